Background: an optimization exercise with open tools, aiming at small area, a short achievable clock period and few clock cycles. Do not read the settings as production practice. At most, simulation tests tie the RTL to the original design; equivalence was not proved. Order is by start time. A run may have started before the one above it ended, and the first run may already hold edits. The series may have gaps, and a smaller design here may also do less where the tests do not look. For runs 4 and 5, only the layout was checked, not whether the RTL still works.

### run.sh
#!/bin/bash
# synth_recipe.tcl (not shown) runs the flow's synth.tcl, then flattens the netlist and writes it again
# the make line also repeats each setting of config.mk as NAME=value (left out here)
make -C /OpenROAD-flow-scripts/flow DESIGN_CONFIG=/design/flow/config.mk WORK_HOME=/design/flow/orfs CLKGATE_MAP_FILE= SYNTH_SCRIPT=/design/flow/synth_recipe.tcl finish
### config.mk
export PLATFORM = sky130hd
export DESIGN_NAME = alu_unit
export DESIGN_NICKNAME = alu_unit
export VERILOG_FILES = /design/flow/design.v
export SDC_FILE = /design/flow/constraint.sdc
export NUM_CORES = 4
export LEC_CHECK = 0
export CAP_MARGIN = 20
export CORE_MARGIN = 2
export CORE_UTILIZATION = 40
export SLEW_MARGIN = 20
### constraint.sdc
create_clock -name core_clock -period 85.0 [get_ports {clk}]
set_input_delay 17.0000 -clock core_clock [delete_from_list [all_inputs] [get_ports {clk}]]
set_output_delay 17.0000 -clock core_clock [all_outputs]
set_load 0.01 [all_outputs]
### design.v
module rca #(parameter N = 32) (
	input  [N-1:0] a,
	input  [N-1:0] b,
	input          ci,
	output [N-1:0] s,
	output         co
);
wire [N:0] c;
assign c[0] = ci;
genvar i;
generate for (i = 0; i < N; i = i + 1) begin : g
	assign s[i]   = a[i] ^ b[i] ^ c[i];
	assign c[i+1] = (a[i] & b[i]) | (a[i] & c[i]) | (b[i] & c[i]);
end endgenerate
assign co = c[N];
endmodule
module csa #(parameter N = 32) (
	input  [N-1:0] x,
	input  [N-1:0] y,
	input  [N-1:0] z,
	output [N-1:0] s,
	output [N-1:0] c
);
assign s = x ^ y ^ z;
wire [N-1:0] m = (x & y) | (x & z) | (y & z);
assign c = {m[N-2:0], 1'b0};
endmodule
module clz32 (
	input  [31:0] x,
	output reg [4:0] n
);
integer i;
always @(*) begin
	n = 5'd0;
	for (i = 0; i < 32; i = i + 1)
		if (x[i]) n = 5'd31 - i[4:0];
end
endmodule
module alu_unit (
	input  wire        clk,
	input  wire        rst,
	input  wire        start,
	input  wire [31:0] op1,
	input  wire [31:0] op2,
	input  wire [3:0]  selALU,
	output wire        done,
	output wire [31:0] result
);
reg [31:0] res;    
reg [31:0] ra;     
reg [31:0] rb;     
reg        rdone;
reg        busy;
reg        mdiv;   
reg        norm;   
reg [4:0]  cnt;    
assign result = res;
assign done   = rdone;
wire        inv = |selALU;
wire [32:0] s   = {1'b0, op1} + {1'b0, op2 ^ {32{inv}}} + {32'b0, inv};
wire        lt  = ~s[32];
wire        eq  = (op1 == op2);
wire        gt  = ~lt & ~eq;
wire        z1  = ~|op1;
wire        z2  = ~|op2;
reg [31:0] r0;
always @(*) begin
	case (selALU)
		4'd0, 4'd1: r0 = s[31:0];
		4'd3:       r0 = {32{z2}};
		4'd6:       r0 = ~op1;
		4'd10:      r0 = {32{eq}};
		4'd11:      r0 = {32{~eq}};
		4'd12:      r0 = {32{gt}};
		4'd13:      r0 = {32{lt}};
		default:    r0 = 32'd0;
	endcase
end
wire is_mul   = (selALU == 4'd2);
wire is_div   = (selALU == 4'd3);
wire mul_long = is_mul & ~z1 & ~z2;
wire div_long = is_div & ~z2 & ~lt;
wire swap     = lt & ~selALU[0];
wire [31:0] pp0 = rb[0] ? ra        : 32'd0;
wire [31:0] pp1 = rb[1] ? (ra << 1) : 32'd0;
wire [31:0] pp2 = rb[2] ? (ra << 2) : 32'd0;
wire [31:0] pp3 = rb[3] ? (ra << 3) : 32'd0;
wire [31:0] s1, c1, s2, c2, s3, c3, mp;
wire        mco;
csa #(32) u_c1 (.x(res), .y(pp0), .z(pp1), .s(s1), .c(c1));
csa #(32) u_c2 (.x(s1),  .y(c1),  .z(pp2), .s(s2), .c(c2));
csa #(32) u_c3 (.x(s2),  .y(c2),  .z(pp3), .s(s3), .c(c3));
rca #(32) u_ma (.a(s3), .b(c3), .ci(1'b0), .s(mp), .co(mco));
wire mul_last = ~|rb[31:4];
wire [4:0] lza, lzb;
clz32 u_lza (.x(ra), .n(lza));
clz32 u_lzb (.x(rb), .n(lzb));
wire [4:0] sh = lzb - lza;
wire [31:0] dt;
wire        dge;
rca #(32) u_ds (.a(ra), .b(~rb), .ci(1'b1), .s(dt), .co(dge));
wire div_last = (cnt == 5'd0);
always @(posedge clk) begin
	if (start) begin
		res  <= r0;
		ra   <= swap ? op2 : op1;
		rb   <= swap ? op1 : op2;
		mdiv <= is_div;
		norm <= 1'b1;
	end else if (mdiv) begin
		if (norm) begin
			rb   <= rb << sh;
			cnt  <= sh;
			norm <= 1'b0;
		end else begin
			res <= {res[30:0], dge};
			if (dge) ra <= dt;
			rb  <= rb >> 1;
			cnt <= cnt - 5'd1;
		end
	end else begin
		res <= mp;
		ra  <= ra << 4;
		rb  <= rb >> 4;
	end
	if (rst) begin
		rdone <= 1'b0;
		busy  <= 1'b0;
	end else if (start) begin
		rdone <= ~(mul_long | div_long);
		busy  <= mul_long | div_long;
	end else if (busy) begin
		if (mdiv ? (~norm & div_last) : mul_last) begin
			rdone <= 1'b1;
			busy  <= 1'b0;
		end else begin
			rdone <= 1'b0;
		end
	end else begin
		rdone <= 1'b0;
	end
end
endmodule
==> metrics.md, run 1 <==
| Metric | Value |
|---|---|
| Critical Path End Type | flop |
| Grt ovf | 0 |
| H-Tree Depth | 3 |
| Synth Flop Type | edfxtp_1 |
| Post-synthesis cell type count | 76 |
| Layout cell share with drive strength beyond 1 | 0.0581 |
| R2r setup slk | 67,690 ps |
| Global routing usage on met1 | 0.434 |
| Top cell type by total area after synthesis | fa_1 |
| Fmax achieved | 45.3 MHz |
| Most frequent cell after synthesis | nor2_1 |
| Post-synthesis net count | 1,997 |
| Number of vias in the routed layout | 13,900 |
| Total wire length | 56,800 um |
| Clk sinks | 105 |
| Ports | 104 |
| IO buf count | 103 |
| Final Skew | 17.9 ps |
| Root buf cell | clkbuf_16 |
| CTS tree | built |
| Final setup vio count | 0 |
| RR Endpoint | res[31] |
| Tightest Pin Transition | ~1100 ps |
| Setup crit start kind | primary input |
| Cell Area, Synth | between 15,000 and 20,000 um2 |
| Post-synth EDFFs | 72 |
| Post-synthesis sequential area ratio | 0.185 |
| RD Place Congestion | 0.955 |
| DR WL/cell | about 25 um |
| Post-CTS Resized | 0 |
| Setup TNS | 0 ps |
| Slew HR | 0.278 |
| RSZ-0062 raised after global routing | no |
| GRT met2 Usage | 0.431 |
| Synth warn | 2 |
| Vias per cell | 6.07 |
| Post-CTS Setup Inserts | 0 |
| Number of buffers created by CTS | 9 |
| Hold Crit Start | busy |
| Worst path required time | 85,100 ps |
| Final nets | 2,032 |
| Number of synthesized register bits | 105 |
| CTS max path bufs | 2 |
| CTS clk-pin slew, worst paths | around 90 ps |
| Period utilization | 0.260 |
| Synth top area share | 0.193 |
| Global Route Usage Sum | 0.292 |
| Diodes inserted | 0 |
| Worst hold path class | flop to flop |
| Die Width | approximately 200 um |
| Mean Syn Cell Area | 8.80 um2 |
| WHS Endpoint | busy |
| GRT met3 Usage | 0.0417 |
| Area of the die | ~40,000 um2 |
| Max cap viols | 0 |
| Worst skew pair latency | 380 ps |
| FILL cells | about 3,700 |
| Critical path arrival | 22,160 ps |
| Max Slew Vio Count | 0 |
| Minimum clock period | 22,060 ps |
| Initial core utilization | 0.406 |
| Ys async rst share | 0 |
| Residual DRC | 0 |
| Commonest cells in the netlist | nor2_1 (182), inv_1 (167), mux2i_1 (153) |
| R2r worst-path depth | 42 |
| Gate Count Post-Synth | 1,733 |
| Crit path kind | primary input to flop |
| Crit path max fanout | 65 |
| Iter 0 DRT Violations | between 1,500 and 2,000 |
| Post-detail-place hpwl | about 43,000 um |
| Grt peak-use layer | met1 |
| Vias in the first global route | ~14,000 |
| Placeable Area | 37,600 um2 |
| Die Y-Extent | 199 um |
| DRT Pass-1 Iters | 6 |
| Crit path launch | selALU[3] |
| Largest net degree at the start of global routing | 85 |
| Worst R2R Start | rb[1] |
| Status | no timing/DRC/antenna violations |
| # hold bufs at CTS | 0 |
| Rows | ~70 |
| Final hold viol count | 0 |
| Synth area leaders | fa_1 (19%), edfxtp_1 (14%), mux2i_1 (10%) |
| P&R area growth vs syn | 11.6% |
| Hold Crit Depth | 2 |
| Initial antenna violation count | 1 |
| Final ANT Viol Nets | 0 |
| First-pass GRT wire length | 85,900 um |
worst max path at each step:
stage                     cells past startpoint  slack [ps]  endpoint
after global routing                         17       62720     ra[2]
after floorplan                              16       64090     ra[1]
after detailed placement                     16       62210   res[12]
after global placement                       17       62340     ra[3]
final                                        16       62940    ra[18]
after CTS                                    17       62610     ra[2]
worst max-delay path: stages:
cell and delay (ps):
clkdlybuf4s50_1 520, or3_1 400, buf_4 220, nor2_4 370
buf_12 250, xnor2_1 90, ha_1 400, a21oi_1 100
o21ai_0 340, o21ai_1 220, a2111oi_4 510, o311ai_4 140
nand3b_1 130, buf_4 780, mux2i_1 500, a21oi_1 120
stage by stage:
stage               utilization  area [um2]  hold WS (ps)  setup slack, ps  instances
floorplan                     -       15200           471            64090       1733
global placement          0.444       16700           489            62340       2267
detailed placement        0.444       16700           497            62210       2267
CTS                       0.452       17000           516            62610       2283
global route              0.453       17000           538            62720       2284
finish                    0.453       17000           506            62940       2284
layout by cell type (no fill, tap or decap), drive strengths merged, types with 6 or more instances in the layout:
cell type        n
a222oi          12
xor2            17
xnor2           85
a21o            17
and3             6
nor4            32
nand4           19
edfxtp          72
nor2           182
o221ai          17
ha              46
clkdlybuf4s50  102
clkbuf           9
a31oi           12
o31ai            9
nand2          118
mux2            15
and2            38
fa             147
o311ai           7
nand3           18
clkinv           7
o211ai          10
inv            171
buf             30
dfxtp           33
nand2b           6
o21ai           75
o22ai           14
nor3            18
nor2b            8
mux4            17
a21oi          151
a211oi          27
o21a             6
mux2i          153
flip-flops by register name, summed over array words and instances (netlist names):
register	cells
busy	1
cnt	5
mdiv	1
norm	1
ra	32
rb	32
rdone	1
res	32
routing by layer:
metal | wire, um | part of all wire
met2 | 24000 | 0.42
met1 | 24900 | 0.44
met3 | 5730 | 0.10
met4 | 2180 | 0.038
met5 | 0 | 0
logic make-up (layout without fill, tap and decap cells):
family	after synthesis	after routing	share of synthesized area
compound gates	400	400	0.169
xor+xnor	103	103	0.0601
simple gates	468	468	0.144
buf+inv	279	319	0.0736
flops	105	105	0.185
fa+ha+maj	193	193	0.231
mux	185	185	0.137
final cells by class:
type / count / area [um2] / area share
clock buffer: 9 / 225 / 0.0132
tap: 511 / 639 / 0.0376
clock inverter: 7 / 81.3 / 0.00478
inverter: 171 / 642 / 0.0377
timing repair buffer: 132 / 1260 / 0.0740
multi-input combinational: 1349 / 11300 / 0.667
sequential: 105 / 2820 / 0.166
Testbench counts, summed over its fixed seeds: cycles 70,885.
Power of run 1 is not shown: the default activity estimate is doubtful for this run.
==> run 2, diff against run 1 <==
--- a/design.v
+++ b/design.v
@@ -54,3 +54,3 @@
 reg        mdiv;   
-reg        norm;   
+reg        first;  
 reg [4:0]  cnt;    
@@ -58,3 +58,3 @@
 assign done   = rdone;
-wire        inv = |selALU;
+wire        inv = selALU[0] | selALU[3];
 wire [32:0] s   = {1'b0, op1} + {1'b0, op2 ^ {32{inv}}} + {32'b0, inv};
@@ -82,7 +82,12 @@
 wire div_long = is_div & ~z2 & ~lt;
-wire swap     = lt & ~selALU[0];
-wire [31:0] pp0 = rb[0] ? ra        : 32'd0;
-wire [31:0] pp1 = rb[1] ? (ra << 1) : 32'd0;
-wire [31:0] pp2 = rb[2] ? (ra << 2) : 32'd0;
-wire [31:0] pp3 = rb[3] ? (ra << 3) : 32'd0;
+wire [4:0] lza, lzb;
+clz32 u_lza (.x(ra), .n(lza));
+clz32 u_lzb (.x(rb), .n(lzb));
+wire        swap = first & (lza > lzb);
+wire [31:0] mx   = swap ? rb : ra;
+wire [31:0] my   = swap ? ra : rb;
+wire [31:0] pp0 = my[0] ? mx        : 32'd0;
+wire [31:0] pp1 = my[1] ? (mx << 1) : 32'd0;
+wire [31:0] pp2 = my[2] ? (mx << 2) : 32'd0;
+wire [31:0] pp3 = my[3] ? (mx << 3) : 32'd0;
 wire [31:0] s1, c1, s2, c2, s3, c3, mp;
@@ -93,33 +98,29 @@
 rca #(32) u_ma (.a(s3), .b(c3), .ci(1'b0), .s(mp), .co(mco));
-wire mul_last = ~|rb[31:4];
-wire [4:0] lza, lzb;
-clz32 u_lza (.x(ra), .n(lza));
-clz32 u_lzb (.x(rb), .n(lzb));
-wire [4:0] sh = lzb - lza;
+wire mul_last = ~|my[31:4];
+wire [4:0]  sh  = first ? (lzb - lza) : 5'd0;
+wire [31:0] dv  = rb << sh;
+wire [4:0]  ce  = first ? sh : cnt;
 wire [31:0] dt;
 wire        dge;
-rca #(32) u_ds (.a(ra), .b(~rb), .ci(1'b1), .s(dt), .co(dge));
-wire div_last = (cnt == 5'd0);
+rca #(32) u_ds (.a(ra), .b(~dv), .ci(1'b1), .s(dt), .co(dge));
+wire div_last = (ce == 5'd0);
 always @(posedge clk) begin
 	if (start) begin
-		res  <= r0;
-		ra   <= swap ? op2 : op1;
-		rb   <= swap ? op1 : op2;
-		mdiv <= is_div;
-		norm <= 1'b1;
-	end else if (mdiv) begin
-		if (norm) begin
-			rb   <= rb << sh;
-			cnt  <= sh;
-			norm <= 1'b0;
+		res   <= r0;
+		ra    <= op1;
+		rb    <= op2;
+		mdiv  <= is_div;
+		first <= 1'b1;
+	end else begin
+		first <= 1'b0;
+		if (mdiv) begin
+			res <= {res[30:0], dge};
+			ra  <= dge ? dt : ra;
+			rb  <= dv >> 1;
+			cnt <= ce - 5'd1;
 		end else begin
-			res <= {res[30:0], dge};
-			if (dge) ra <= dt;
-			rb  <= rb >> 1;
-			cnt <= cnt - 5'd1;
+			res <= mp;
+			ra  <= mx << 4;
+			rb  <= my >> 4;
 		end
-	end else begin
-		res <= mp;
-		ra  <= ra << 4;
-		rb  <= rb >> 4;
 	end
@@ -131,9 +132,5 @@
 		busy  <= mul_long | div_long;
-	end else if (busy) begin
-		if (mdiv ? (~norm & div_last) : mul_last) begin
-			rdone <= 1'b1;
-			busy  <= 1'b0;
-		end else begin
-			rdone <= 1'b0;
-		end
+	end else if (busy & (mdiv ? div_last : mul_last)) begin
+		rdone <= 1'b1;
+		busy  <= 1'b0;
 	end else begin
==> run 2 against run 1 <==
Routed wire length decreased by 2.9%. Largest cell class unchanged. Flip-flop and latch count stayed put. Global-route usage down 0.49 points. Register-to-register slack got worse by 3300 ps. Critical endpoint is now res[20]. Clock-buffer cell count grew 2. Die area fell by 2.8%.
==> metrics.md, run 2 <==
| Metric | Value |
|---|---|
| Status | no timing/DRC/antenna violations |
| Top cell type by total area after synthesis | fa_1 |
| Post-Synth Adder-Cell Area | 0.234 |
| Number of vias in the routed layout | 13,900 |
| Post-synth EDFFs | 38 |
| Post-detail-place hpwl | 43,400 um |
| Synth Area in XOR/XNOR | 0.0615 |
| Global routing usage on met1 | 0.398 |
| Total wire length | between 50,000 and 60,000 um |
| Cells along the critical path | clkdlybuf4s50_1 > nor2_4 > buf_4 > xnor2_1 > inv_1 > fa_1 > and2b_1 > o311a_1 > o21ai_0 > a211oi_1 > o211ai_2 > a31o_2 > a221oi_4 > nand2b_1 > o221ai_1 |
| RR Endpoint | res[31] |
| Number of buffers created by CTS | 9 |
| # hold bufs at CTS | 0 |
| Ys async rst share | 0 |
| Worst hold path class | flop to flop |
| Worst skew pair latency | approximately 370 ps |
| RSZ-0062 raised after global routing | no |
| Synth top area share | 0.199 |
| Final hold viol count | 0 |
| Vias in the first global route | ~13,000 |
| R2r setup slk | 64,370 ps |
| Most common cell after layout, fill and taps aside | nor2_1 |
| CTS tree | built |
| Period utilization | 0.258 |
| Max incr delay on CP | 830 ps |
| Kind of cell adding the most delay to the critical path | compound AO/OA/AOI/OAI gates |
| Die Y-Extent | 196 um |
| FF/Latch Area | 2480 um2 |
| Setup crit start kind | primary input |
| Post-synthesis net count | 2,057 |
| Max cap viols | 0 |
| Root buf cell | clkbuf_16 |
| Final Skew | roughly 12 ps |
| Die Width | 196 um |
| Area of the die | 38,600 um2 |
| Grt ovf | 0 |
| CTS clk-pin slew, worst paths | 80 ps |
| Setup TNS | 0 ps |
| RD Place Congestion | 0.978 |
| R2r worst-path depth | 57 |
| WHS Endpoint | busy |
| Critical path arrival | 22,130 ps |
| GRT met3 Usage | 0.0536 |
| Tightest Pin Transition | 1020 ps |
| P&R area growth vs syn | 11.7% |
| Placeable Area | 36,500 um2 |
| Largest registers | ra x32, rb x32, res x32 |
| Fmax achieved | 45.6 MHz |
| Vias per cell | between 6 and 7 |
| Residual DRC | 0 |
| First-pass GRT wire length | 83,200 um |
| Final nets | 2,091 |
| Rows | 70 |
| Synth warn | 2 |
| FILL cells | ~3,700 |
| Global Route Usage Sum | 0.287 |
| Most frequent cell after synthesis | nor2_1 |
| DRT Pass-1 Iters | 6 |
| Worst R2R Start | ra[5] |
| Hold Crit Start | busy |
| DR WL/cell | 23.9 um |
| Final ANT Viol Nets | 0 |
| Post-CTS Resized | 0 |
| Slew HR | 0.319 |
| Iter 0 DRT Violations | 1,352 |
| CTS max path bufs | 2 |
| Post-CTS Setup Inserts | 0 |
| H-Tree Depth | 3 |
| Critical Path End Type | flop |
| IO buf count | 103 |
| Number of synthesized register bits | 105 |
| Bufs and invs on worst path | 3 |
| Grt peak-use layer | met2 |
| Largest family of logic cells by synthesized area | adder cells |
| Ports | between 100 and 150 |
| Worst path required time | about 85,000 ps |
| Crit path kind | primary input to flop |
| Clk sinks | 105 |
| Gate Count Post-Synth | 1,797 |
| Final setup vio count | 0 |
| Hold Crit Depth | 2 |
| Commonest cells in the netlist | nor2_1 (194), nand2_1 (180), mux2i_1 (158) |
| Crit path max fanout | 33 |
| Minimum clock period | around 22,000 ps |
| Cell Area, Synth | approximately 15,000 um2 |
| Initial core utilization | 0.406 |
| Mean Syn Cell Area | 8.24 um2 |
| Synth area leaders | fa_1 (20%), mux2i_1 (11%), dfxtp_1 (9.1%) |
| Post-synthesis simple-gate area fraction | 0.170 |
| Mux share of post-synthesis cell area | 0.133 |
| GRT met2 Usage | 0.451 |
| Initial antenna violation count | 2 |
| Most frequent cells in the layout | nor2_1 (193), nand2_1 (178), mux2i_1 (156) |
| Area taken by multi-input logic gates | 11,300 um2 |
| Largest net degree at the start of global routing | 97 |
| Max Slew Vio Count | 0 |
| Crit path max-delay cell type | nand2b_1 |
| Layout cell share with drive strength beyond 1 | 0.0648 |
| Synth Flop Type | dfxtp_1 |
| Post-synthesis sequential area ratio | 0.168 |
| Synth Area in Compound Gates | 0.165 |
| Post-synthesis cell type count | 68 |
-- run 2: cells by family (layout without fill, tap and decap cells) --
group / after synthesis / after routing
simple gates: 560 / 560
xor+xnor: 104 / 104
buf+inv: 263 / 302
flops: 105 / 105
mux: 190 / 190
fa+ha+maj: 189 / 189
compound gates: 386 / 386
other cells: 0 / 1
-- run 2: how the worst max path moves through the flow --
| stage | from | to | slack, ps | cells past startpoint |
|---|---|---|---|---|
| finish | selALU[3] | res[20] | 63060 | 15 |
| global route | selALU[3] | res[12] | 62680 | 15 |
| CTS | selALU[3] | res[9] | 63110 | 15 |
| detailed placement | selALU[3] | res[9] | 62720 | 15 |
| global placement | selALU[3] | res[2] | 62850 | 15 |
| floorplan | selALU[0] | res[19] | 64530 | 17 |
-- run 2: worst register-to-register path, delay by kind of cell (launching register included) --
| family | cells | cell delay [ps] |
|---|---|---|
| flip-flops | 1 | 520 |
| AND/OR/NAND/NOR | 5 | 1110 |
| adder cells (fa/ha/maj) | 32 | 14410 |
| buffers and inverters | 3 | 500 |
| XOR/XNOR | 5 | 880 |
| AO/OA/AOI/OAI | 11 | 2890 |
| multiplexers | 1 | 300 |
-- run 2: stage by stage --
stage               hold WS [ps]  instance area [um2]  worst slack [ps]  utilization  cells
detailed placement           468                16200             62720        0.445   2288
floorplan                    442                14800             64530            -   1797
finish                       486                16500             63060        0.453   2305
global route                 517                16500             62680        0.453   2304
global placement             457                16200             62850        0.445   2288
CTS                          481                16500             63110        0.453   2304
-- run 2: routing by layer --
layer | share of wire | up-vias
li1 | - | 6288
met1 | 0.43 | 6851
met2 | 0.45 | 659
met3 | 0.089 | 105
met4 | 0.037 | 0
met5 | 0 | -
-- run 2: layout make-up --
cell class,instances,area share
Tap cell,468,0.0354
Inverter,152,0.0345
Timing Repair Buffer,134,0.0762
Clock inverter,5,0.00295
Antenna cell,1,0.000151
Multi-Input combinational cell,1429,0.686
Clock buffer,11,0.0147
Sequential cell,105,0.150
Testbench counts for the RTL of run 2, summed over its fixed seeds: cycles 69,196.
Power of run 2 is left out: the tool's default activity adds up to more than one toggle a clock period on the data nets, which glitch-free logic cannot reach.
==> run 3, diff against run 2 <==
==> flow/run.sh (new file) <==
#!/bin/bash
# Standard ORFS layout, with the timing repair steps asked to leave
# SETUP_SLACK_MARGIN ns of setup slack so that they work on the paths
# that set the achieved period. Constraints and clock are the standard flow's own.
set -euo pipefail
export SETUP_SLACK_MARGIN=$(cat flow/margin.txt)
bash standard.sh > standard.log 2>&1
==> flow/margin.txt (new file) <==
66.5
==> standard.sh (new file) <==
#!/bin/bash
# synth_recipe.tcl (not shown) runs the flow's synth.tcl, then flattens the netlist and writes it again
# the make line also repeats each setting of config.mk as NAME=value (left out here)
make -C /OpenROAD-flow-scripts/flow DESIGN_CONFIG=/design/flow/config.mk WORK_HOME=/design/flow/orfs CLKGATE_MAP_FILE= SYNTH_SCRIPT=/design/flow/synth_recipe.tcl "${@:-finish}"
removed: run.sh
==> run 3 against run 2 <==
Synthesized cell count unchanged. Clock-buffer cell count decreased by 2. Clock skew decreased by 2.5 ps. Flip-flop and latch count unchanged. Non-clock buffer count increased by 60. Largest cell class unchanged.
==> metrics.md, run 3 <==
| Metric | Value |
|---|---|
| DRT Pass-1 Iters | 6 |
| Most frequent cells in the layout | nor2_1 (188), nand2_1 (175), mux2i_1 (155) |
| First-pass GRT wire length | around 88,000 um |
| Most frequent cell after synthesis | nor2_1 |
| Fmax achieved | ~50 MHz |
| Critical Path End Type | flop |
| Mean Syn Cell Area | 8.24 um2 |
| RSZ-0062 raised after global routing | yes |
| Tightest Pin Transition | 1210 ps |
| Number of vias in the routed layout | 14,400 |
| Vias in the first global route | ~14,000 |
| Synth area leaders | fa_1 (20%), mux2i_1 (11%), dfxtp_1 (9.1%) |
| Largest net degree at the start of global routing | 82 |
| H-Tree Depth | 3 |
| Post-synthesis net count | slightly above 2,000 |
| Worst path required time | 85,230 ps |
| Area taken by multi-input logic gates | approximately 12,000 um2 |
| Number of buffers created by CTS | 9 |
| Residual DRC | 0 |
| Gate Count Post-Synth | between 1,500 and 2,000 |
| Hold Crit Depth | 2 |
| Synth warn | 2 |
| Global Route Usage Sum | 0.301 |
| Setup crit start kind | primary input |
| Critical path arrival | 20,120 ps |
| FILL cells | between 3,000 and 4,000 |
| Setup TNS | 0 ps |
| Diodes inserted | 0 |
| R2r setup slk | 65,800 ps |
| Cell Area, Synth | about 15,000 um2 |
| Crit path launch | selALU[0] |
| Final setup vio count | 0 |
| Die Width | 196 um |
| Area of the die | 38,600 um2 |
| Initial core utilization | 0.406 |
| Layout cell share with drive strength beyond 1 | 0.151 |
| R2r worst-path depth | 58 |
| Root buf cell | clkbuf_16 |
| Worst hold path class | flop to flop |
| Clk sinks | 105 |
| CP endpoint | res[4] |
| Crit path kind | primary input to flop |
| Grt ovf | 0 |
| IO buf count | 103 |
| Max Slew Vio Count | 0 |
| Final Skew | between 9 and 10 ps |
| Most common cell after layout, fill and taps aside | nor2_1 |
| Largest registers | ra x32, rb x32, res x32 |
| Die Y-Extent | 196 um |
| Vias per cell | 6.07 |
| Period utilization | 0.234 |
| Final ANT Viol Nets | 0 |
| Top cell type by total area after synthesis | fa_1 |
| RR Endpoint | res[31] |
| FF/Latch Area | 2490 um2 |
| Ports | 104 |
| Placeable Area | 36,500 um2 |
| Minimum clock period | 19,890 ps |
| Ys async rst share | 0 |
| Synth top area share | 0.199 |
| Post-detail-place hpwl | 43,000 um |
| Worst R2R Start | ra[0] |
| Initial antenna violation count | 0 |
| Post-synth EDFFs | 38 |
| DR WL/cell | between 20 and 25 um |
| Max cap viols | 0 |
| Commonest cells in the netlist | nor2_1 (194), nand2_1 (180), mux2i_1 (158) |
| Final nets | 2,157 |
| Iter 0 DRT Violations | around 1,400 |
| Rows | 70 |
| RD Place Congestion | 0.983 |
| Number of synthesized register bits | ~110 |
| CTS max path bufs | 2 |
| Post-synthesis cell type count | 68 |
| P&R area growth vs syn | 20.7% |
| CTS tree | built |
| Synth Flop Type | dfxtp_1 |
| Worst skew pair latency | 380 ps |
| Total wire length | approximately 58,000 um |
| Status | no timing/DRC/antenna violations |
| Post-synthesis sequential area ratio | 0.168 |
| CTS clk-pin slew, worst paths | roughly 80 ps |
| Final hold viol count | 0 |
| Slew HR | 0.187 |
| Crit path max fanout | 7 |
==> run 3: changes by cell type in the layout (fill, tap and decap cells not counted), moves of 10 or more <==
cell,previous run,this run
buf_4,32,78
clkdlybuf4s50_1,102,58
dlygate4sd2_1,0,28
dlymetal6s2s_1,0,10
ha_1,42,30
o221ai_1,25,4
o221ai_2,0,21
==> run 3: layout make-up <==
cell class              count  share of cell area
repair buffers            194               0.105
inverters                 152              0.0323
clock buffers               9              0.0126
flip-flops and latches    105               0.139
multi-input cells        1435               0.671
well taps                 468              0.0327
clock inverters             7             0.00658
==> run 3: cell families (layout without fill, tap and decap cells) <==
group,count (synthesis),after routing,share of synthesized area
simple gates,560,566,0.170
compound gates,386,386,0.165
buf+inv,263,362,0.0691
mux,190,190,0.133
fa+ha+maj,189,189,0.234
flops,105,105,0.168
xor+xnor,104,104,0.0615
==> run 3: metrics by stage <==
| step | std cells | util | worst slack [ps] | instance area, um2 | hold slack (ps) |
|---|---|---|---|---|---|
| floorplan | 1797 | - | 65040 | 14900 | 442 |
| global placement | 2286 | 0.446 | 63570 | 16300 | 457 |
| detailed placement | 2286 | 0.446 | 63450 | 16300 | 458 |
| CTS | 2340 | 0.472 | 65140 | 17200 | 470 |
| global route | 2370 | 0.490 | 65060 | 17900 | 489 |
| finish | 2370 | 0.490 | 65110 | 17900 | 473 |
==> run 3: worst min path at each step <==
stage          from   end  slack [ps]
3_3_place_gp   busy  busy         460
5_1_grt        busy  busy         490
3_5_place_dp   busy  busy         460
4_1_cts        busy  busy         470
6_report       busy  busy         470
2_1_floorplan  busy  busy         440
==> run 3: what timing repair did <==
action / CTS / global route
hold endpoints to repair: 0 / 0
setup endpoints to repair: 77 / 72
buffers inserted: 33 / 25
gates resized for setup: 122 / 79
gates cloned: 5 / 4
hold buffers: 0 / 0
pin swaps: 16 / 27
==> run 3: layer usage <==
| metal | track usage | share of wire |
|---|---|---|
| met1 | 0.419 | 0.43 |
| met2 | 0.483 | 0.46 |
| met3 | 0.0500 | 0.082 |
| met4 | 0.0822 | 0.031 |
| met5 | 0 | 0 |
==> run 3: critical path: stages <==
cell and delay [ps]:
buf_12 110, nor2_4 130, buf_12 170, buf_6 150, xnor2_1 70, ha_1 350, a21oi_2 170, a21boi_4 220
o22ai_2 120, or3_4 360, o211ai_4 260, a311oi_2 160, a221oi_4 260, buf_6 190, nand2b_4 240, o221ai_1 130
Power of run 3 is left out for the same reason.
==> run 4, diff against run 3 <==
--- a/design.v
+++ b/design.v
@@ -15,2 +15,17 @@
 assign co = c[N];
+endmodule
+module csel32 (
+	input  [31:0] a,
+	input  [31:0] b,
+	input         ci,
+	output [31:0] s,
+	output        co
+);
+wire        cm, c0, c1;
+wire [15:0] h0, h1;
+rca #(16) u_lo (.a(a[15:0]),  .b(b[15:0]),  .ci(ci),   .s(s[15:0]), .co(cm));
+rca #(16) u_h0 (.a(a[31:16]), .b(b[31:16]), .ci(1'b0), .s(h0),      .co(c0));
+rca #(16) u_h1 (.a(a[31:16]), .b(b[31:16]), .ci(1'b1), .s(h1),      .co(c1));
+assign s[31:16] = cm ? h1 : h0;
+assign co       = cm ? c1 : c0;
 endmodule
@@ -55,2 +70,3 @@
 reg        first;  
+reg        swp;    
 reg [4:0]  cnt;    
@@ -58,5 +74,5 @@
 assign done   = rdone;
-wire        inv = selALU[0] | selALU[3];
+wire        inv = selALU[0];           
 wire [32:0] s   = {1'b0, op1} + {1'b0, op2 ^ {32{inv}}} + {32'b0, inv};
-wire        lt  = ~s[32];
+wire        lt  = (op1 < op2);
 wire        eq  = (op1 == op2);
@@ -85,3 +101,3 @@
 clz32 u_lzb (.x(rb), .n(lzb));
-wire        swap = first & (lza > lzb);
+wire        swap = first & swp;
 wire [31:0] mx   = swap ? rb : ra;
@@ -97,3 +113,3 @@
 csa #(32) u_c3 (.x(s2),  .y(c2),  .z(pp3), .s(s3), .c(c3));
-rca #(32) u_ma (.a(s3), .b(c3), .ci(1'b0), .s(mp), .co(mco));
+csel32     u_ma (.a(s3), .b(c3), .ci(1'b0), .s(mp), .co(mco));
 wire mul_last = ~|my[31:4];
@@ -104,3 +120,3 @@
 wire        dge;
-rca #(32) u_ds (.a(ra), .b(~dv), .ci(1'b1), .s(dt), .co(dge));
+csel32     u_ds (.a(ra), .b(~dv), .ci(1'b1), .s(dt), .co(dge));
 wire div_last = (ce == 5'd0);
@@ -112,2 +128,3 @@
 		mdiv  <= is_div;
+		swp   <= lt;
 		first <= 1'b1;
==> flow/margin.txt (replaced) <==
65.5
==> run 4 against run 3 <==
Worst hold slack worse by 13 ps. Clock skew increased by 7.3 ps. Synthesized cell count up 13%. Register-to-register slack better by 5300 ps. Flip-flop and latch count rose by 1.
==> metrics.md, run 4 <==
| Metric | Value |
|---|---|
| Worst skew pair latency | 370 ps |
| # hold bufs at CTS | 0 |
| WHS Endpoint | busy |
| Ports | 104 |
| Most used cell, CP | buf_8 |
| Critical path arrival | 20,200 ps |
| DRT Pass-1 Iters | 5 |
| Synth area leaders | fa_1 (15%), dfxtp_1 (8.4%), ha_1 (8.2%) |
| Diodes inserted | 0 |
| Total wire length | 56,100 um |
| Number of vias in the routed layout | ~15,000 |
| Mean Syn Cell Area | 7.87 um2 |
| Kind of cell adding the most delay to the critical path | compound AO/OA/AOI/OAI gates |
| Max Slew Vio Count | 0 |
| Post-synthesis net count | between 2,000 and 2,500 |
| Residual DRC | 0 |
| Hold Crit Start | busy |
| Synth warn | 2 |
| Minimum clock period | 19,890 ps |
| Vias per cell | 5.89 |
| Largest net degree at the start of global routing | between 80 and 90 |
| Synth top area share | 0.146 |
| IO buf count | 103 |
| FF/Latch Area | 2510 um2 |
| CTS clk-pin slew, worst paths | 80 ps |
| Final ANT Viol Nets | 0 |
| Gate Count Post-Synth | 2,028 |
| Worst path required time | 85,310 ps |
| Die Y-Extent | 204 um |
| CTS max path bufs | 2 |
| Setup ws final | between 60,000 and 70,000 ps |
| Post-synthesis sequential area ratio | 0.157 |
| Hold Slack | 460 ps |
| Slew HR | 0.315 |
| Rows | 73 |
| RR Endpoint | ra[2] |
| Setup crit start kind | primary input |
| Post-synth EDFFs | 39 |
| Layout cell share with drive strength beyond 1 | 0.127 |
| Crit path max-delay cell type | or4_1 |
| Post-place instance area | about 17,000 um2 |
| Ys async rst share | 0 |
| Initial antenna violation count | 1 |
| Post-synthesis cell type count | 71 |
| Post-detail-place hpwl | 43,500 um |
| Vias in the first global route | 14,900 |
| Max cap viols | 0 |
| Design area | 18,600 um2 |
| Worst hold path class | flop to flop |
| Status | no timing/DRC/antenna violations |
| Final hold viol count | 0 |
| Grt ovf | 0 |
| Most common cell after layout, fill and taps aside | nor2_1 |
| R2r setup slk | 71,140 ps |
| Die Width | 204 um |
| Max incr delay on CP | 410 ps |
| Final nets | 2,374 |
| Largest registers | ra x32, rb x32, res x32 |
| Cells along the critical path | buf_8 > buf_12 > buf_8 > xor2_1 > ha_1 > nor2b_4 > o21ai_2 > a21boi_2 > o211ai_1 > a21o_1 > a311o_1 > nand2_2 > a211oi_4 > nor3b_2 > buf_4 > o31ai_4 > or4_1 > a31o_2 > nand4_1 |
| Most frequent cells in the layout | nor2_1 (213), inv_1 (207), nand2_1 (180) |
| Bufs and invs on worst path | 4 |
| H-Tree Depth | 3 |
| Setup TNS | 0 ps |
| Area taken by multi-input logic gates | ~13,000 um2 |
| CTS tree | built |
| DR WL/cell | 21.5 um |
| Fmax achieved | slightly above 50 MHz |
| Worst R2R Start | rb[0] |
| RSZ-0062 raised after global routing | yes |
| Synth Flop Type | dfxtp_1 |
| First-pass GRT wire length | 86,800 um |
| Iter 0 DRT Violations | 1,376 |
| FILL cells | 3,885 |
| P&R area growth vs syn | 16.5% |
| Top cell type by total area after synthesis | fa_1 |
| Initial core utilization | 0.403 |
| Tightest Pin Transition | 1010 ps |
| Period utilization | 0.234 |
| RD Place Congestion | 0.913 |
| Area of the die | 41,500 um2 |
| Hold Crit Depth | 2 |
| Number of buffers created by CTS | 9 |
| Final setup vio count | 0 |
| R2r worst-path depth | 47 |
| Crit path kind | primary input to flop |
| Crit path max fanout | 5 |
| Number of synthesized register bits | between 100 and 150 |
| Final Skew | 16.8 ps |
| Clk sinks | 106 |
| Placeable Area | 39,500 um2 |
| Commonest cells in the netlist | inv_1 (214), nor2_1 (214), nand2_1 (184) |
| Global Route Usage Sum | 0.272 |
| Cell Area, Synth | 16,000 um2 |
| Critical Path End Type | flop |
| Placement Setup Slack | 63,880 ps |
| Root buf cell | clkbuf_16 |
run 4: cell count changes after synthesis, moves of 20 or more:
cell and change:
fa_1 -31, xnor2_1 -26, ha_1 +63, clkbuf_1 +25, o21ai_0 +33, o221ai_1 -22, mux2i_1 -50, nor2_1 +20
a21oi_1 +23, inv_1 +62
run 4: how the worst max path moves through the flow:
| stage | start | to | slack (ps) | cells after the start |
|---|---|---|---|---|
| after floorplan | selALU[0] | res[30] | 65000 | 17 |
| after global placement | op1[0] | res[30] | 63940 | 16 |
| after detailed placement | op1[0] | res[30] | 63880 | 16 |
| after CTS | selALU[0] | res[31] | 65120 | 16 |
| after global routing | selALU[0] | res[30] | 65000 | 19 |
| final | selALU[0] | res[30] | 65110 | 19 |
run 4: layer usage:
layer	GRT usage	up-vias	routed length, um
met3	0.0344	89	3970
met4	0.0959	0	1820
met5	0	-	0
met2	0.417	611	24800
li1	-	7140	-
met1	0.392	7536	25400
run 4: what timing repair did:
item,4_1_cts,5_1_grt
buffers inserted,26,13
pin swaps,53,47
cloned,4,0
endpoints found under the setup margin,35,32
gates resized for setup,214,50
run 4: cell type report:
cell class	count	area share
multi-input cells	1584	0.683
well taps	525	0.0353
repair buffers	167	0.0853
clock buffers	12	0.0144
clock inverters	4	0.00256
flip-flops and latches	106	0.135
inverters	214	0.0440
run 4: kinds of logic (layout without fill, tap and decap cells):
group / Yosys count / in the layout / share of synthesized area
buffers and inverters: 338 / 397 / 0.0804
flip-flops: 106 / 106 / 0.157
AO/OA/AOI/OAI: 491 / 491 / 0.191
XOR/XNOR: 90 / 90 / 0.0513
adder cells (fa/ha/maj): 221 / 221 / 0.228
AND/OR/NAND/NOR: 638 / 638 / 0.186
multiplexers: 144 / 144 / 0.107
run 4: tightest hold or removal path, cell delays in order, from the launching register on:
cell     delay [ps]
dfxtp_1         320
nand2_1          50
a21oi_1          50
run 4: stage by stage:
step / utilization / cells
5_1_grt: 0.470 / 2612
2_1_floorplan: - / 2028
4_1_cts: 0.464 / 2599
6_report: 0.470 / 2612
3_5_place_dp: 0.441 / 2553
3_3_place_gp: 0.441 / 2553
Power of run 4 is not shown: the default activity estimate is doubtful for this run.
==> run 5, diff against run 4 <==
==> flow/margin.txt (replaced) <==
66.5
==> run 5 against run 4 <==
Fmax up 0.22%. Final area up 1.1%. Setup slack better by 43 ps. Non-clock buffer count up 5. Final cell count up 0.19%. Routed wire length up 0.44%. Register-to-register slack worse by 140 ps. Synthesized cell count unchanged. Area after synthesis unchanged. Critical path depth unchanged. Via count up 0.35%. Clock skew up 6.5 ps. Largest cell class unchanged.
==> metrics.md, run 5 <==
| Metric | Value |
|---|---|
| Rows | 73 |
| Synth warn | 2 |
| DR WL/cell | about 22 um |
| Gate Count Post-Synth | 2,028 |
| Largest net degree at the start of global routing | roughly 140 |
| Slew HR | 0.292 |
| Layout cell share with drive strength beyond 1 | 0.137 |
| Number of vias in the routed layout | around 15,000 |
| Synth area leaders | fa_1 (15%), dfxtp_1 (8.4%), ha_1 (8.2%) |
| Final nets | 2,379 |
| Worst skew pair latency | 380 ps |
| Setup TNS | 0 ps |
| Post-synthesis sequential area ratio | 0.157 |
| Number of buffers created by CTS | 9 |
| Most common cell after layout, fill and taps aside | nor2_1 |
| Initial core utilization | 0.403 |
| RSZ-0062 raised after global routing | yes |
| Area of the die | 41,500 um2 |
| P&R area growth vs syn | 17.8% |
| Crit path kind | primary input to flop |
| Max cap viols | 0 |
| Setup crit start kind | primary input |
| Fmax achieved | 50.4 MHz |
| Clk sinks | about 110 |
| Critical Path End Type | flop |
| Ports | 104 |
| Design area | roughly 19,000 um2 |
| Global Route Usage Sum | 0.273 |
| IO buf count | 103 |
| Mean Syn Cell Area | just under 8 um2 |
| Commonest cells in the netlist | inv_1 (214), nor2_1 (214), nand2_1 (184) |
| FILL cells | 3,806 |
| Number of synthesized register bits | roughly 110 |
| Max Slew Vio Count | 0 |
| Ys async rst share | 0 |
| Top cell type by total area after synthesis | fa_1 |
| Status | no timing/DRC/antenna violations |
| Post-detail-place hpwl | 43,600 um |
| Die Width | 204 um |
| Vias per cell | between 5 and 6 |
| DRT Pass-1 Iters | 7 |
| Worst path required time | between 80,000 and 90,000 ps |
| CTS max path bufs | 2 |
| Post-synth EDFFs | 39 |
| Final hold viol count | 0 |
| R2r setup slk | 71,000 ps |
| Tightest Pin Transition | 1040 ps |
| Grt ovf | 0 |
| Synth top area share | 0.146 |
| Critical path arrival | 20,140 ps |
| Final ANT Viol Nets | 0 |
| Placeable Area | 39,500 um2 |
| First-pass GRT wire length | between 80,000 and 90,000 um |
| Vias in the first global route | ~15,000 |
| Crit path max fanout | 8 |
| Period utilization | 0.233 |
| RD Place Congestion | 0.922 |
| Cell Area, Synth | 16,000 um2 |
| Final setup vio count | 0 |
| H-Tree Depth | 3 |
| Most frequent cells in the layout | nor2_1 (213), inv_1 (204), nand2_1 (181) |
| Initial antenna violation count | 1 |
| Residual DRC | 0 |
| Root buf cell | clkbuf_16 |
| CTS clk-pin slew, worst paths | 90 ps |
| FF/Latch Area | 2510 um2 |
| Largest registers | ra x32, rb x32, res x32 |
| Worst hold path class | flop to flop |
| Post-synthesis net count | 2,320 |
| Synth Flop Type | dfxtp_1 |
| Post-synthesis cell type count | 71 |
| Area taken by multi-input logic gates | 12,800 um2 |
| Die Y-Extent | between 200 and 250 um |
| Total wire length | 56,300 um |
| CTS tree | built |
| Minimum clock period | 19,850 ps |
| Post-place instance area | between 15,000 and 20,000 um2 |
| Diodes inserted | 0 |
| Final Skew | 23.4 ps |
| Iter 0 DRT Violations | between 1,000 and 1,500 |
[run 5: cell count changes in the layout (fill, tap and decap cells not counted), sizes merged]
| cell | before | now |
|---|---|---|
| clkdlybuf4s50 | 45 | 43 |
| clkbuf | 18 | 13 |
| buf | 79 | 83 |
| bufinv | 1 | 0 |
| clkdlybuf4s15 | 4 | 14 |
| inv | 213 | 214 |
| dlymetal6s2s | 3 | 1 |
[run 5: area by class of cell]
type,instances,area share
clock buffers,12,0.0131
clock inverters,4,0.00146
flip-flops and latches,106,0.134
repair buffers,172,0.0917
multi-input cells,1584,0.681
well taps,525,0.0350
inverters,214,0.0437
[run 5: cell families after synthesis]
group                    count (synthesis)  share of synthesized area
AND/OR/NAND/NOR                        638                      0.186
AO/OA/AOI/OAI                          491                      0.191
buffers and inverters                  338                     0.0804
adder cells (fa/ha/maj)                221                      0.228
multiplexers                           144                      0.107
flip-flops                             106                      0.157
XOR/XNOR                                90                     0.0513
[run 5: per-stage QoR]
stage	worst slack (ps)	cells	util	hold WS, ps
2_1_floorplan	65000	2028	-	431
3_3_place_gp	63980	2552	0.442	445
3_5_place_dp	63910	2552	0.442	453
4_1_cts	65180	2604	0.468	466
5_1_grt	65020	2617	0.475	517
6_report	65150	2617	0.475	476
[run 5: path summary, 6_finish.rpt]
path / end / start / cells past startpoint
setup reg to reg: ra[0] / rb[0] / 47
setup / recovery: res[29] / selALU[0] / 19
hold reg to reg: busy / busy / 2
hold / removal: busy / busy / 2
[run 5: worst max-delay path, cell delays in order]
cell and delay [ps]:
buf_8 100, buf_12 140, buf_8 120, buf_6 110
xor2_1 150, ha_2 200, a21o_1 170, a21o_4 240
a2111oi_4 350, nor2_2 90, a31o_4 250, a211o_1 310
a31oi_4 230, buf_6 110, buf_4 110, nor2_1 50
nor4_1 160, a31oi_1 70, o2111ai_1 170
[run 5: metal layers]
layer  up-vias  share of wire  global-route usage
met4         0          0.034              0.0933
met5         -              0                   0
li1       7168              -                   -
met3        94          0.083              0.0431
met2       641           0.44               0.424
met1      7527           0.44               0.386
[run 5: timing repair]
item,4_1_cts,5_1_grt
setup endpoints to repair,92,56
resized for setup,260,37
pin swaps,63,24
hold buffers,0,0
cloned,4,0
setup buffers,32,13
Power of run 5 is not shown: the default activity estimate is doubtful for this run.
==> run 6, diff against run 5 <==
--- a/design.v
+++ b/design.v
@@ -15,17 +15,2 @@
 assign co = c[N];
-endmodule
-module csel32 (
-	input  [31:0] a,
-	input  [31:0] b,
-	input         ci,
-	output [31:0] s,
-	output        co
-);
-wire        cm, c0, c1;
-wire [15:0] h0, h1;
-rca #(16) u_lo (.a(a[15:0]),  .b(b[15:0]),  .ci(ci),   .s(s[15:0]), .co(cm));
-rca #(16) u_h0 (.a(a[31:16]), .b(b[31:16]), .ci(1'b0), .s(h0),      .co(c0));
-rca #(16) u_h1 (.a(a[31:16]), .b(b[31:16]), .ci(1'b1), .s(h1),      .co(c1));
-assign s[31:16] = cm ? h1 : h0;
-assign co       = cm ? c1 : c0;
 endmodule
@@ -70,3 +55,2 @@
 reg        first;  
-reg        swp;    
 reg [4:0]  cnt;    
@@ -74,5 +58,5 @@
 assign done   = rdone;
-wire        inv = selALU[0];           
+wire        inv = selALU[0] | selALU[3];
 wire [32:0] s   = {1'b0, op1} + {1'b0, op2 ^ {32{inv}}} + {32'b0, inv};
-wire        lt  = (op1 < op2);
+wire        lt  = ~s[32];
 wire        eq  = (op1 == op2);
@@ -101,3 +85,3 @@
 clz32 u_lzb (.x(rb), .n(lzb));
-wire        swap = first & swp;
+wire        swap = first & (lza > lzb);
 wire [31:0] mx   = swap ? rb : ra;
@@ -113,3 +97,3 @@
 csa #(32) u_c3 (.x(s2),  .y(c2),  .z(pp3), .s(s3), .c(c3));
-csel32     u_ma (.a(s3), .b(c3), .ci(1'b0), .s(mp), .co(mco));
+rca #(32) u_ma (.a(s3), .b(c3), .ci(1'b0), .s(mp), .co(mco));
 wire mul_last = ~|my[31:4];
@@ -120,3 +104,3 @@
 wire        dge;
-csel32     u_ds (.a(ra), .b(~dv), .ci(1'b1), .s(dt), .co(dge));
+rca #(32) u_ds (.a(ra), .b(~dv), .ci(1'b1), .s(dt), .co(dge));
 wire div_last = (ce == 5'd0);
@@ -128,3 +112,2 @@
 		mdiv  <= is_div;
-		swp   <= lt;
 		first <= 1'b1;
==> flow/margin.txt (replaced) <==
65
==> run 6 against run 5 <==
Die area is 7.0% lower. Critical path depth down 5. Register-to-register slack worse by 5300 ps. Clock skew down 12 ps. Still clean on timing, DRC and antenna. Worst hold slack better by 1.6 ps. Core utilization barely moved. Area after synthesis decreased by 7.2%. Routed wire length up 0.66%. Final cell count is 9.9% lower. Clock-buffer cell count is 3 lower.
==> metrics.md, run 6 <==
| Metric | Value |
|---|---|
| Slew HR | 0.217 |
| Most common cell after layout, fill and taps aside | nor2_1 |
| IO buf count | 103 |
| Most frequent cells in the layout | nor2_1 (189), nand2_1 (178), mux2i_1 (155) |
| Iter 0 DRT Violations | ~1,500 |
| Post-detail-place hpwl | 42,900 um |
| RSZ-0062 raised after global routing | yes |
| CTS clk-pin slew, worst paths | approximately 90 ps |
| Final hold viol count | 0 |
| Setup TNS | 0 ps |
| Die Width | 196 um |
| Vias per cell | ~6.0 |
| Synth top area share | 0.199 |
| RD Place Congestion | 0.972 |
| CP endpoint | res[4] |
| FF/Latch Area | approximately 2500 um2 |
| Setup crit start kind | primary input |
| Ys async rst share | 0 |
| Crit path max fanout | 7 |
| Global Route Usage Sum | 0.292 |
| Final setup vio count | 0 |
| Worst skew pair latency | ~380 ps |
| Root buf cell | clkbuf_16 |
| DRT Pass-1 Iters | 6 |
| Status | no timing/DRC/antenna violations |
| Residual DRC | 0 |
| First-pass GRT wire length | 84,500 um |
| P&R area growth vs syn | 17.1% |
| H-Tree Depth | 3 |
| Post-synth EDFFs | 38 |
| Period utilization | 0.235 |
| Number of synthesized register bits | 105 |
| Largest net degree at the start of global routing | just over 90 |
| Fmax achieved | 50.1 MHz |
| Top cell type by total area after synthesis | fa_1 |
| Initial antenna violation count | 1 |
| Placement Setup Slack | 63,430 ps |
| DR WL/cell | roughly 24 um |
| Hold Crit Depth | 2 |
| Synth warn | 2 |
| Post-synthesis sequential area ratio | 0.168 |
| R2r setup slk | 65,720 ps |
| Worst path required time | 85,220 ps |
| Minimum clock period | around 20,000 ps |
| Max Slew Vio Count | 0 |
| Worst R2R Start | ra[5] |
| Die Y-Extent | 196 um |
| Max cap viols | 0 |
| Post-synthesis cell type count | 68 |
| Most frequent cell after synthesis | nor2_1 |
| Clk sinks | roughly 110 |
| Synth area leaders | fa_1 (20%), mux2i_1 (11%), dfxtp_1 (9.1%) |
| Worst hold path class | flop to flop |
| Commonest cells in the netlist | nor2_1 (194), nand2_1 (180), mux2i_1 (158) |
| Final ANT Viol Nets | 0 |
| Area taken by multi-input logic gates | 11,700 um2 |
| Largest registers | ra x32, rb x32, res x32 |
| RR Endpoint | res[31] |
| Initial core utilization | 0.406 |
| Number of buffers created by CTS | 9 |
| Total wire length | about 57,000 um |
| Layout cell share with drive strength beyond 1 | 0.121 |
| Ports | 104 |
| Synth Flop Type | dfxtp_1 |
| Tightest Pin Transition | 1170 ps |
| Mean Syn Cell Area | 8.24 um2 |
| Vias in the first global route | ~14,000 |
| Critical path arrival | 20,170 ps |
| CTS max path bufs | 2 |
| Number of vias in the routed layout | 14,200 |
| Gate Count Post-Synth | 1,797 |
| Crit path launch | op2[0] |
| Crit path kind | primary input to flop |
| Post-synthesis net count | approximately 2,100 |
| Area of the die | about 39,000 um2 |
| CTS tree | built |
| R2r worst-path depth | 56 |
| Final Skew | 11.2 ps |
| FILL cells | roughly 3,600 |
| Grt ovf | 0 |
| Placeable Area | 36,500 um2 |
| Setup ws final | between 60,000 and 70,000 ps |
| Cell Area, Synth | between 10,000 and 15,000 um2 |
| Rows | 70 |
| Critical Path End Type | flop |
| Final nets | roughly 2,100 |
| Diodes inserted | 0 |
## run 6: cells by family after synthesis
group                    count (synthesis)  share of synthesized area
AND/OR/NAND/NOR                        560                      0.170
XOR/XNOR                               104                     0.0615
flip-flops                             105                      0.168
buffers and inverters                  263                     0.0691
adder cells (fa/ha/maj)                189                      0.234
multiplexers                           190                      0.133
AO/OA/AOI/OAI                          386                      0.165
## run 6: repair_timing
action | CTS | global route
hold buffers | 0 | 0
setup endpoints to repair | 34 | 31
gates resized for setup | 61 | 53
setup buffers | 11 | 31
pin swaps | 5 | 26
gates cloned | 5 | 2
## run 6: how the worst min path moves through the flow
stage / start / endpoint / slack (ps)
final: busy / busy / 480
after global routing: busy / busy / 510
after CTS: busy / busy / 480
after detailed placement: busy / busy / 470
after global placement: busy / busy / 460
after floorplan: busy / busy / 440
## run 6: layout make-up
cell class,count,share of cell area
sequential,105,0.143
clock inverter,7,0.00440
multi-input combinational,1434,0.674
timing repair buffer,183,0.0986
tap,468,0.0337
inverter,152,0.0329
clock buffer,9,0.0130
## run 6: per-stage QoR
| step | util | instances | hold WS [ps] | instance area (um2) |
|---|---|---|---|---|
| 2_1_floorplan | - | 1797 | 442 | 14900 |
| 3_3_place_gp | 0.447 | 2292 | 457 | 16300 |
| 3_5_place_dp | 0.447 | 2292 | 468 | 16300 |
| 4_1_cts | 0.462 | 2324 | 480 | 16900 |
| 5_1_grt | 0.475 | 2358 | 512 | 17400 |
| 6_report | 0.475 | 2358 | 477 | 17400 |
## run 6: critical path: stages
cell	delay [ps]
clkdlybuf4s18_2	350
or3_4	230
nand2_1	90
fa_2	360
and2b_1	220
o311a_1	220
o21ai_4	90
a211oi_4	340
o211ai_2	160
a31o_2	290
a221oi_4	310
buf_6	170
nand2b_4	210
o221ai_1	130
## run 6: per-layer routing
| layer | wire length (um) | up-vias | global-route usage |
|---|---|---|---|
| met5 | 18 | - | 0 |
| met4 | 2110 | 2 | 0.100 |
| met3 | 5020 | 111 | 0.0640 |
| met2 | 25400 | 699 | 0.452 |
| met1 | 24100 | 7016 | 0.402 |
| li1 | - | 6396 | - |
Testbench counts for the RTL of run 6, summed over its fixed seeds: cycles 69,196.
Power of run 6 is not shown: default switching activity piles up to over one toggle a cycle in this logic, so the estimate is an artifact.
==> run 7, diff against run 6 <==
--- a/config.mk
+++ b/config.mk
@@ -7,5 +7,6 @@
 export LEC_CHECK = 0
+export ABC_AREA = 1
 export CAP_MARGIN = 20
 export CORE_MARGIN = 2
-export CORE_UTILIZATION = 40
+export CORE_UTILIZATION = 55
 export SLEW_MARGIN = 20
==> run 7 against run 6 <==
Still clean on timing, DRC and antenna. Global-route usage increased by 9.2 points. Register-to-register slack improved by 20 ps. Final cell count increased by 2.5%. Setup slack improved by 53 ps. Fmax increased by 0.27%. Final area decreased by 6.2%. Area after synthesis decreased by 3.0%. Via count increased by 4.0%. Non-clock buffer count decreased by 38. Synthesized cell count increased by 12%. Critical endpoint is now res[24]. Highest routed layer is now met4.
==> metrics.md, run 7 <==
| Metric | Value |
|---|---|
| Number of synthesized register bits | between 100 and 150 |
| Post-synthesis cell type count | 62 |
| Placeable Area | around 26,000 um2 |
| Max incr delay on CP | ~730 ps |
| Residual DRC | 0 |
| Layout Cells excl Fill | about 2,400 |
| Most common cell after layout, fill and taps aside | nand2_1 |
| P&R area growth vs syn | 13.3% |
| RSZ-0062 raised after global routing | no |
| Final nets | roughly 2,300 |
| Fmax achieved | ~50 MHz |
| Top cell type by total area after synthesis | fa_1 |
| Tightest Pin Transition | about 930 ps |
| Number of buffers created by CTS | 9 |
| Final ANT Viol Nets | 0 |
| Ys async rst share | 0 |
| Slew HR | 0.381 |
| First-pass GRT wire length | around 82,000 um |
| R2r setup slk | roughly 66,000 ps |
| Final hold viol count | 0 |
| Minimum clock period | 19,900 ps |
| Post-synthesis sequential area ratio | 0.173 |
| Die Width | 166 um |
| Synth warn | 2 |
| Cell Area, Synth | approximately 14,000 um2 |
| H-Tree Depth | 3 |
| Worst path required time | 85,240 ps |
| Post-Place Cells | 2,381 |
| Status | no timing/DRC/antenna violations |
| Total wire length | 53,500 um |
| Crit path kind | primary input to flop |
| CP endpoint | res[24] |
| Vias per cell | 6.12 |
| Clk sinks | 105 |
| Placement Setup Slack | 64,040 ps |
| CTS clk-pin slew, worst paths | 80 ps |
| Setup TNS | 0 ps |
| DRT Pass-1 Iters | 6 |
| Area of the die | 27,400 um2 |
| Final Skew | 18.3 ps |
| Synth area leaders | fa_1 (20%), nand2_1 (12%), dfxtp_1 (9.3%) |
| Critical Path End Type | flop |
| Number of vias in the routed layout | 14,800 |
| Gate Count Post-Synth | 2,004 |
| Worst hold path class | flop to flop |
| Largest net degree at the start of global routing | 83 |
| Critical path arrival | just over 20,000 ps |
| CTS max path bufs | 2 |
| Crit path max fanout | 13 |
| Worst R2R Start | ra[1] |
| Worst skew pair latency | 370 ps |
| Grt ovf | 0 |
| Crit path max-delay cell type | clkdlybuf4s50_1 |
| Final setup vio count | 0 |
| Max Slew Vio Count | 0 |
| RD Place Congestion | 1.04 |
| Synth Flop Type | dfxtp_1 |
| Commonest cells in the netlist | nand2_1 (465), inv_1 (261), nor2_1 (163) |
| Crit path launch | op1[9] |
| Mean Syn Cell Area | slightly above 7 um2 |
| Diodes inserted | 0 |
| Initial core utilization | 0.556 |
| Post-detail-place hpwl | between 40,000 and 50,000 um |
| IO buf count | 103 |
| Setup crit start kind | primary input |
| Cells along the critical path | clkdlybuf4s50_1 > xnor2_1 > nand3_1 > or4_1 > nor4_2 > o21ai_0 > nand3_1 > nand3_4 > buf_12 > inv_2 > o2111ai_1 > nand2_1 > nand2_1 |
| Setup ws final | roughly 65,000 ps |
| Initial antenna violation count | 0 |
| DR WL/cell | 22.1 um |
| Most frequent cells in the layout | nand2_1 (464), inv_1 (259), nor2_1 (160) |
| Layout cell share with drive strength beyond 1 | 0.0783 |
| Global Route Usage Sum | 0.384 |
| RR Endpoint | res[31] |
| Max cap viols | 0 |
| Most frequent cell after synthesis | nand2_1 |
| CTS tree | built |
| Vias in the first global route | 13,700 |
| R2r worst-path depth | 79 |
| Root buf cell | clkbuf_16 |
| Period utilization | 0.234 |
| FILL cells | 2,427 |
| Post-synth EDFFs | 38 |
| Post-synthesis net count | about 2,300 |
| Synth top area share | 0.205 |
| Ports | 104 |
| Die Y-Extent | 166 um |
| Largest registers | ra x32, rb x32, res x32 |
| Iter 0 DRT Violations | 1,765 |
| # hold bufs at CTS | 0 |
| Rows | 59 |
-- run 7: cell types whose count changed in the layout (fill, tap and decap cells not counted), moves of 19 or more --
cell | before | now
nor2_1 | 189 | 160
nand2_1 | 178 | 464
a22oi_1 | 0 | 30
nor3_1 | 32 | 13
inv_1 | 151 | 259
a21oi_1 | 101 | 72
buf_4 | 73 | 40
mux2i_1 | 155 | 24
o21ai_1 | 1 | 80
xnor2_1 | 54 | 20
o211ai_1 | 14 | 46
mux2_2 | 30 | 0
nand3_1 | 19 | 62
-- run 7: what timing repair did --
action	CTS	global route
setup buffers	8	7
endpoints found under the hold margin	0	0
endpoints found under the setup margin	34	32
gates cloned	3	2
gates resized for setup	16	36
pin swaps	4	7
-- run 7: kinds of logic after synthesis --
kind of cell,Yosys count,synth area share
simple gates,806,0.238
compound gates,442,0.189
buf+inv,373,0.101
fa+ha+maj,189,0.241
flops,105,0.173
xor+xnor,65,0.0396
mux,24,0.0167
-- run 7: worst min path at each step --
stage	from	to	slack (ps)	cells after the start
after floorplan	busy	rdone	450	2
after global placement	busy	rdone	470	2
after detailed placement	busy	rdone	480	2
after CTS	busy	rdone	490	2
after global routing	busy	rdone	530	2
final	busy	rdone	490	2
-- run 7: per-layer routing --
layer / wire (um) / up-vias / track usage
met4: 2720 / 0 / 0.163
met5: 0 / - / 0
met1: 22200 / 7085 / 0.551
li1: - / 6765 / -
met2: 23200 / 817 / 0.576
met3: 5330 / 123 / 0.0636
-- run 7: worst max-delay path: cells and delay by family --
family / cells / cell delay, ps
and+or+nand+nor: 7 / 1710
AOI/OAI and AO/OA: 2 / 260
buffers and inverters: 3 / 1000
xor gates and xnor gates: 1 / 170
-- run 7: cell type report --
class	count	area, um2	area share
clock buffer	10	239	0.0147
clock inverter	6	50.0	0.00308
inverter	285	1110	0.0680
multi-input combinational	1530	10600	0.652
sequential	105	2480	0.153
tap	335	419	0.0258
timing repair buffer	145	1370	0.0840
timing repair inverter	1	5.00	0.000308
-- run 7: through the flow --
stage / area [um2] / utilization / hold slack (ps)
floorplan: 14400 / - / 451
global placement: 15700 / 0.606 / 474
detailed placement: 15700 / 0.606 / 482
CTS: 16100 / 0.624 / 494
global route: 16300 / 0.630 / 527
finish: 16300 / 0.630 / 495
Power of run 7 is left out for the same reason.
==> run 8, diff against run 7 <==
--- a/design.v
+++ b/design.v
@@ -55,4 +55,6 @@
 reg        first;  
+reg        fnot;   
+reg        fone;   
 reg [4:0]  cnt;    
-assign result = res;
+assign result = res | (~ra & {32{fnot}}) | {32{fone}};
 assign done   = rdone;
@@ -62,22 +64,15 @@
 wire        eq  = (op1 == op2);
-wire        gt  = ~lt & ~eq;
 wire        z1  = ~|op1;
 wire        z2  = ~|op2;
-reg [31:0] r0;
-always @(*) begin
-	case (selALU)
-		4'd0, 4'd1: r0 = s[31:0];
-		4'd3:       r0 = {32{z2}};
-		4'd6:       r0 = ~op1;
-		4'd10:      r0 = {32{eq}};
-		4'd11:      r0 = {32{~eq}};
-		4'd12:      r0 = {32{gt}};
-		4'd13:      r0 = {32{lt}};
-		default:    r0 = 32'd0;
-	endcase
-end
-wire is_mul   = (selALU == 4'd2);
-wire is_div   = (selALU == 4'd3);
-wire mul_long = is_mul & ~z1 & ~z2;
-wire div_long = is_div & ~z2 & ~lt;
+wire is_addsub = (selALU[3:1] == 3'd0);
+wire is_mul    = (selALU == 4'd2);
+wire is_div    = (selALU == 4'd3);
+wire is_not    = (selALU == 4'd6);
+wire one       = ((selALU == 4'd10) &  eq)
+               | ((selALU == 4'd11) & ~eq)
+               | ((selALU == 4'd12) & ~lt & ~eq)
+               | ((selALU == 4'd13) &  lt)
+               | (is_div & z2);
+wire mul_long  = is_mul & ~z1 & ~z2;
+wire div_long  = is_div & ~z2 & ~lt;
 wire [4:0] lza, lzb;
@@ -108,3 +103,3 @@
 	if (start) begin
-		res   <= r0;
+		res   <= s[31:0] & {32{is_addsub}};
 		ra    <= op1;
@@ -126,2 +121,4 @@
 	end
+	fnot <= start & is_not;
+	fone <= start & one;
 	if (rst) begin
==> flow/margin.txt (replaced) <==
66
==> run 8 against run 7 <==
Final cell count grew 2.2%. Core utilization grew 4.5 points. Via count grew 0.81%. Fmax grew 1.4%. Critical path depth grew 14. Routed wire length grew 0.85%. Register-to-register slack gained 280 ps. Setup slack gained 270 ps. Non-clock buffer count grew 57. Area after synthesis shrank 0.73%. Critical path type unchanged. Critical endpoint unchanged.
==> metrics.md, run 8 <==
| Metric | Value |
|---|---|
| RD Place Congestion | 1.02 |
| Kind of cell adding the most delay to the critical path | simple AND/OR/NAND/NOR gates |
| First-pass GRT wire length | roughly 82,000 um |
| Diodes inserted | 0 |
| Final nets | 2,394 |
| Mean Syn Cell Area | a little over 7 um2 |
| Tightest Pin Transition | 960 ps |
| Final ANT Viol Nets | 0 |
| DRT Pass-1 Iters | 8 |
| Hold Crit Start | res[1] |
| Post-synth EDFFs | 38 |
| Vias per cell | 6.04 |
| Design area | 17,100 um2 |
| Grt ovf | 0 |
| Post-detail-place hpwl | ~41,000 um |
| Post-synthesis cell type count | 53 |
| DR WL/cell | roughly 22 um |
| Most common cell after layout, fill and taps aside | nand2_1 |
| Layout cell share with drive strength beyond 1 | 0.126 |
| Die Y-Extent | 165 um |
| Most frequent cells in the layout | nand2_1 (469), inv_1 (268), nor2_1 (176) |
| Synth area leaders | fa_1 (21%), nand2_1 (13%), dfxtp_1 (9.7%) |
| Worst path required time | 85,260 ps |
| Area of the die | between 20,000 and 30,000 um2 |
| Most used cell, CP | nand2_2 |
| Post-synthesis sequential area ratio | 0.177 |
| Hold Crit Depth | 2 |
| Crit path max-delay cell type | fa_2 |
| Setup crit start kind | primary input |
| CTS clk-pin slew, worst paths | 90 ps |
| Synth warn | 2 |
| Worst hold path class | flop to flop |
| Status | no timing/DRC/antenna violations |
| Critical Path End Type | flop |
| Slew HR | 0.360 |
| Rows | 58 |
| CTS max path bufs | 2 |
| IO buf count | 103 |
| Die Width | 165 um |
| Ys async rst share | 0 |
| CTS tree | built |
| Critical path arrival | just under 20,000 ps |
| Top cell type by total area after synthesis | fa_1 |
| Number of synthesized register bits | 107 |
| Final setup vio count | 0 |
| Number of vias in the routed layout | 14,900 |
| Post-synthesis net count | between 2,000 and 2,500 |
| WP depth | 27 |
| Max Slew Vio Count | 0 |
| Crit path kind | primary input to flop |
| Worst R2R Start | ra[1] |
| Vias in the first global route | 14,200 |
| Clk sinks | 107 |
| Max incr delay on CP | 420 ps |
| Final hold viol count | 0 |
| R2r setup slk | 66,020 ps |
| Post-layout util | 0.675 |
| Root buf cell | clkbuf_16 |
| Fmax achieved | about 51 MHz |
| RR Endpoint | res[31] |
| Largest registers | ra x32, rb x32, res x32 |
| Final Skew | about 17 ps |
| Global Route Usage Sum | 0.401 |
| Synth top area share | 0.206 |
| Initial core utilization | 0.563 |
| Placeable Area | ~25,000 um2 |
| Period utilization | 0.231 |
| Commonest cells in the netlist | nand2_1 (495), inv_1 (277), nor2_1 (182) |
| Worst skew pair latency | 380 ps |
| Post-place instance area | 15,700 um2 |
| Gate Count Post-Synth | about 2,000 |
| Largest net degree at the start of global routing | 69 |
| # hold bufs at CTS | 0 |
| H-Tree Depth | 3 |
| R2r worst-path depth | 64 |
| Max cap viols | 0 |
| Bufs and invs on worst path | 6 |
| Setup TNS | 0 ps |
| Residual DRC | 0 |
| Synth Flop Type | dfxtp_1 |
| Setup ws final | about 65,000 ps |
| Iter 0 DRT Violations | 2,013 |
| Ports | 104 |
| RSZ-0062 raised after global routing | yes |
| Minimum clock period | around 20,000 ps |
| Number of buffers created by CTS | 9 |
| FILL cells | 2,252 |
| Placement Setup Slack | 64,120 ps |
| Most frequent cell after synthesis | nand2_1 |
| WHS Endpoint | res[2] |
| Cell Area, Synth | 14,300 um2 |
| Initial antenna violation count | 1 |
| Crit path max fanout | 5 |
| Total wire length | 53,900 um |
| P&R area growth vs syn | 19.9% |
run 8: worst max-delay path by stage:
stage               startpoint  endpoint  slack [ps]
CTS                      ra[1]   res[31]       65510
floorplan            selALU[0]      busy       65550
finish               selALU[3]   res[24]       65370
global route         selALU[3]   res[26]       65220
global placement     selALU[0]   res[26]       64250
detailed placement   selALU[0]   res[26]       64120
run 8: cell type report:
class                      instances  area [um2]  area share
clock buffer                      11         243      0.0142
clock inverter                     5        60.1     0.00351
inverter                         286        1100      0.0646
multi-input combinational       1528       10700       0.628
sequential                       107        2530       0.148
tap                              330         413      0.0241
timing repair buffer             202        2010       0.117
run 8: metrics by stage:
stage	hold slack (ps)	std cells
after floorplan	446	2006
after global placement	466	2388
after detailed placement	480	2389
after CTS	494	2439
after global routing	534	2469
final	490	2469
run 8: worst min-delay path: cells and delay by family (launching register included):
family | cells | cell delay, ps
flip-flops | 1 | 350
AO/OA/AOI/OAI | 1 | 70
AND/OR/NAND/NOR | 1 | 60
run 8: cells by family (layout without fill, tap and decap cells):
| kind of cell | count (synthesis) | after routing | share of synthesized area |
|---|---|---|---|
| compound gates | 410 | 410 | 0.174 |
| buf+inv | 374 | 504 | 0.103 |
| simple gates | 827 | 830 | 0.240 |
| mux | 26 | 26 | 0.0183 |
| flops | 107 | 107 | 0.177 |
| xor+xnor | 73 | 73 | 0.0448 |
| fa+ha+maj | 189 | 189 | 0.243 |
run 8: timing repair:
action	CTS	global route
endpoints found under the setup margin	66	30
gates resized for setup	134	50
buffers inserted	29	28
pin swaps	26	35
hold endpoints to repair	0	0
cloned	5	1
run 8: metal layers:
layer	GRT usage	vias up	share of wire	wire, um
li1	-	6825	-	-
met1	0.563	7134	0.42	22600
met2	0.602	840	0.44	23600
met3	0.0907	109	0.10	5660
met4	0.150	2	0.037	2010
met5	0	-	0.00024	13
Testbench counts for the RTL of run 8, summed over its fixed seeds: cycles 69,196.
Power of run 8 is left out for the same reason.
==> run 9, diff against run 8 <==
==> flow/margin.txt (replaced) <==
65
==> run 9 against run 8 <==
Still clean on timing, DRC and antenna. Core utilization fell by 3.0 points. Final area decreased by 4.5%. Routed wire length is 3.6% lower. Final cell count fell by 1.8%. First-iteration DRC count is 17% lower. Critical path type unchanged.
==> metrics.md, run 9 <==
| Metric | Value |
|---|---|
| Worst path required time | between 80,000 and 90,000 ps |
| CTS clk-pin slew, worst paths | 90 ps |
| CTS max path bufs | 2 |
| Number of buffers created by CTS | 9 |
| Design area | 16,300 um2 |
| Top cell type by total area after synthesis | fa_1 |
| Post-synthesis net count | 2,266 |
| Mean Syn Cell Area | ~7.1 um2 |
| Fmax achieved | between 50 and 60 MHz |
| Critical Path End Type | flop |
| Final ANT Viol Nets | 0 |
| Post-synthesis sequential area ratio | 0.177 |
| Layout cell share with drive strength beyond 1 | 0.0783 |
| Largest registers | ra x32, rb x32, res x32 |
| Most frequent cells in the layout | nand2_1 (493), inv_1 (273), nor2_1 (177) |
| Period utilization | 0.232 |
| Crit path max fanout | 4 |
| Critical path arrival | 19,970 ps |
| Rows | 58 |
| Worst R2R Start | ra[1] |
| Grt ovf | 0 |
| IO buf count | 103 |
| FILL cells | 2,381 |
| Gate Count Post-Synth | 2,006 |
| Max cap viols | 0 |
| Root buf cell | clkbuf_16 |
| Max Slew Vio Count | 0 |
| R2r setup slk | 65,800 ps |
| Status | no timing/DRC/antenna violations |
| Die Width | about 170 um |
| Minimum clock period | 19,710 ps |
| Synth area leaders | fa_1 (21%), nand2_1 (13%), dfxtp_1 (9.7%) |
| Worst skew pair latency | 370 ps |
| Synth warn | 2 |
| P&R area growth vs syn | 14.5% |
| Most common cell after layout, fill and taps aside | nand2_1 |
| Setup crit start kind | primary input |
| Most frequent cell after synthesis | nand2_1 |
| Post-synthesis cell type count | 53 |
| Vias in the first global route | about 14,000 |
| Post-layout util | 0.645 |
| Hold Crit Depth | 2 |
| Total wire length | 52,000 um |
| RSZ-0062 raised after global routing | yes |
| RR Endpoint | res[31] |
| Setup TNS | 0 ps |
| Commonest cells in the netlist | nand2_1 (495), inv_1 (277), nor2_1 (182) |
| Cell Area, Synth | roughly 14,000 um2 |
| Area of the die | 27,200 um2 |
| Diodes inserted | 0 |
| Global Route Usage Sum | 0.387 |
| Final nets | 2,349 |
| Number of vias in the routed layout | 14,500 |
| Post-place instance area | 15,600 um2 |
| DRT Pass-1 Iters | 5 |
| Tightest Pin Transition | 1190 ps |
| CTS tree | built |
| Hold Crit Start | busy |
| Worst hold path class | flop to flop |
| DR WL/cell | 21.4 um |
| Iter 0 DRT Violations | 1,679 |
| H-Tree Depth | 3 |
| Synth top area share | 0.206 |
| Post-synth EDFFs | 38 |
| Final hold viol count | 0 |
| RD Place Congestion | 1.00 |
| Number of synthesized register bits | 107 |
| Synth Flop Type | dfxtp_1 |
| # hold bufs at CTS | 0 |
| First-pass GRT wire length | 79,300 um |
| Ports | 104 |
| Post-detail-place hpwl | 40,200 um |
| Final setup vio count | 0 |
| Crit path kind | primary input to flop |
| Final Skew | 19.0 ps |
| WHS Endpoint | rdone |
| Initial core utilization | 0.563 |
| Ys async rst share | 0 |
| Post-Place Cells | 2,389 |
| Slew HR | 0.201 |
| Die Y-Extent | approximately 170 um |
| Layout Cells excl Fill | 2,424 |
| R2r worst-path depth | around 80 |
| Vias per cell | roughly 6 |
| Placeable Area | 25,300 um2 |
| Largest net degree at the start of global routing | 68 |
| Residual DRC | 0 |
| Clk sinks | 107 |
| Initial antenna violation count | 0 |
[run 9: timing repair]
item,CTS,global route
gates resized for setup,18,46
setup endpoints to repair,21,11
pin swaps,4,7
buffers inserted,8,6
cloned,1,4
[run 9: worst max-delay path by stage]
stage | startpoint | endpoint | depth (start not counted)
2_1_floorplan | selALU[0] | res[26] | 25
3_3_place_gp | selALU[0] | res[26] | 25
3_5_place_dp | selALU[0] | res[26] | 25
4_1_cts | op2[0] | res[28] | 26
5_1_grt | ra[1] | res[31] | 80
6_report | op1[3] | res[26] | 22
[run 9: cell type report]
type / instances / area [um2] / area share
clock inverter: 6 / 92.6 / 0.00567
multi-input combinational: 1528 / 10500 / 0.643
timing repair inverter: 1 / 5.00 / 0.000307
inverter: 286 / 1080 / 0.0663
tap: 330 / 413 / 0.0253
timing repair buffer: 156 / 1480 / 0.0904
sequential: 107 / 2520 / 0.155
clock buffer: 10 / 239 / 0.0146
[run 9: critical path, cell delays in order]
cell and delay [ps]:
clkdlybuf4s50_1 620, ha_1 330, a21oi_1 140, nand2_1 70, nand2_1 80, nand2_1 70
a21oi_2 170, nor2_1 60, nor2_1 120, o21bai_1 90, nand2_1 80, nand2_1 90
nand2_1 110, o21ai_4 80, a21oi_2 200, o21ai_2 100, a21oi_2 210, inv_1 100
nand2_1 70, nand3_1 60, nand3_1 90, nand2_1 50
[run 9: cells by family (layout without fill, tap and decap cells)]
logic type               count (synthesis)  after routing  synth area share
AND/OR/NAND/NOR                        827            830             0.240
AO/OA/AOI/OAI                          410            410             0.174
buffers and inverters                  374            459             0.103
adder cells (fa/ha/maj)                189            189             0.243
flip-flops                             107            107             0.177
XOR/XNOR                                73             73            0.0448
multiplexers                            26             26            0.0183
[run 9: per-layer routing]
layer / routed length (um) / global-route usage / up-vias
li1: - / - / 6718
met1: 21800 / 0.545 / 6945
met2: 22600 / 0.591 / 801
met3: 5730 / 0.0839 / 78
met4: 1660 / 0.132 / 2
met5: 101 / 0 / -
[run 9: stage by stage]
step | worst slack, ps | hold slack, ps
floorplan | 65200 | 446
global placement | 64220 | 468
detailed placement | 64170 | 473
CTS | 65020 | 483
global route | 64910 | 508
finish | 65290 | 488
Power of run 9 is left out for the same reason.
==> run 10, diff against run 9 <==
==> flow/run.sh (replaced) <==
#!/bin/bash
# Standard ORFS layout, with two changes to how the layout is made:
# - the timing repair steps are asked to leave SETUP_SLACK_MARGIN ns of
#   setup slack (flow/margin.txt) so that they work on the paths that set
#   the achieved period;
# - the port buffers are plain buffers rather than delay cells.
# Constraints and clock are the standard flow's own.
set -euo pipefail
export SETUP_SLACK_MARGIN=$(cat flow/margin.txt)
export BUFFER_PORTS_ARGS="-buffer_cell sky130_fd_sc_hd__buf_1"
bash standard.sh > standard.log 2>&1
==> flow/margin.txt (replaced) <==
65.5
==> run 10 against run 9 <==
Final area is 1.3% lower. Clock skew is 8.4 ps lower. Area after synthesis stayed put. Fmax down 0.47%. Final cell count grew 0.91%. Register-to-register slack improved by 290 ps. Die area is the same.
==> metrics.md, run 10 <==
| Metric | Value |
|---|---|
| Post-synthesis sequential area ratio | 0.177 |
| Gate Count Post-Synth | about 2,000 |
| Hold Crit Depth | 2 |
| Slew HR | 0.298 |
| Commonest cells in the netlist | nand2_1 (495), inv_1 (277), nor2_1 (182) |
| Grt ovf | 0 |
| Most frequent cell after synthesis | nand2_1 |
| Max Slew Vio Count | 0 |
| Synth top area share | 0.206 |
| Area of the die | 27,200 um2 |
| Number of synthesized register bits | 107 |
| Initial antenna violation count | 0 |
| Setup crit start kind | primary input |
| Post-synthesis cell type count | 53 |
| WHS Endpoint | res[2] |
| Vias per cell | ~6.0 |
| Vias in the first global route | between 10,000 and 15,000 |
| DRT Pass-1 Iters | 6 |
| RR Endpoint | res[31] |
| Iter 0 DRT Violations | 1,689 |
| Minimum clock period | roughly 20,000 ps |
| Setup TNS | 0 ps |
| Synth Area in Compound Gates | 0.174 |
| Rows | 58 |
| Most common cell after layout, fill and taps aside | nand2_1 |
| Final hold viol count | 0 |
| Clk sinks | 107 |
| Largest net degree at the start of global routing | 63 |
| Initial core utilization | 0.563 |
| Post-detail-place hpwl | 41,100 um |
| Final ANT Viol Nets | 0 |
| CTS clk-pin slew, worst paths | 80 ps |
| Number of vias in the routed layout | 14,700 |
| Fmax achieved | 50.5 MHz |
| Period utilization | 0.233 |
| First-pass GRT wire length | between 70,000 and 80,000 um |
| DR WL/cell | ~22 um |
| Number of buffers created by CTS | 9 |
| Die Y-Extent | 165 um |
| Status | no timing/DRC/antenna violations |
| Global Route Usage Sum | 0.394 |
| Post-layout util | 0.636 |
| CTS max path bufs | 2 |
| R2r setup slk | roughly 66,000 ps |
| Largest family of logic cells by synthesized area | adder cells |
| Root buf cell | clkbuf_16 |
| Critical Path End Type | flop |
| RSZ-0062 raised after global routing | yes |
| Total wire length | 53,500 um |
| Setup ws final | 65,200 ps |
| Final Skew | 10.6 ps |
| Post-Synth Adder-Cell Area | 0.243 |
| Mux share of post-synthesis cell area | 0.0183 |
| Residual DRC | 0 |
| Max cap viols | 0 |
| RD Place Congestion | between 1 and 1.5 |
| Hold Crit Start | res[1] |
| Placement Setup Slack | roughly 64,000 ps |
| Final setup vio count | 0 |
| Post-synth EDFFs | 38 |
| Final nets | 2,370 |
| Cell Area, Synth | 14,300 um2 |
| Die Width | 165 um |
| Synth area leaders | fa_1 (21%), nand2_1 (13%), dfxtp_1 (9.7%) |
| Ys async rst share | 0 |
| R2r worst-path depth | 77 |
| Layout cell share with drive strength beyond 1 | 0.109 |
| CTS tree | built |
| H-Tree Depth | 3 |
| Mean Syn Cell Area | between 7 and 8 um2 |
| Critical path arrival | 20,060 ps |
| IO buf count | slightly above 100 |
| Synth Flop Type | dfxtp_1 |
| Synth warn | 2 |
| Most frequent cells in the layout | nand2_1 (475), inv_1 (270), nor2_1 (175) |
| Synth Area in XOR/XNOR | 0.0448 |
| Worst skew pair latency | between 300 and 400 ps |
| Hold Slack | about 520 ps |
| Top cell type by total area after synthesis | fa_1 |
| Post-synthesis simple-gate area fraction | 0.240 |
| Largest registers | ra x32, rb x32, res x32 |
| Post-synthesis net count | 2,266 |
| Tightest Pin Transition | 1050 ps |
| Placeable Area | 25,300 um2 |
| Worst R2R Start | ra[1] |
| Worst hold path class | flop to flop |
| Crit path max fanout | 6 |
| Ports | approximately 100 |
| P&R area growth vs syn | 13.0% |
| Worst path required time | ~85,000 ps |
| Crit path kind | primary input to flop |
## run 10: worst max path at each step
stage,start,endpoint,slack (ps),cells past startpoint
3_5_place_dp,selALU[3],res[30],64300,23
2_1_floorplan,selALU[3],res[26],65500,25
6_report,selALU[0],res[4],65200,26
4_1_cts,ra[1],res[31],65350,81
3_3_place_gp,selALU[3],res[30],64330,23
5_1_grt,selALU[0],res[30],65130,22
## run 10: cells by family (layout without fill, tap and decap cells)
kind of cell / Yosys count / count (layout)
other: 0 / 1
AO/OA/AOI/OAI: 410 / 410
multiplexers: 26 / 26
adder cells (fa/ha/maj): 189 / 189
AND/OR/NAND/NOR: 827 / 830
XOR/XNOR: 73 / 73
flip-flops: 107 / 107
buffers and inverters: 374 / 480
## run 10: layout make-up
type	instances	area, um2
Clock buffer	10	250
Tap cell	330	413
Fill cell	2445	9210
Timing Repair Buffer	178	1080
Antenna cell	1	2.50
Sequential cell	107	2520
Inverter	286	1090
Clock inverter	6	61.3
Multi-Input combinational cell	1528	10700
## run 10: metal layers
metal / share of wire / wire length [um] / vias up / GRT usage
met5: 0 / 0 / - / 0
met3: 0.11 / 5780 / 99 / 0.0643
met2: 0.44 / 23500 / 802 / 0.606
li1: - / - / 6761 / -
met4: 0.034 / 1840 / 0 / 0.136
met1: 0.42 / 22300 / 7063 / 0.564
## run 10: stage by stage
step	instance area, um2	instances
global route	16100	2445
CTS	15800	2434
detailed placement	15000	2389
floorplan	14300	2006
global placement	15000	2389
finish	16100	2446
## run 10: critical path, stage by stage
cell and delay [ps]:
buf_8 110, inv_8 60, nand2_8 100, xor2_1 170
ha_1 410, nand3_2 140, nand2_2 110, nand2_2 70
buf_4 140, buf_6 100, buf_4 120, buf_4 120
buf_4 120, buf_4 120, buf_4 120, buf_6 100
buf_6 100, buf_6 100, buf_6 110, buf_6 100
buf_6 100, buf_6 100, buf_6 110, buf_6 110
nand2_4 60, o21ai_4 50
## run 10: repair_timing
item / CTS / global route
gates cloned: 2 / 2
endpoints found under the setup margin: 66 / 60
gates resized for setup: 62 / 76
hold buffers: 0 / 0
buffers inserted: 27 / 9
pin swaps: 10 / 31
Power of run 10 is left out for the same reason.
==> run 11, diff against run 10 <==
--- a/design.v
+++ b/design.v
@@ -29,10 +29,32 @@
 	input  [31:0] x,
-	output reg [4:0] n
+	output [4:0]  n
 );
-integer i;
-always @(*) begin
-	n = 5'd0;
-	for (i = 0; i < 32; i = i + 1)
-		if (x[i]) n = 5'd31 - i[4:0];
-end
+wire [15:0] v0;
+wire [15:0] n0;
+wire [7:0]  v1;
+wire [15:0] n1;
+wire [3:0]  v2;
+wire [11:0] n2;
+wire [1:0]  v3;
+wire [7:0]  n3;
+genvar i;
+generate
+	for (i = 0; i < 16; i = i + 1) begin : l0
+		assign v0[i] = x[2*i+1] | x[2*i];
+		assign n0[i] = ~x[2*i+1];
+	end
+	for (i = 0; i < 8; i = i + 1) begin : l1
+		assign v1[i]         = v0[2*i+1] | v0[2*i];
+		assign n1[2*i+1:2*i] = v0[2*i+1] ? {1'b0, n0[2*i+1]} : {1'b1, n0[2*i]};
+	end
+	for (i = 0; i < 4; i = i + 1) begin : l2
+		assign v2[i]         = v1[2*i+1] | v1[2*i];
+		assign n2[3*i+2:3*i] = v1[2*i+1] ? {1'b0, n1[4*i+3:4*i+2]} : {1'b1, n1[4*i+1:4*i]};
+	end
+	for (i = 0; i < 2; i = i + 1) begin : l3
+		assign v3[i]         = v2[2*i+1] | v2[2*i];
+		assign n3[4*i+3:4*i] = v2[2*i+1] ? {1'b0, n2[6*i+5:6*i+3]} : {1'b1, n2[6*i+2:6*i]};
+	end
+endgenerate
+assign n = v3[1] ? {1'b0, n3[7:4]} : {1'b1, n3[3:0]};
 endmodule
==> flow/margin.txt (replaced) <==
65.3
==> run 11 against run 10 <==
Still clean. Worst hold slack lost 27 ps. Clock-buffer cell count shrank 1. Synthesized cell count rose by 7.8%. Critical path depth down 9. Final cell count grew 4.5%. Setup slack improved by 370 ps. Sequential share of layout area grew 0.50 points. Clock skew is 3.7 ps higher. First-iteration DRC count grew 18%. Die area increased by 2.1%. Routed wire length rose by 7.6%. Area after synthesis rose by 2.1%. Highest routed layer is now met5.
==> metrics.md, run 11 <==
| Metric | Value |
|---|---|
| Synth warn | 1 |
| Crit path max-delay cell type | fa_1 |
| Critical Path End Type | flop |
| Setup crit start kind | primary input |
| Synth Flop Type | dfxtp_1 |
| DR WL/cell | 22.5 um |
| Kind of cell adding the most delay to the critical path | simple AND/OR/NAND/NOR gates |
| Max Slew Vio Count | 0 |
| Fmax achieved | ~50 MHz |
| Initial antenna violation count | 3 |
| Vias per cell | around 6.2 |
| Worst skew pair latency | roughly 380 ps |
| Total wire length | 57,500 um |
| Worst hold path class | flop to flop |
| Tightest Pin Transition | 1200 ps |
| Residual DRC | 0 |
| Placeable Area | roughly 26,000 um2 |
| Top cell type by total area after synthesis | fa_1 |
| Status | no timing/DRC/antenna violations |
| Die Y-Extent | 167 um |
| Gate Count Post-Synth | 2,163 |
| Ys async rst share | 0 |
| Largest net degree at the start of global routing | between 80 and 90 |
| Global Route Usage Sum | 0.416 |
| CTS max path bufs | 2 |
| Most frequent cells in the layout | nand2_1 (558), inv_1 (324), nor2_1 (217) |
| Final nets | roughly 2,500 |
| RSZ-0062 raised after global routing | no |
| Post-synth EDFFs | 38 |
| Root buf cell | clkbuf_16 |
| Iter 0 DRT Violations | 1,990 |
| Most used cell, CP | nand2_1 |
| Period utilization | 0.229 |
| Bufs and invs on worst path | 3 |
| CTS clk-pin slew, worst paths | approximately 90 ps |
| Setup TNS | 0 ps |
| Commonest cells in the netlist | nand2_1 (562), inv_1 (325), nor2_1 (220) |
| Max incr delay on CP | between 400 and 500 ps |
| Most common cell after layout, fill and taps aside | nand2_1 |
| Crit path max fanout | 32 |
| Max cap viols | 0 |
| Number of buffers created by CTS | 9 |
| Initial core utilization | 0.559 |
| Mean Syn Cell Area | 6.73 um2 |
| Synth top area share | 0.202 |
| DRT Pass-1 Iters | 6 |
| Worst path required time | 85,290 ps |
| First-pass GRT wire length | 87,900 um |
| Largest registers | ra x32, rb x32, res x32 |
| CTS tree | built |
| Final ANT Viol Nets | 0 |
| RD Place Congestion | 1.06 |
| Number of vias in the routed layout | 15,700 |
| H-Tree Depth | 3 |
| Number of synthesized register bits | 107 |
| Area taken by multi-input logic gates | 10,500 um2 |
| FF/Latch Area | 2520 um2 |
| Grt ovf | 0 |
| FILL cells | 2,611 |
| Post-synthesis sequential area ratio | 0.173 |
| Critical path arrival | 19,720 ps |
| Final hold viol count | 0 |
| Area of the die | 27,800 um2 |
| Post-synthesis net count | 2,423 |
| Post-synthesis cell type count | 43 |
| Rows | 59 |
| IO buf count | 103 |
| Final setup vio count | 0 |
| Crit path kind | primary input to flop |
| Hold Slack | roughly 500 ps |
| Most frequent cell after synthesis | nand2_1 |
| Slew HR | 0.192 |
| Ports | around 100 |
| Cells along the critical path | buf_1 > inv_1 > nand2_2 > buf_12 > o21ai_0 > fa_1 > o21ai_2 > nand2_1 > nand2_1 > nand2_1 > nand2_1 > nand3_1 > nand2_1 > nand3_1 > nand3_1 > nand2_1 > a21oi_1 |
| Die Width | approximately 170 um |
| Vias in the first global route | around 15,000 |
| Minimum clock period | 19,430 ps |
| Cell Area, Synth | 14,600 um2 |
| Final Skew | 14.3 ps |
| P&R area growth vs syn | 7.22% |
| Post-detail-place hpwl | 45,400 um |
| Layout cell share with drive strength beyond 1 | 0.0311 |
| Clk sinks | approximately 110 |
| Synth area leaders | fa_1 (20%), nand2_1 (14%), dfxtp_1 (9.5%) |
run 11: changes by cell type after synthesis, sizes merged, moves of 18 or more:
cell,change
nand3,+43
nand2,+61
or2,-26
o21ai,+60
nor2,+36
mux2i,-18
inv,+52
a21oi,-20
run 11: through the flow:
stage	std cells	instance area [um2]	util	setup WS, ps
floorplan	2163	14600	-	65610
CTS	2552	15500	0.595	65330
finish	2556	15600	0.599	65570
detailed placement	2536	15200	0.583	64790
global placement	2536	15200	0.583	64880
global route	2554	15600	0.599	65310
run 11: final cells by class:
type	instances	area share
sequential	107	0.161
timing repair buffer	126	0.0374
multi-input combinational	1630	0.673
antenna	2	0.000320
clock buffer	9	0.0144
tap	335	0.0268
clock inverter	7	0.00441
inverter	340	0.0822
run 11: logic make-up (layout without fill, tap and decap cells):
logic type	after synthesis	after routing	synth area share
flip-flops	107	107	0.173
AO/OA/AOI/OAI	441	441	0.176
AND/OR/NAND/NOR	929	929	0.257
multiplexers	8	8	0.00550
other	0	2	0
XOR/XNOR	63	63	0.0379
buffers and inverters	426	482	0.112
adder cells (fa/ha/maj)	189	189	0.238
run 11: final timing paths:
path / start / end / slack, ps / cells past startpoint
setup / recovery: selALU[0] / busy / 65570 / 17
hold / removal: busy / busy / 490 / 2
setup reg to reg: ra[7] / res[31] / 66110 / 59
hold reg to reg: busy / busy / 490 / 2
run 11: what timing repair did:
item / CTS / global route
resized for setup: 1 / 33
pin swaps: 0 / 0
setup buffers: 0 / 2
hold endpoints to repair: 0 / 0
hold buffers: 0 / 0
setup endpoints to repair: 4 / 10
run 11: layer usage:
layer | vias to the layer above | track usage | share of wire
li1 | 7071 | - | -
met1 | 7395 | 0.548 | 0.39
met2 | 999 | 0.643 | 0.44
met3 | 256 | 0.0722 | 0.096
met4 | 2 | 0.249 | 0.072
met5 | - | 0 | 0.00023
run 11: tightest hold or removal path: cells and delay by family (launching register included):
| kind | cells | cell delay, ps |
|---|---|---|
| AO/OA/AOI/OAI | 1 | 60 |
| flip-flops | 1 | 320 |
| AND/OR/NAND/NOR | 1 | 70 |
Testbench counts for the RTL of run 11, summed over its fixed seeds: cycles 69,196.
Power of run 11 is left out for the same reason.
==> run 12, diff against run 11 <==
--- a/design.v
+++ b/design.v
@@ -29,32 +29,10 @@
 	input  [31:0] x,
-	output [4:0]  n
+	output reg [4:0] n
 );
-wire [15:0] v0;
-wire [15:0] n0;
-wire [7:0]  v1;
-wire [15:0] n1;
-wire [3:0]  v2;
-wire [11:0] n2;
-wire [1:0]  v3;
-wire [7:0]  n3;
-genvar i;
-generate
-	for (i = 0; i < 16; i = i + 1) begin : l0
-		assign v0[i] = x[2*i+1] | x[2*i];
-		assign n0[i] = ~x[2*i+1];
-	end
-	for (i = 0; i < 8; i = i + 1) begin : l1
-		assign v1[i]         = v0[2*i+1] | v0[2*i];
-		assign n1[2*i+1:2*i] = v0[2*i+1] ? {1'b0, n0[2*i+1]} : {1'b1, n0[2*i]};
-	end
-	for (i = 0; i < 4; i = i + 1) begin : l2
-		assign v2[i]         = v1[2*i+1] | v1[2*i];
-		assign n2[3*i+2:3*i] = v1[2*i+1] ? {1'b0, n1[4*i+3:4*i+2]} : {1'b1, n1[4*i+1:4*i]};
-	end
-	for (i = 0; i < 2; i = i + 1) begin : l3
-		assign v3[i]         = v2[2*i+1] | v2[2*i];
-		assign n3[4*i+3:4*i] = v2[2*i+1] ? {1'b0, n2[6*i+5:6*i+3]} : {1'b1, n2[6*i+2:6*i]};
-	end
-endgenerate
-assign n = v3[1] ? {1'b0, n3[7:4]} : {1'b1, n3[3:0]};
+integer i;
+always @(*) begin
+	n = 5'd0;
+	for (i = 0; i < 32; i = i + 1)
+		if (x[i]) n = 5'd31 - i[4:0];
+end
 endmodule
==> flow/margin.txt (replaced) <==
65
==> run 12 against run 11 <==
Clock skew shrank 4.1 ps. Fmax shrank 2.0%. Non-clock buffer count grew 29. Register-to-register slack lost 440 ps. Final cell count shrank 5.2%. Area after synthesis shrank 2.1%. Worst hold slack gained 25 ps. Largest cell class unchanged. Clock-buffer cell count grew 1. Critical path depth grew 6. Flip-flop and latch count is the same. First-iteration DRC count shrank 16%. Via count shrank 8.2%.
==> metrics.md, run 12 <==
| Metric | Value |
|---|---|
| WHS Endpoint | res[2] |
| Initial core utilization | 0.563 |
| Hold Crit Start | res[1] |
| CTS max path bufs | 2 |
| Area of the die | 27,200 um2 |
| R2r worst-path depth | 61 |
| Minimum clock period | 19,820 ps |
| FILL cells | ~2,500 |
| Most frequent cell after synthesis | nand2_1 |
| Ys async rst share | 0 |
| Number of vias in the routed layout | 14,400 |
| Commonest cells in the netlist | nand2_1 (495), inv_1 (277), nor2_1 (182) |
| Worst hold path class | flop to flop |
| Max cap viols | 0 |
| FF/Latch Area | 2520 um2 |
| Vias per cell | 5.96 |
| H-Tree Depth | 3 |
| Iter 0 DRT Violations | roughly 1,700 |
| Setup ws final | 65,180 ps |
| Gate Count Post-Synth | about 2,000 |
| Area taken by multi-input logic gates | 10,400 um2 |
| Most common cell after layout, fill and taps aside | nand2_1 |
| Rows | 58 |
| Largest registers | ra x32, rb x32, res x32 |
| Worst skew pair latency | 370 ps |
| Die Y-Extent | 165 um |
| Cell Area, Synth | 14,300 um2 |
| Period utilization | 0.233 |
| Post-synth EDFFs | 38 |
| Post-synthesis net count | 2,266 |
| Final Skew | between 10 and 15 ps |
| CTS clk-pin slew, worst paths | 80 ps |
| Post-synthesis cell type count | between 50 and 60 |
| Final setup vio count | 0 |
| Tightest Pin Transition | around 1200 ps |
| Number of synthesized register bits | 107 |
| Global Route Usage Sum | 0.375 |
| # hold bufs at CTS | 0 |
| Vias in the first global route | 13,400 |
| Number of buffers created by CTS | 9 |
| Total wire length | 50,900 um |
| Final ANT Viol Nets | 0 |
| Placement Setup Slack | 64,540 ps |
| Max Slew Vio Count | 0 |
| Final hold viol count | 0 |
| IO buf count | 103 |
| Post-synthesis sequential area ratio | 0.177 |
| CTS tree | built |
| RSZ-0062 raised after global routing | yes |
| DR WL/cell | between 20 and 25 um |
| Critical Path End Type | flop |
| Setup crit start kind | primary input |
| Die Width | 165 um |
| Clk sinks | 107 |
| Synth warn | 2 |
| Ports | roughly 100 |
| Most frequent cells in the layout | nand2_1 (494), inv_1 (276), nor2_1 (178) |
| Residual DRC | 0 |
| Layout cell share with drive strength beyond 1 | 0.0703 |
| Status | no timing/DRC/antenna violations |
| R2r setup slk | 65,670 ps |
| Mean Syn Cell Area | 7.11 um2 |
| Grt ovf | 0 |
| Critical path arrival | 20,040 ps |
| First-pass GRT wire length | 76,900 um |
| Slew HR | 0.231 |
| Setup TNS | 0 ps |
| RD Place Congestion | ~1.1 |
| Final nets | 2,347 |
| Largest net degree at the start of global routing | 76 |
| Synth Flop Type | dfxtp_1 |
| Diodes inserted | 0 |
| Fmax achieved | 50.4 MHz |
| Hold Crit Depth | 2 |
| DRT Pass-1 Iters | 5 |
| Crit path max fanout | 8 |
| RR Endpoint | res[31] |
| P&R area growth vs syn | 8.85% |
| Crit path kind | primary input to flop |
| Root buf cell | clkbuf_16 |
| Top cell type by total area after synthesis | fa_1 |
| Initial antenna violation count | 0 |
| Post-detail-place hpwl | 39,900 um |
| Placeable Area | 25,300 um2 |
| Worst path required time | about 85,000 ps |
| Worst R2R Start | ra[3] |
| Synth top area share | 0.206 |
| Synth area leaders | fa_1 (21%), nand2_1 (13%), dfxtp_1 (9.7%) |
-- run 12: cell count changes after synthesis, sizes merged, moves of 12 or more --
cell    delta
or2       +26
a21oi     +20
mux2i     +18
clkbuf    +12
o21ai     -60
nor4      +13
inv       -52
nor2      -36
nand2     -61
nand3     -43
-- run 12: cell families after synthesis --
family,share of synthesized area
adders and majority gates,0.243
muxes,0.0183
xor gates and xnor gates,0.0448
buffers and inverters,0.103
and+or+nand+nor,0.240
AOI/OAI and AO/OA,0.174
DFF,0.177
-- run 12: worst max path at each step --
| stage | from | end | slack (ps) | cells after the start |
|---|---|---|---|---|
| detailed placement | selALU[3] | res[26] | 64540 | 25 |
| global placement | selALU[3] | res[26] | 64590 | 25 |
| CTS | ra[3] | res[31] | 64930 | 62 |
| floorplan | selALU[0] | res[26] | 65200 | 25 |
| global route | ra[1] | res[31] | 64930 | 82 |
| finish | selALU[3] | res[31] | 65180 | 23 |
-- run 12: repair_timing --
| action | CTS | global route |
|---|---|---|
| buffers inserted | 0 | 10 |
| endpoints found under the setup margin | 5 | 13 |
| gates cloned | 0 | 3 |
| resized for setup | 3 | 27 |
| pin swaps | 0 | 4 |
-- run 12: final cells by class --
cell class              instances  share of cell area
clock buffers                  10              0.0148
clock inverters                 6             0.00459
inverters                     286              0.0692
multi-input cells            1528               0.671
flip-flops and latches        107               0.163
well taps                     330              0.0266
repair buffers                155              0.0509
-- run 12: worst max-delay path, cell delays in order --
cell,delay (ps)
buf_1,120
inv_2,150
nand2_8,110
xnor2_1,240
inv_1,80
ha_1,270
nand2_1,60
o21ai_2,180
nand2_2,100
a21oi_4,160
a31oi_1,180
o21ai_2,220
nand2_1,90
nand2_2,100
nand2_1,70
nand2_2,80
nand2_1,70
nand2_2,130
nand4_1,140
nand2_1,90
nand2_1,50
nand3_1,190
o221ai_1,160
-- run 12: per-stage QoR --
stage               area [um2]  hold slack, ps  instances  utilization
finish                   15500             513       2422        0.613
floorplan                14300             446       2006            -
detailed placement       15000             490       2393        0.593
global placement         15000             469       2393        0.593
CTS                      15300             507       2409        0.606
global route             15500             545       2422        0.613
-- run 12: routing by layer --
layer | vias to the layer above | GRT usage | wire length [um]
li1 | 6726 | - | -
met1 | 6923 | 0.551 | 22100
met2 | 731 | 0.577 | 22700
met3 | 59 | 0.0635 | 4970
met4 | 0 | 0.0909 | 1110
met5 | - | 0 | 0
Testbench counts for the RTL of run 12, summed over its fixed seeds: cycles 69,196.
Power of run 12 is left out for the same reason.
==> run 13, diff against run 12 <==
--- a/design.v
+++ b/design.v
@@ -29,10 +29,32 @@
 	input  [31:0] x,
-	output reg [4:0] n
+	output [4:0]  n
 );
-integer i;
-always @(*) begin
-	n = 5'd0;
-	for (i = 0; i < 32; i = i + 1)
-		if (x[i]) n = 5'd31 - i[4:0];
-end
+wire [15:0] v0;
+wire [15:0] n0;
+wire [7:0]  v1;
+wire [15:0] n1;
+wire [3:0]  v2;
+wire [11:0] n2;
+wire [1:0]  v3;
+wire [7:0]  n3;
+genvar i;
+generate
+	for (i = 0; i < 16; i = i + 1) begin : l0
+		assign v0[i] = x[2*i+1] | x[2*i];
+		assign n0[i] = ~x[2*i+1];
+	end
+	for (i = 0; i < 8; i = i + 1) begin : l1
+		assign v1[i]         = v0[2*i+1] | v0[2*i];
+		assign n1[2*i+1:2*i] = v0[2*i+1] ? {1'b0, n0[2*i+1]} : {1'b1, n0[2*i]};
+	end
+	for (i = 0; i < 4; i = i + 1) begin : l2
+		assign v2[i]         = v1[2*i+1] | v1[2*i];
+		assign n2[3*i+2:3*i] = v1[2*i+1] ? {1'b0, n1[4*i+3:4*i+2]} : {1'b1, n1[4*i+1:4*i]};
+	end
+	for (i = 0; i < 2; i = i + 1) begin : l3
+		assign v3[i]         = v2[2*i+1] | v2[2*i];
+		assign n3[4*i+3:4*i] = v2[2*i+1] ? {1'b0, n2[6*i+5:6*i+3]} : {1'b1, n2[6*i+2:6*i]};
+	end
+endgenerate
+assign n = v3[1] ? {1'b0, n3[7:4]} : {1'b1, n3[3:0]};
 endmodule
==> flow/margin.txt (replaced) <==
65.5
--- a/config.mk
+++ b/config.mk
@@ -10,3 +10,3 @@
 export CORE_MARGIN = 2
-export CORE_UTILIZATION = 55
+export CORE_UTILIZATION = 65
 export SLEW_MARGIN = 20
==> run 13 against run 12 <==
Die area fell by 13%. Synthesized cell count rose by 7.8%. Fmax up 2.3%. Area after synthesis is 2.1% higher. Core utilization is 9.9 points higher. Clock skew is 1.0 ps higher. Flip-flop and latch count stayed put. Register-to-register slack improved by 370 ps. Largest cell class unchanged. Via count increased by 12%. Final cell count increased by 3.3%. Global-route usage is 9.7 points higher. Still clean. Final area up 0.35%.
==> metrics.md, run 13 <==
| Metric | Value |
|---|---|
| Tightest Pin Transition | around 1400 ps |
| Worst R2R Start | ra[15] |
| Hold Crit Depth | 2 |
| Number of synthesized register bits | 107 |
| Max cap viols | 0 |
| CTS clk-pin slew, worst paths | approximately 80 ps |
| Global Route Usage Sum | 0.472 |
| Worst path required time | approximately 85,000 ps |
| Slew HR | 0.0641 |
| Residual DRC | 0 |
| Placeable Area | roughly 22,000 um2 |
| Die Y-Extent | 154 um |
| Crit path kind | primary input to flop |
| Cell Area, Synth | between 10,000 and 15,000 um2 |
| Initial core utilization | 0.665 |
| Vias per cell | 6.47 |
| Layout cell share with drive strength beyond 1 | 0.0338 |
| Top cell type by total area after synthesis | fa_1 |
| Hold Crit Start | busy |
| Rows | 54 |
| Total wire length | 55,700 um |
| CTS max path bufs | 2 |
| R2r setup slk | 66,040 ps |
| Diodes inserted | 0 |
| Largest registers | ra x32, rb x32, res x32 |
| Worst skew pair latency | 380 ps |
| FILL cells | 1,878 |
| Die Width | 154 um |
| Crit path max fanout | 32 |
| Vias in the first global route | between 15,000 and 20,000 |
| Commonest cells in the netlist | nand2_1 (562), inv_1 (325), nor2_1 (220) |
| Number of buffers created by CTS | 9 |
| Setup crit start kind | primary input |
| Placement Setup Slack | 64,610 ps |
| Minimum clock period | 19,380 ps |
| DR WL/cell | ~22 um |
| Post-synthesis sequential area ratio | 0.173 |
| DRT Pass-1 Iters | 7 |
| Grt ovf | 0 |
| Final nets | about 2,500 |
| # hold bufs at CTS | 0 |
| R2r worst-path depth | a little under 60 |
| H-Tree Depth | 3 |
| Setup ws final | about 66,000 ps |
| IO buf count | between 100 and 150 |
| Root buf cell | clkbuf_16 |
| Mean Syn Cell Area | slightly below 7 um2 |
| First-pass GRT wire length | 85,700 um |
| Synth Flop Type | dfxtp_1 |
| Crit path launch | selALU[0] |
| WHS Endpoint | busy |
| Fmax achieved | 51.6 MHz |
| Post-synthesis net count | about 2,400 |
| Final ANT Viol Nets | 0 |
| Ys async rst share | 0 |
| Largest net degree at the start of global routing | 66 |
| Max Slew Vio Count | 0 |
| Critical Path End Type | flop |
| RD Place Congestion | 1.13 |
| Post-synthesis cell type count | 43 |
| Synth area leaders | fa_1 (20%), nand2_1 (14%), dfxtp_1 (9.5%) |
| CTS tree | built |
| Most common cell after layout, fill and taps aside | nand2_1 |
| Post-synth EDFFs | 38 |
| Clk sinks | 107 |
| Final setup vio count | 0 |
| Period utilization | 0.228 |
| Number of vias in the routed layout | 16,200 |
| Post-detail-place hpwl | 43,200 um |
| Most frequent cell after synthesis | nand2_1 |
| Status | no timing/DRC/antenna violations |
| Setup TNS | 0 ps |
| RSZ-0062 raised after global routing | yes |
| Synth top area share | 0.202 |
| Worst hold path class | flop to flop |
| Critical path arrival | 19,670 ps |
| Initial antenna violation count | 0 |
| Most frequent cells in the layout | nand2_1 (559), inv_1 (325), nor2_1 (217) |
| Synth warn | 1 |
| Gate Count Post-Synth | 2,163 |
| Ports | 104 |
| Final Skew | 11.2 ps |
| RR Endpoint | res[31] |
| Area of the die | roughly 24,000 um2 |
| P&R area growth vs syn | 6.93% |
| Hold Slack | 497 ps |
| Iter 0 DRT Violations | 2,577 |
| Final hold viol count | 0 |
run 13: stage by stage:
stage	utilization	std cells	instance area, um2
floorplan	-	2163	14600
global placement	0.692	2482	15100
detailed placement	0.692	2482	15100
CTS	0.706	2498	15400
global route	0.712	2502	15600
finish	0.712	2502	15600
run 13: layout make-up:
cell class	count	area (um2)	area share
clock inverters	7	58.8	0.00378
clock buffers	9	225	0.0145
flip-flops and latches	107	2520	0.162
repair buffers	128	599	0.0385
inverters	340	1290	0.0827
well taps	280	350	0.0225
multi-input cells	1631	10500	0.676
run 13: kinds of logic (layout without fill, tap and decap cells):
family	Yosys count	in the layout	synth area share
XOR/XNOR	63	63	0.0379
AO/OA/AOI/OAI	441	441	0.176
buffers and inverters	426	484	0.112
adder cells (fa/ha/maj)	189	189	0.238
AND/OR/NAND/NOR	929	930	0.257
flip-flops	107	107	0.173
multiplexers	8	8	0.00550
run 13: worst max path at each step:
stage                     endpoint  slack [ps]  cells after the start
after floorplan            res[30]       65610                     14
after CTS                  res[31]       65530                     58
final                         busy       65620                     17
after detailed placement   res[30]       64610                     15
after global placement        busy       64720                     17
after global routing          busy       65490                     17
run 13: layer usage:
layer / vias up / wire [um] / part of all wire / global-route usage
li1: 7074 / - / - / -
met1: 7332 / 19000 / 0.34 / 0.593
met2: 1409 / 24100 / 0.43 / 0.731
met3: 372 / 7440 / 0.13 / 0.104
met4: 0 / 5100 / 0.092 / 0.319
met5: - / 0 / 0 / 0
run 13: critical path, cell delays in order:
cell	delay, ps
buf_1	150
inv_1	120
nand2_2	100
buf_12	240
o21ai_0	210
fa_2	450
o21ai_4	240
nand2_1	70
nand2_1	150
nand2_1	90
nand2_2	160
nand3_2	150
nand2_1	140
nand3_1	70
nand3_1	110
nand2_1	80
a21oi_1	120
run 13: timing repair:
item | 4_1_cts | 5_1_grt
cloned | 0 | 1
endpoints found under the setup margin | 19 | 15
pin swaps | 0 | 1
buffers inserted | 0 | 3
resized for setup | 8 | 30
Testbench counts for the RTL of run 13, summed over its fixed seeds: cycles 69,196.
Power of run 13 is left out for the same reason.
==> run 14, diff against run 13 <==
--- a/config.mk
+++ b/config.mk
@@ -12 +12,2 @@
 export SLEW_MARGIN = 20
+export TNS_END_PERCENT = 0
==> run 14 against run 13 <==
Worst hold slack about the same. Still clean. Register-to-register slack about the same. Critical path type unchanged. Global-route usage about the same. First-iteration DRC count down 0.54%. Critical endpoint unchanged.
==> metrics.md, run 14 <==
| Metric | Value |
|---|---|
| CTS tree | built |
| Cell Area, Synth | 14,600 um2 |
| Total wire length | 55,700 um |
| Vias per cell | 6.47 |
| Slew HR | 0.100 |
| Most used cell, CP | nand2_1 |
| Layout cell share with drive strength beyond 1 | 0.0351 |
| Post-layout util | 0.712 |
| WP depth | 16 |
| Ports | between 100 and 150 |
| CTS max path bufs | 2 |
| Max Slew Vio Count | 0 |
| Diodes inserted | 0 |
| Synth Area in Compound Gates | 0.176 |
| Setup crit start kind | primary input |
| Cells along the critical path | buf_1 > inv_1 > nand2_2 > buf_12 > xor2_1 > ha_1 > nand2_1 > nor2_1 > inv_1 > nor4_1 > a21oi_1 > nand2_1 > nand3_1 > nand3_1 > nand2_1 > a21oi_1 |
| Area of the die | around 24,000 um2 |
| Most frequent cell after synthesis | nand2_1 |
| Crit path kind | primary input to flop |
| RD Place Congestion | 1.13 |
| Hold Slack | 496 ps |
| # hold bufs at CTS | 0 |
| Final nets | approximately 2,500 |
| Die Width | 154 um |
| Rows | 54 |
| Post-synth EDFFs | 38 |
| Gate Count Post-Synth | 2,163 |
| Largest net degree at the start of global routing | 66 |
| Worst hold path class | flop to flop |
| Most common cell after layout, fill and taps aside | nand2_1 |
| DR WL/cell | between 20 and 25 um |
| Initial core utilization | 0.665 |
| Synth top area share | 0.202 |
| Synth warn | 1 |
| Final setup vio count | 0 |
| Mean Syn Cell Area | about 6.7 um2 |
| Placeable Area | around 22,000 um2 |
| Synth Flop Type | dfxtp_1 |
| Largest registers | ra x32, rb x32, res x32 |
| Die Y-Extent | roughly 150 um |
| Crit path max fanout | 32 |
| Kind of cell adding the most delay to the critical path | simple AND/OR/NAND/NOR gates |
| IO buf count | 103 |
| RSZ-0062 raised after global routing | yes |
| Clk sinks | about 110 |
| Post-synthesis sequential area ratio | 0.173 |
| Mux share of post-synthesis cell area | 0.00550 |
| Post-Synth Adder-Cell Area | 0.238 |
| Largest family of logic cells by synthesized area | simple AND/OR/NAND/NOR gates |
| Bufs and invs on worst path | 4 |
| Hold Crit Start | busy |
| Worst R2R Start | ra[15] |
| Post-synthesis net count | 2,423 |
| CTS clk-pin slew, worst paths | 80 ps |
| Fmax achieved | 51.7 MHz |
| Max incr delay on CP | 450 ps |
| Max cap viols | 0 |
| Number of vias in the routed layout | 16,200 |
| Worst skew pair latency | around 380 ps |
| Critical path arrival | 19,650 ps |
| Residual DRC | 0 |
| Minimum clock period | about 19,000 ps |
| Synth area leaders | fa_1 (20%), nand2_1 (14%), dfxtp_1 (9.5%) |
| Vias in the first global route | roughly 15,000 |
| Commonest cells in the netlist | nand2_1 (562), inv_1 (325), nor2_1 (220) |
| Post-synthesis cell type count | 43 |
| Crit path launch | selALU[0] |
| Root buf cell | clkbuf_16 |
| Tightest Pin Transition | 1340 ps |
| R2r worst-path depth | 58 |
| Final Skew | 11.8 ps |
| Post-detail-place hpwl | roughly 43,000 um |
| First-pass GRT wire length | 85,700 um |
| Number of buffers created by CTS | 9 |
| Ys async rst share | 0 |
| Grt ovf | 0 |
| Global Route Usage Sum | 0.472 |
| Number of synthesized register bits | about 110 |
| Crit path max-delay cell type | nor4_1 |
| Final hold viol count | 0 |
| DRT Pass-1 Iters | 8 |
| Post-synthesis simple-gate area fraction | 0.257 |
| Critical Path End Type | flop |
| Setup TNS | 0 ps |
| Top cell type by total area after synthesis | fa_1 |
| Synth Area in XOR/XNOR | 0.0379 |
| Worst path required time | 85,290 ps |
| Period utilization | 0.228 |
| Status | no timing/DRC/antenna violations |
| Hold Crit Depth | 2 |
| P&R area growth vs syn | 6.99% |
| Iter 0 DRT Violations | 2,563 |
| Initial antenna violation count | 0 |
| Most frequent cells in the layout | nand2_1 (558), inv_1 (325), nor2_1 (217) |
| Final ANT Viol Nets | 0 |
| H-Tree Depth | 3 |
-- run 14: cell counts after synthesis --
Identical to the previous run, type by type.
-- run 14: metal layers --
metal  vias to the layer above  wire (um)  track usage
li1                       7073          -            -
met3                       351       7530        0.110
met4                         0       4950        0.314
met2                      1390      24000        0.730
met1                      7383      19200        0.591
met5                         -          0            0
-- run 14: cell type report --
| type | instances | area (um2) |
|---|---|---|
| Inverter | 340 | 1290 |
| Clock inverter | 7 | 58.8 |
| Fill cell | 1872 | 6310 |
| Multi-Input combinational cell | 1631 | 10500 |
| Tap cell | 280 | 350 |
| Clock buffer | 9 | 225 |
| Sequential cell | 107 | 2520 |
| Timing Repair Buffer | 128 | 599 |
-- run 14: final timing paths --
| kind | slack [ps] | endpoint |
|---|---|---|
| max | 65640 | busy |
| min | 500 | busy |
| max reg2reg | 66050 | res[31] |
| min reg2reg | 500 | busy |
-- run 14: stage by stage --
stage | setup WS, ps | std cells | instance area (um2)
after global placement | 64720 | 2482 | 15100
after floorplan | 65610 | 2163 | 14600
after global routing | 65480 | 2502 | 15600
final | 65640 | 2502 | 15600
after detailed placement | 64610 | 2482 | 15100
after CTS | 65480 | 2498 | 15400
-- run 14: kinds of logic after synthesis --
| kind of cell | Yosys count |
|---|---|
| flip-flops | 107 |
| buffers and inverters | 426 |
| multiplexers | 8 |
| XOR/XNOR | 63 |
| adder cells (fa/ha/maj) | 189 |
| AO/OA/AOI/OAI | 441 |
| AND/OR/NAND/NOR | 929 |
-- run 14: worst reg2reg max path: cells and delay by family, from the launching register on --
kind	cells	cell delay (ps)
compound gates	2	530
simple gates	17	2200
fa+ha+maj	31	14260
buf+inv	7	1150
xor+xnor	1	200
flops	1	510
-- run 14: what timing repair did --
action	4_1_cts	5_1_grt
pin swaps	0	1
endpoints found under the setup margin	19	15
setup buffers	0	3
gates cloned	0	1
resized for setup	7	33
Power of run 14 is left out for the same reason.
==> run 15, diff against run 14 <==
==> flow/margin.txt (replaced) <==
65.9
==> run 15 against run 14 <==
Fmax rose by 1.4%. Setup slack better by 270 ps. Synthesized cell count did not move. Global-route usage shrank 0.81 points. Final area increased by 2.0%. Clock-buffer cell count rose by 1. Via count down 1.3%.
==> metrics.md, run 15 <==
| Metric | Value |
|---|---|
| Placeable Area | 21,900 um2 |
| Root buf cell | clkbuf_16 |
| Worst hold path class | flop to flop |
| Post-synthesis cell type count | 43 |
| Gate Count Post-Synth | 2,163 |
| Mean Syn Cell Area | 6.73 um2 |
| Most common cell after layout, fill and taps aside | nand2_1 |
| FF/Latch Area | 2520 um2 |
| Hold Slack | 494 ps |
| Crit path kind | primary input to flop |
| Initial antenna violation count | 1 |
| Number of synthesized register bits | around 110 |
| Die Width | 154 um |
| Cell Area, Synth | 14,600 um2 |
| Worst R2R Start | ra[14] |
| Largest registers | ra x32, rb x32, res x32 |
| Final setup vio count | 0 |
| Number of vias in the routed layout | 16,000 |
| R2r setup slk | 66,490 ps |
| Post-Place Cells | 2,479 |
| P&R area growth vs syn | 9.09% |
| Initial core utilization | 0.665 |
| Slew HR | 0.158 |
| Synth top area share | 0.202 |
| Fmax achieved | 52.4 MHz |
| Minimum clock period | approximately 19,000 ps |
| Vias per cell | 6.36 |
| Commonest cells in the netlist | nand2_1 (562), inv_1 (325), nor2_1 (220) |
| Crit path max fanout | 8 |
| Critical Path End Type | flop |
| # hold bufs at CTS | 0 |
| Synth Flop Type | dfxtp_1 |
| CTS max path bufs | 2 |
| Rows | 54 |
| Period utilization | 0.224 |
| IO buf count | 103 |
| RR Endpoint | res[31] |
| Tightest Pin Transition | 1250 ps |
| Max cap viols | 0 |
| Post-synthesis net count | 2,423 |
| Most frequent cell after synthesis | nand2_1 |
| Clk sinks | ~110 |
| Synth area leaders | fa_1 (20%), nand2_1 (14%), dfxtp_1 (9.5%) |
| Final hold viol count | 0 |
| Setup crit start kind | primary input |
| Vias in the first global route | 14,900 |
| Grt ovf | 0 |
| Area of the die | 23,600 um2 |
| Critical path arrival | 19,350 ps |
| Ports | between 100 and 150 |
| Die Y-Extent | 154 um |
| Most frequent cells in the layout | nand2_1 (556), inv_1 (318), nor2_1 (214) |
| CTS clk-pin slew, worst paths | 80 ps |
| RD Place Congestion | about 1.1 |
| Layout Cells excl Fill | 2,513 |
| CTS tree | built |
| Total wire length | 55,900 um |
| Layout cell share with drive strength beyond 1 | 0.0569 |
| Status | no timing/DRC/antenna violations |
| Setup TNS | 0 ps |
| R2r worst-path depth | 55 |
| Residual DRC | 0 |
| DRT Pass-1 Iters | 8 |
| WHS Endpoint | busy |
| Largest net degree at the start of global routing | 74 |
| Final nets | 2,488 |
| Worst skew pair latency | 370 ps |
| RSZ-0062 raised after global routing | yes |
| Post-synthesis sequential area ratio | 0.173 |
| Worst path required time | 85,260 ps |
| Diodes inserted | 0 |
| Iter 0 DRT Violations | 2,409 |
| Max Slew Vio Count | 0 |
| Final Skew | 8.92 ps |
| First-pass GRT wire length | 83,800 um |
| Number of buffers created by CTS | 9 |
| Synth warn | 1 |
| Top cell type by total area after synthesis | fa_1 |
| FILL cells | 1,884 |
| Ys async rst share | 0 |
| H-Tree Depth | 3 |
| Final ANT Viol Nets | 0 |
| Hold Crit Start | busy |
| Post-detail-place hpwl | 43,500 um |
| Post-synth EDFFs | 38 |
| DR WL/cell | approximately 22 um |
| Hold Crit Depth | 2 |
| Area taken by multi-input logic gates | 10,800 um2 |
| Global Route Usage Sum | 0.464 |
==> run 15: cell count changes in the layout (fill, tap and decap cells not counted), moves of 4 or more <==
cell     delta
a21oi_1     -8
a21oi_2     +8
buf_4      +10
ha_1        -4
ha_2        +4
inv_1       -7
inv_2       +6
nor4_1      -4
==> run 15: cell families after synthesis <==
| group | Yosys count | synth area share |
|---|---|---|
| simple gates | 929 | 0.257 |
| buf+inv | 426 | 0.112 |
| compound gates | 441 | 0.176 |
| flops | 107 | 0.173 |
| xor+xnor | 63 | 0.0379 |
| fa+ha+maj | 189 | 0.238 |
| mux | 8 | 0.00550 |
==> run 15: repair_timing <==
item | CTS | global route
setup endpoints to repair | 31 | 23
setup buffers | 0 | 15
pin swaps | 1 | 9
cloned | 1 | 2
gates resized for setup | 17 | 78
==> run 15: routing by layer <==
layer / up-vias / GRT usage / routed length (um)
met5: - / 0 / 0
met3: 294 / 0.107 / 7320
met2: 1305 / 0.732 / 24700
li1: 7116 / - / -
met4: 0 / 0.280 / 4430
met1: 7268 / 0.580 / 19400
==> run 15: area by class of cell <==
type                            instances  area share
Clock buffer                           10      0.0144
Clock inverter                          6     0.00378
Inverter                              340      0.0813
Multi-Input combinational cell       1633       0.677
Sequential cell                       107       0.159
Tap cell                              280      0.0220
Timing Repair Buffer                  137      0.0424
==> run 15: worst max-delay path: stages <==
cell      delay (ps)
clkbuf_2         180
inv_8             90
nand2_8          140
xor2_1           250
inv_1             80
ha_1             280
nand2_1           80
o21ai_4          260
a21o_1           280
nand3_1          100
nand2_1          150
nand2_1          150
nand2_1          110
nand2_1           50
nand3_1           80
nand2_1           60
==> run 15: through the flow <==
stage,util,worst slack (ps),instance area (um2)
after detailed placement,0.691,64630,15100
final,0.726,65920,15900
after global placement,0.691,64720,15100
after global routing,0.726,65860,15900
after floorplan,-,65880,14600
after CTS,0.706,65860,15500
==> run 15: worst max path at each step <==
| stage | start | endpoint | slack, ps |
|---|---|---|---|
| after global routing | rb[14] | res[31] | 65860 |
| after global placement | selALU[0] | busy | 64720 |
| after floorplan | selALU[0] | res[24] | 65880 |
| after detailed placement | selALU[0] | busy | 64630 |
| after CTS | selALU[0] | res[31] | 65860 |
| final | selALU[0] | res[25] | 65920 |
Power of run 15 is left out for the same reason.

afterwards: timing with drivers on the ports:
The flow's constraints put no driver on any port. The routed layouts listed below were extracted and timed again, unchanged, in two steps. Step 1: set_driving_cell puts a clkbuf_16 on clk and a buf_2 on each other input, an assumption about the parent block. Step 2 times the ports against the registers' clock, not the clock port: input delays grow and output delays shrink by t, the midpoint of the rising clock arrivals with the driver on. a / b / c = ideal ports / drivers / drivers and shift; a / b = the first two.
| run | shift t [ns] | setup slack, ns | worst data-port slew with drivers (ns) | cell pins on the clock port's net |
|---|---|---|---|---|
| run 1 | 0.421 | 62.936 / 62.965 / 62.544 | 0.04 | 1 |
| run 2 | 0.420 | 63.056 / 63.079 / 62.659 | 0.04 | 1 |
| run 3 | 0.428 | 65.107 / 65.112 / 64.684 | 0.21 | 1 |
| run 4 | 0.419 | 65.110 / 65.122 / 64.703 | 0.06 | 1 |
| run 5 | 0.419 | 65.153 / 65.158 / 64.738 | 0.06 | 1 |
| run 6 | 0.421 | 65.049 / 65.065 / 64.644 | 0.04 | 1 |
| run 7 | 0.410 | 65.102 / 65.128 / 64.718 | 0.05 | 1 |
| run 8 | 0.421 | 65.373 / 65.376 / 64.955 | 0.06 | 1 |
| run 9 | 0.410 | 65.292 / 65.319 / 64.909 | 0.05 | 1 |
| run 10 | 0.419 | 65.200 / 65.201 / 64.782 | 0.06 | 1 |
| run 11 | 0.423 | 65.567 / 65.596 / 65.173 | 0.04 | 1 |
| run 12 | 0.419 | 65.177 / 65.201 / 64.782 | 0.04 | 1 |
| run 13 | 0.422 | 65.619 / 65.645 / 65.223 | 0.04 | 1 |
| run 14 | 0.427 | 65.644 / 65.674 / 65.247 | 0.04 | 1 |
| run 15 | 0.420 | 65.918 / 65.946 / 65.526 | 0.04 | 1 |
After both steps setup and hold are still met in every run listed. The setup slack of run 3, which loses most, moves by +0.005 ns with the drivers and by -0.423 ns with both steps.
